Context: an optimization exercise on an open-source flow, tuned for small area and a short achievable clock period. The choices shown serve that exercise and are no tape-out recipe. Only simulation tests tie the RTL to the original design; equivalence was not proved. The runs stand in the order in which they began. Some may have run side by side, so a run need not build on the results above it, and the first need not be the original design. The series may have gaps, and a smaller design here may also do less where the tests do not look. Power figures rest on the tool's default switching activity, not on a simulated workload.

`flow/run.sh`:
```
#!/bin/bash
# synth_recipe.tcl (not shown) runs the flow's synth.tcl, then flattens the netlist and writes it again
# the make line also repeats each setting of config.mk as NAME=value (left out here)
make -C /OpenROAD-flow-scripts/flow DESIGN_CONFIG=/design/flow/config.mk WORK_HOME=/design/flow/orfs CLKGATE_MAP_FILE= SYNTH_SCRIPT=/design/flow/synth_recipe.tcl finish
```
`flow/config.mk`:
```
export PLATFORM = sky130hd
export DESIGN_NAME = pipeline_top
export DESIGN_NICKNAME = pipeline_top
export VERILOG_FILES = /design/flow/design.v
export SDC_FILE = /design/flow/constraint.sdc
export NUM_CORES = 4
export LEC_CHECK = 0
export CAP_MARGIN = 20
export CORE_MARGIN = 2
export CORE_UTILIZATION = 40
export SLEW_MARGIN = 20
```
`flow/constraint.sdc`:
```
create_clock -name core_clock -period 10.0 [get_ports {clk_i}]
set_input_delay 2.0000 -clock core_clock [delete_from_list [all_inputs] [get_ports {clk_i}]]
set_output_delay 2.0000 -clock core_clock [all_outputs]
set_load 0.01 [all_outputs]
```
`flow/design.v`:
```
module mux_2x1 (
input logic [12:0] a,b,
input logic sel,
output logic [12:0] mux_out
);
always_comb begin
case(sel)
1'b0: mux_out = a;
1'b1: mux_out = b;
endcase
end 
endmodule
module mux_3x1 (
input logic [31:0] A,B,C,
input logic [1:0] sel,
output logic [31:0] mux3		
);
always_comb begin
case(sel)
2'b00 : mux3 = A;
2'b01 : mux3 = B;
2'b10 : mux3 = C;
2'b11 : mux3 = 0;
endcase
end
endmodule
module mux_AB_sel (
input logic [31:0] a,b,
input logic select,
output logic [31:0] result 		
);
always_comb begin
case(select)
1'b0 : result = a;
1'b1 : result = b;
endcase
end
endmodule
module next_PC_calculator (
input logic [12:0] number_a, number_b, 
output logic [12:0] sum
);
assign sum = number_a + number_b;
endmodule
module PC_adder (
input logic [31:0] a,
input logic [31:0] b,
output logic [31:0] c
);
assign c = a + b;
endmodule
module D_flipflop (
input logic [12:0] D, 
input logic clk, rst, en,
output logic [12:0] Q
);
always_ff@ (posedge clk or negedge rst) begin
if (!rst)
begin
Q <= 0;
end
else begin
if (!en)
begin
Q <= D;
end
else if (en)
begin
Q <= Q;
end 
end
end
endmodule
module program_counter (
input logic [12:0] PC_branch,
input logic clk_i,
input logic rst_ni,
input logic selPC,
input logic enable,
output reg [12:0] current_PC,
output reg [12:0] PC_plus_4
);
logic [12:0] mux_output;
logic [12:0] PC_now;
logic [12:0] PC_next;
assign current_PC = PC_now;
assign PC_plus_4 = PC_next;
next_PC_calculator next_PC(.number_a(PC_now),
.number_b(4),
.sum(PC_next)
);
 mux_2x1 PC_select (.a(PC_next), 
.b(PC_branch),
.sel(selPC),
.mux_out(mux_output)
);
D_flipflop reg_1 (.D(mux_output), 
.en(enable),
.clk(clk_i),
.rst(rst_ni),
.Q(PC_now)
);
endmodule
module fetch_cycle (
input logic clk, rst,
input logic flush,
input logic PCSrcE,
input logic StallF,
input logic StallD,
input logic [12:0] PCTargetE,
output logic [12:0] imem_addr_o,
input logic [31:0] imem_rdata_i,
output logic [31:0] InstrD,
output logic [12:0] PCD, PCPlus4D
);
logic [12:0] PCF;
logic [12:0] PCPlus4F;
reg [31:0] InstrF_reg;
reg [12:0] PCF_reg;
reg [12:0] PCPlus4F_reg; 
program_counter PC_module (.clk_i(clk),
.enable(StallF),
.rst_ni(rst),
.selPC(PCSrcE),
.PC_branch(PCTargetE),
.current_PC(PCF),
.PC_plus_4(PCPlus4F)
);
logic [31:0] InstrF;
assign imem_addr_o = PCF;
assign InstrF = imem_rdata_i;
always@ (posedge clk or negedge rst) begin
if (rst == 1'b0)
begin
InstrF_reg <= 32'h00000000;
PCF_reg <= 13'b0;
PCPlus4F_reg <= 13'b0;
end
else begin
if (flush == 1'b1)
begin
InstrF_reg <= 32'h00000000;
PCF_reg <= 13'b0;
PCPlus4F_reg <= 13'b0;
end
else if (StallD == 1'b0)
begin
InstrF_reg <= InstrF;
PCF_reg <= PCF;
PCPlus4F_reg <= PCPlus4F;
end
end
end
assign InstrD = InstrF_reg;
assign PCD = PCF_reg;
assign PCPlus4D = PCPlus4F_reg;
endmodule
module alu_dec(
    input logic [6:0] func7,
    input logic [2:0] func3,
    input logic instr30,
    output logic [3:0] alucontrol
	);
    always_comb begin
	 alucontrol = 4'b0000;
	 if(func7 == 7'b1100011 && func3 == 3'b001)  
	 begin
	 alucontrol = 4'b0001;  
	 end
	 else if(func7 == 7'b1100011 && func3 == 3'b000)  
	 begin
	 alucontrol = 4'b0001;  
	 end
	 else if(func7 == 7'b1100011 && func3 == 3'b100)  
	 begin
	 alucontrol = 4'b0010;  
	 end
	 else if(func7 == 7'b1100011 && func3 == 3'b110)  
	 begin
	 alucontrol = 4'b0011;  
	 end
	 else if (func7 == 7'b1101111 || func7 == 7'b0010111 || func7 == 7'b0100011 || func7 == 7'b0110111 ) 
	 begin
	 alucontrol = 4'b0000;  
	 end
	 else if (func7 == 7'b0010011)
	 begin
	 case(func3)
	 3'b000 : alucontrol = 4'b0000;  
	 3'b010 : alucontrol = 4'b0010;  
	 3'b011 : alucontrol = 4'b0011;  
	 3'b100 : alucontrol = 4'b0100;  
	 3'b110 : alucontrol = 4'b0101;  
	 3'b111 : alucontrol = 4'b0110;  
	 3'b001 : alucontrol = 4'b0111;  
	 3'b101 : case(instr30)
	        1'b0 : alucontrol = 4'b1000;  
			  1'b1 : alucontrol = 4'b1001;  
			  endcase
	 endcase
	 end
	 else if (func7 == 7'b0110011)
	 begin
	 case(func3)
	 3'b000 : case(instr30)
	        1'b0 : alucontrol = 4'b0000;  
			  1'b1 : alucontrol = 4'b0001;  
			  endcase
	 3'b001 : alucontrol = 4'b0111;  
	 3'b010 : alucontrol = 4'b0010;  
	 3'b011 : alucontrol = 4'b0011;  
	 3'b100 : alucontrol = 4'b0100;  
	 3'b101 : case(instr30)
	        1'b0 : alucontrol = 4'b1000;  
			  1'b1 : alucontrol = 4'b1001;  
			  endcase
	 3'b110 : alucontrol = 4'b0101;  
	 3'b111 : alucontrol = 4'b0110;  
	 endcase
	 end
	 else if (func7 == 7'b0000011 || func7 == 7'b1100111)
	 begin
	 alucontrol = 4'b0000;  
	 end
	 end
	 endmodule
module ctrl_unit (
   input logic [6:0] funct7,
   input logic [2:0] funct3,
	input logic inst30,
   output logic jump_sel,
   output logic br_sel,
   output logic rd_wren,
	output logic mem_wren,
	output logic op_b_sel,
	output logic [1:0] op_a_sel,
	output logic [6:0] imm_sel,
	output logic [1:0] wb_sel,
   output logic [3:0] alu_sel
	);
	alu_dec alu_decoder0 (.func7(funct7), .func3(funct3), .instr30(inst30),
	.alucontrol(alu_sel)
	);
	always_comb begin
	wb_sel = 2'b00;
	imm_sel = 7'b0000000;
	br_sel = 0;
	jump_sel = 0;
	op_b_sel = 0;
	op_a_sel = 2'b00;  
	mem_wren = 0;
	rd_wren = 0;
	if (funct7 == 7'b0110011)  
   begin
	wb_sel = 2'b00;
	br_sel = 0;
	jump_sel = 0;
	op_b_sel = 0;
	mem_wren = 0;
	rd_wren = 1;
	end
	else if (funct7 == 7'b0010011)  
	begin
	wb_sel = 2'b00;
	imm_sel = funct7;
	br_sel = 0;
	jump_sel = 0;
	op_b_sel = 1;
	mem_wren = 0;
	rd_wren = 1;
	end
	else if (funct7 == 7'b0000011)
	begin
	wb_sel = 2'b01;
	imm_sel = funct7;
	br_sel = 0;
	jump_sel = 0;
	op_b_sel = 1;
	mem_wren = 0;
	rd_wren = 1;
	end
	else if(funct7 == 7'b0100011)
	begin
	imm_sel = funct7;
	br_sel = 0;
	jump_sel = 0;
	op_b_sel = 1;
	mem_wren = 1;
	rd_wren = 0;
	end
	else if(funct7 == 7'b1100011 && funct3 == 3'b001)  
	begin
	imm_sel = funct7;
	br_sel = 1;
	jump_sel = 0;
	op_b_sel = 0;
	mem_wren = 0;
	rd_wren = 0;
	end
	else if(funct7 == 7'b1100011 && funct3 == 3'b000)  
	begin
	imm_sel = funct7;
	br_sel = 1;
	jump_sel = 0;
	op_b_sel = 0;
	mem_wren = 0;
	rd_wren = 0;
	end
	else if(funct7 == 7'b1100011 && funct3 == 3'b100)  
	begin
	imm_sel = funct7;
	br_sel = 1;
	jump_sel = 0;
	op_b_sel = 0;
	mem_wren = 0;
	rd_wren = 0;
	end
	else if(funct7 == 7'b1100011 && funct3 == 3'b110)  
	begin
	imm_sel = funct7;
	br_sel = 1;
	jump_sel = 0;
	op_b_sel = 0;
	mem_wren = 0;
	rd_wren = 0;
	end
	else if (funct7 == 7'b1101111)  
	begin
	imm_sel = funct7;
	wb_sel = 2'b10;
	br_sel = 1;
	jump_sel = 1;
	op_b_sel = 1;
	mem_wren = 0;
	rd_wren = 1;
	end
	else if (funct7 == 7'b1100111)  
	begin
	imm_sel = 7'b0010011;
	wb_sel = 2'b10;
	br_sel = 1;
	jump_sel = 1;
	op_b_sel = 1;
	mem_wren = 0;
	rd_wren = 1;
	end
	else if (funct7 == 7'b0010111)  
	begin 
	imm_sel = funct7;
	wb_sel = 2'b00;
	br_sel = 0;
	jump_sel = 0;
	op_b_sel = 1;
	op_a_sel = 2'b01;
	mem_wren = 0;
	rd_wren = 1;
	end
	else if (funct7 == 7'b0110111)  
	begin
	imm_sel = 7'b0010111;  
	wb_sel = 2'b00;
	op_a_sel = 2'b10;
	br_sel = 0;
	jump_sel = 0;
	op_b_sel = 1;
	mem_wren = 0;
	rd_wren = 1;
	end
end
	endmodule
module immediate_generator (
   input logic [31:0] instruction,
   output logic [31:0] immOut,
   input logic [6:0] opcode
	);
   always_comb 
   case (opcode)
        7'b0010011: immOut  = { {21{instruction[31]}}, instruction[30:25], instruction[24:21], instruction[20]};    
        7'b0100011: immOut  = { {21{instruction[31]}}, instruction[30:25], instruction[11:8], instruction[7]};      
        7'b0010111: immOut  = { instruction[31], instruction[30:20], instruction[19:12], {12{1'b0}} };              
        7'b0000011: immOut  = { {21{instruction[31]}}, instruction[30:25], instruction[24:21], instruction[20]};    
        7'b1101111: immOut  = { {12{instruction[31]}}, instruction[19:12], instruction[20], instruction[30:25], instruction[24:21], {1{1'b0}}};   
        7'b1100011: immOut  = { {20{instruction[31]}}, instruction[7], instruction[30:25], instruction[11:8], {1{1'b0}}};   
        default: immOut = 32'b0;
		  endcase
		  endmodule 
module regfile (
  input logic clk_i,
  input logic rst_ni,
  input logic [4:0] rs1_addr,
  input logic [4:0] rs2_addr,
  input logic [4:0] rd_addr,
  input logic [31:0] rd_data,
  input logic rd_wren,
  output logic [31:0] rs1_data,
  output logic [31:0] rs2_data
  );
  reg [31:0] register[0:31];
  integer i;
  assign rs1_data = (rs1_addr == 0) ? 0 :
                    (rd_wren && (rd_addr == rs1_addr)) ? rd_data : register[rs1_addr];
  assign rs2_data = (rs2_addr == 0) ? 0 :
                    (rd_wren && (rd_addr == rs2_addr)) ? rd_data : register[rs2_addr];
  always@ (posedge clk_i or negedge rst_ni) begin
    if (!rst_ni) 
	 begin
      for (i=0;i<32;i=i+1) begin
	   register[i] <= 0;
	   end
	 end
    else begin
	 if (rd_wren)
	 begin
	 register[rd_addr] <= rd_data;
	 end
	 end
	 end
	 endmodule
module decode_cycle (
input logic clk, RegWriteW, rst,
input logic flush,
input logic [31:0] InstrD,
input logic [31:0] ResultW,
input logic [12:0] PCD,PCPlus4D,
input logic [4:0] rd_addr_W,
output logic [1:0] op_a_sel_E,
output logic JalrE,
output logic [2:0] funct3_E,
output logic RegWriteE,
output logic MemWriteE,
output logic BrE,
output logic JumpE,
output logic [3:0] ALUControlE,
output logic [1:0] ResultSrcE,
output logic op_b_sel_E,
output logic [31:0] rs1_E,
output logic [31:0] rs2_E,
output logic [31:0] immOut_E,
output logic [4:0] rd_addr_E,
output logic [12:0] PCE,
output logic [12:0] PCPlus4E,
output logic [4:0] rs1_addr_E,
output logic [4:0] rs2_addr_E,
output logic [4:0] rs1_addr_D_out,
output logic [4:0] rs2_addr_D_out
);
logic RegWriteD;
logic MemWriteD;
logic BrD;
logic JumpD;
logic [3:0] ALUControlD;
logic [1:0] ResultSrcD;
logic [6:0] ImmSrcD;
logic op_b_sel_D;
logic [1:0] op_a_sel_D;
logic [31:0] rs1_D;
logic [31:0] rs2_D;
logic [31:0] immOut_D;
logic [4:0] rs1_addr_D;
logic [4:0] rs2_addr_D;
assign rs1_addr_D = InstrD[19:15];
assign rs2_addr_D = InstrD[24:20];
ctrl_unit control (.funct7(InstrD[6:0]),
.funct3(InstrD[14:12]),
.inst30(InstrD[30]),
.br_sel(BrD),
.jump_sel(JumpD),
.rd_wren(RegWriteD),
.mem_wren(MemWriteD),
.op_b_sel(op_b_sel_D),
.op_a_sel(op_a_sel_D),
.imm_sel(ImmSrcD),
.wb_sel(ResultSrcD),
.alu_sel(ALUControlD)
 );
 regfile rf (.clk_i(clk),
.rst_ni(rst),
.rs1_addr(InstrD[19:15]),
.rs2_addr(InstrD[24:20]),
.rd_addr(rd_addr_W),
.rd_data(ResultW),
.rd_wren(RegWriteW),
.rs1_data(rs1_D),
.rs2_data(rs2_D)
 );
 immediate_generator imm_ext(.instruction(InstrD),
.immOut(immOut_D),
.opcode(ImmSrcD)
 );
reg RegWriteD_reg;
reg MemWriteD_reg;
reg BrD_reg;
reg JumpD_reg;
reg [3:0] ALUControlD_reg;
reg [1:0] ResultSrcD_reg;
reg op_b_sel_D_reg;
reg [1:0] op_a_sel_D_reg;
reg JalrD_reg;
reg [2:0] funct3_D_reg;
reg [31:0] rs1_D_reg;
reg [31:0] rs2_D_reg;
reg [31:0] immOut_D_reg;
reg [4:0] rd_addr_D_reg;
reg [12:0] PCD_reg;
reg [12:0] PCPlus4D_reg;
reg [4:0] rs1_addr_D_reg;
reg [4:0] rs2_addr_D_reg;
always@ (posedge clk or negedge rst) begin
if (rst == 1'b0)
begin
RegWriteD_reg <= 1'b0;
MemWriteD_reg <= 1'b0;
BrD_reg <= 1'b0;
JumpD_reg <= 1'b0;
ALUControlD_reg <= 4'b0;
ResultSrcD_reg <= 2'b0;
op_b_sel_D_reg <= 1'b0;
rs1_D_reg <= 32'b0;
rs2_D_reg <= 32'b0;
immOut_D_reg <= 32'b0;
rd_addr_D_reg <= 5'b0;
PCD_reg <= 13'b0;
PCPlus4D_reg <= 13'b0;
rs1_addr_D_reg <= 5'b0;
rs2_addr_D_reg <= 5'b0;
op_a_sel_D_reg <= 2'b0;
JalrD_reg <= 1'b0;
funct3_D_reg <= 3'b0;
end
else if (flush == 1'b1) begin
RegWriteD_reg <= 1'b0;
MemWriteD_reg <= 1'b0;
BrD_reg <= 1'b0;
JumpD_reg <= 1'b0;
ALUControlD_reg <= 4'b0;
ResultSrcD_reg <= 2'b0;
op_b_sel_D_reg <= 1'b0;
rs1_D_reg <= 32'b0;
rs2_D_reg <= 32'b0;
immOut_D_reg <= 32'b0;
rd_addr_D_reg <= 5'b0;
PCD_reg <= 13'b0;
PCPlus4D_reg <= 13'b0;
rs1_addr_D_reg <= 5'b0;
rs2_addr_D_reg <= 5'b0;
op_a_sel_D_reg <= 2'b0;
JalrD_reg <= 1'b0;
funct3_D_reg <= 3'b0;
end
else begin
op_a_sel_D_reg <= op_a_sel_D;
JalrD_reg <= (InstrD[6:0] == 7'b1100111);
funct3_D_reg <= InstrD[14:12];
RegWriteD_reg <= RegWriteD;
MemWriteD_reg <= MemWriteD;
BrD_reg <= BrD;
JumpD_reg <= JumpD;
ALUControlD_reg <= ALUControlD;
ResultSrcD_reg <= ResultSrcD;
op_b_sel_D_reg <= op_b_sel_D;
rs1_D_reg <= rs1_D;
rs2_D_reg <= rs2_D;
immOut_D_reg <= immOut_D;
rd_addr_D_reg <= InstrD[11:7];
PCD_reg <= PCD;
PCPlus4D_reg <= PCPlus4D;
rs1_addr_D_reg <= rs1_addr_D;
rs2_addr_D_reg <= rs2_addr_D;
end
end
assign op_a_sel_E = op_a_sel_D_reg;
assign JalrE = JalrD_reg;
assign funct3_E = funct3_D_reg;
assign RegWriteE = RegWriteD_reg;
assign MemWriteE = MemWriteD_reg;
assign BrE = BrD_reg;
assign JumpE = JumpD_reg;
assign ALUControlE = ALUControlD_reg;
assign ResultSrcE = ResultSrcD_reg;
assign op_b_sel_E = op_b_sel_D_reg;
assign rs1_E =  rs1_D_reg;
assign rs2_E =  rs2_D_reg;
assign immOut_E = immOut_D_reg;
assign rd_addr_E =  rd_addr_D_reg;
assign PCE = PCD_reg;
assign PCPlus4E = PCPlus4D_reg;
assign rs1_addr_E = rs1_addr_D_reg;
assign rs2_addr_E = rs2_addr_D_reg;
assign rs1_addr_D_out = rs1_addr_D;
assign rs2_addr_D_out = rs2_addr_D;
endmodule
  module alu (
  input logic [31:0] operand_a,
  input logic [31:0] operand_b,
  input logic [3:0] alu_op,
  output logic [31:0] alu_data,
  output logic br_less,
  output logic br_less_u,
  output logic br_equal
  );
  logic [31:0] a_xor_b;
  logic [31:0] a_or_b;
  logic [31:0] a_and_b;
  logic [31:0] sll;
  logic [31:0] srl;
  logic [31:0] sra;
  logic [31:0] not_b;
  logic [31:0] sum_or_sub;
  logic [31:0] mux_2x1;
  logic [32:0] compare_unsigned;
  logic slt;
  logic sltu;
  assign a_xor_b = operand_a ^ operand_b;
  assign a_or_b = operand_a | operand_b;
  assign a_and_b = operand_a & operand_b;
  assign sll = operand_a << operand_b[4:0];
  assign srl = operand_a >> operand_b[4:0];
  assign sra = $signed(operand_a) >>> operand_b[4:0];
  assign not_b = ~operand_b;
  assign mux_2x1 = (alu_op[0] == 1'b0) ? operand_b:not_b;
  assign sum_or_sub = operand_a + mux_2x1 + {31'b0,alu_op[0]};
  assign compare_unsigned = {1'b0,operand_a} + {1'b0,not_b} + 33'd1;
  assign sltu = ~compare_unsigned[32];
  assign slt = (operand_a[31] ^ operand_b[31]) ? operand_a[31] : compare_unsigned[31];
  assign br_less = slt;
  assign br_less_u = sltu;
  assign br_equal = (operand_a == operand_b) ? 1 : 0;
  always_comb begin 
  case (alu_op)
  4'b0000 : alu_data = sum_or_sub;  
  4'b0001 : alu_data = sum_or_sub;  
  4'b0010 : alu_data = {31'b0,slt};
  4'b0011 : alu_data = {31'b0,sltu};
  4'b0100 : alu_data = a_xor_b;
  4'b0101 : alu_data = a_or_b;
  4'b0110 : alu_data = a_and_b;
  4'b0111 : alu_data = sll;
  4'b1000 : alu_data = srl;
  4'b1001 : alu_data = sra;
  default : alu_data = 32'b0;
  endcase
  end
  endmodule
module execute_cycle (
input logic clk, rst,
input logic [1:0] op_a_sel_E,
input logic JalrE,
input logic [2:0] funct3_E,
input logic RegWriteE,
input logic MemWriteE,
input logic BrE,
input logic JumpE,
input logic [3:0] ALUControlE,
input logic [1:0] ResultSrcE,
input logic op_b_sel_E,
input logic [31:0] rs1_E,
input logic [31:0] rs2_E,
input logic [31:0] immOut_E,
input logic [4:0] rd_addr_E,
input logic [12:0] PCE,
input logic [12:0] PCPlus4E,
input logic [1:0] ForwardAE,
input logic [1:0] ForwardBE,
input logic [31:0] ResultW,
output logic [12:0] PCTargetE,
output logic PCSrcE,
output logic RegWriteM,
output logic MemWriteM,
output logic [1:0] ResultSrcM,
output logic [31:0] ALUResultM,
output logic [31:0] WriteDataM,
output logic [4:0] rd_addr_M,
output logic [12:0] PCPlus4M
);
logic [31:0] SrcA;
logic [31:0] SrcB;
logic [31:0] srcA_forward;
logic [31:0] srcB_forward;
logic [31:0] ResultE;
logic br_less_E;
logic br_less_u_E;
logic br_equal_E;
logic br_taken_E;
logic [31:0] PC_result;
reg RegWriteE_reg;
reg [1:0] ResultSrcE_reg;
reg MemWriteE_reg;
reg [31:0] ResultE_reg;
reg [31:0] rs2_E_reg;  
reg [4:0] rd_addr_E_reg;
reg [12:0] PCPlus4E_reg;
mux_3x1 op_A_forward (.A(rs1_E),
.B(ResultW),
.C(ALUResultM),
.sel(ForwardAE),
.mux3(srcA_forward)
);
mux_3x1 op_B_forward (.A(rs2_E),
.B(ResultW),
.C(ALUResultM),
.sel(ForwardBE),
.mux3(srcB_forward)
);
mux_3x1 alu_src_A (.A(srcA_forward),
.B({19'b0,PCE}),
.C(32'b0),
.sel(op_a_sel_E),
.mux3(SrcA)
);
mux_AB_sel alu_src_B (.a(srcB_forward),
.b(immOut_E),
.select(op_b_sel_E),
.result(SrcB)
);
alu alu_unit (.operand_a(SrcA),
.operand_b(SrcB),
.alu_op(ALUControlE),
.alu_data(ResultE),
.br_less(br_less_E),
.br_less_u(br_less_u_E),
.br_equal(br_equal_E)
);
PC_adder PC_branch_compute (.a(JalrE ? srcA_forward : {19'b0,PCE}),
.b(immOut_E),
.c(PC_result)
);
always_comb begin
case (funct3_E)
3'b000 : br_taken_E = br_equal_E;
3'b001 : br_taken_E = ~br_equal_E;
3'b100 : br_taken_E = br_less_E;
3'b110 : br_taken_E = br_less_u_E;
default : br_taken_E = 1'b0;
endcase
end
always@ (posedge clk or negedge rst) begin
if (rst == 1'b0)
begin
RegWriteE_reg <= 1'b0;
MemWriteE_reg <= 1'b0;
ResultE_reg <= 32'b0;
ResultSrcE_reg <= 2'b0;
rs2_E_reg <= 32'b0;
rd_addr_E_reg <= 5'b0;
PCPlus4E_reg <= 13'b0;
end
else begin
RegWriteE_reg <= RegWriteE;
MemWriteE_reg <= MemWriteE;
ResultE_reg <= ResultE;
ResultSrcE_reg <= ResultSrcE;
rs2_E_reg <= srcB_forward;
rd_addr_E_reg <= rd_addr_E;
PCPlus4E_reg <= PCPlus4E;
end
end
assign PCSrcE = (BrE & br_taken_E) | (JumpE); 
assign PCTargetE = {PC_result[12:1], PC_result[0] & ~JalrE};
assign RegWriteM = RegWriteE_reg;
assign MemWriteM = MemWriteE_reg;
assign ALUResultM = ResultE_reg;
assign ResultSrcM = ResultSrcE_reg;
assign WriteDataM = rs2_E_reg;
assign rd_addr_M = rd_addr_E_reg;
assign PCPlus4M = PCPlus4E_reg;
endmodule
module reg32 (
 input logic clk_reg,
 input logic rstn_reg,
 input logic reg_we,
 input logic [9:0] operand_a, operand_b,
 input logic [31:0] reg_in,
 output logic [31:0] reg_out
 );
 always_ff@(posedge clk_reg,negedge rstn_reg)
 begin
 if (!rstn_reg) 
 begin
 reg_out <= 0;
 end
 else begin
 if ((reg_we) && (operand_a >= operand_b) && ((operand_a) <= (operand_b + 9))) 
 begin
 reg_out <= reg_in;
 end
 end
 end
 endmodule
 module data_region (
 input logic clk_d,
 input logic [5:0] d_addr,
 input logic wren,
 input logic [31:0] data_in,
 output logic [31:0] data_out
 );
 reg[31:0] data_mem[0:63];
 assign data_out = (wren == 0) ? data_mem[d_addr] : 0;
 always@(posedge clk_d) begin
 if(wren)
 begin
 data_mem[d_addr] <= data_in;
 end
 end
 endmodule
 module final_mux (
 input [9:0] main_addr,
 input [31:0] a, c,
 output [31:0] mux_out
 );
 assign mux_out = (main_addr < 512) ? a :
 (main_addr > 575 && main_addr < 640) ? c : 0;
 endmodule
 module lsu (
 input logic clk_i, 
 input logic [9:0] addr,
 input logic [31:0] st_data,
 input logic st_en,
 input logic rst_ni,
 input logic [31:0] io_sw,
 output logic [31:0] ld_data,
 output logic [31:0] io_hex0,
 output logic [31:0] io_hex1,
 /*verilator lint_off unused*/
 output logic [31:0] io_hex2,
 output logic [31:0] io_hex3,
 output logic [31:0] io_hex4,
 output logic [31:0] io_hex5,
 output logic [31:0] io_hex6,
 output logic [31:0] io_hex7,
 output logic [31:0] io_ledr,
 output logic [31:0] io_ledg,
 output logic [31:0] io_lcd
 /*verilator lint_on unused*/
 );
 logic [31:0] data_region_out;
 logic data_we;
 logic [5:0] daddr;
 assign data_we = (addr < 512 && st_en) ? 1 : 0;
 assign daddr = addr[5:0];
 reg32 hex0 (.clk_reg(clk_i),
 .reg_we(st_en),
 .rstn_reg(rst_ni),
 .operand_a(addr),
 .operand_b(10'h200),
 .reg_in(st_data),
 .reg_out(io_hex0)
 );
 reg32 hex1 (.clk_reg(clk_i),
 .reg_we(st_en),
 .rstn_reg(rst_ni),
 .operand_a(addr),
 .operand_b(10'h210),
 .reg_in(st_data),
 .reg_out(io_hex1)
 );
 reg32 hex2 (.clk_reg(clk_i),
 .reg_we(st_en),
 .rstn_reg(rst_ni),
 .operand_a(addr),
 .operand_b(10'h220),
 .reg_in(st_data),
 .reg_out(io_hex2)
 );
 reg32 hex3 (.clk_reg(clk_i),
 .reg_we(st_en),
 .rstn_reg(rst_ni),
 .operand_a(addr),
 .operand_b(10'h230),
 .reg_in(st_data),
 .reg_out(io_hex3)
 );
 reg32 hex4 (.clk_reg(clk_i),
 .reg_we(st_en),
 .rstn_reg(rst_ni),
 .operand_a(addr),
 .operand_b(10'h240),
 .reg_in(st_data),
 .reg_out(io_hex4)
 );
 reg32 hex5 (.clk_reg(clk_i),
 .reg_we(st_en),
 .rstn_reg(rst_ni),
 .operand_a(addr),
 .operand_b(10'h250),
 .reg_in(st_data),
 .reg_out(io_hex5)
 );
 reg32 hex6 (.clk_reg(clk_i),
 .reg_we(st_en),
 .rstn_reg(rst_ni),
 .operand_a(addr),
 .operand_b(10'h260),
 .reg_in(st_data),
 .reg_out(io_hex6)
 );
 reg32 hex7 (.clk_reg(clk_i),
 .reg_we(st_en),
 .rstn_reg(rst_ni),
 .operand_a(addr),
 .operand_b(10'h270),
 .reg_in(st_data),
 .reg_out(io_hex7)
 );
 reg32 ledr (.clk_reg(clk_i),
 .reg_we(st_en),
 .rstn_reg(rst_ni),
 .operand_a(addr),
 .operand_b(10'h280),
 .reg_in(st_data),
 .reg_out(io_ledr)
 );
 reg32 ledg (.clk_reg(clk_i),
 .reg_we(st_en),
 .rstn_reg(rst_ni),
 .operand_a(addr),
 .operand_b(10'h290),
 .reg_in(st_data),
 .reg_out(io_ledg)
 );
 reg32 lcd (.clk_reg(clk_i),
 .reg_we(st_en),
 .rstn_reg(rst_ni),
 .operand_a(addr),
 .operand_b(10'h2A0),
 .reg_in(st_data),
 .reg_out(io_lcd)
 );
 data_region region_0 (.clk_d(clk_i),
 .d_addr(daddr),
 .wren(data_we),
 .data_in(st_data),
 .data_out(data_region_out)
 );
 final_mux output_select (.main_addr(addr),
 .a(data_region_out),
 .c(io_sw),
 .mux_out(ld_data)
 );
 endmodule
module decoder_7seg (
input logic [3:0] data,
output logic [6:0] hexcode
); 
always_comb begin
case(data)
4'b0000 : hexcode = 7'b0000001;  
4'b0001 : hexcode = 7'b1001111;  
4'b0010 : hexcode = 7'b0010010;  
4'b0011 : hexcode = 7'b0000110;  
4'b0100 : hexcode = 7'b1001100;  
4'b0101 : hexcode = 7'b0100100;  
4'b0110 : hexcode = 7'b0100000;  
4'b0111 : hexcode = 7'b0001111;  
4'b1000 : hexcode = 7'b0000000;  
4'b1001 : hexcode = 7'b0000100;  
4'b1010 : hexcode = 7'b0001000;  
4'b1011 : hexcode = 7'b1100000;  
4'b1100 : hexcode = 7'b0110001;  
4'b1101 : hexcode = 7'b1000010;  
4'b1110 : hexcode = 7'b0110000;  
4'b1111 : hexcode = 7'b0111000;  
default : hexcode = 7'b1111111;
endcase
end 
endmodule		  
module memory_cycle (
input logic clk, rst,
input logic [31:0] io_sw_M,
input logic RegWriteM,
input logic MemWriteM,
input logic [1:0] ResultSrcM,
input logic [31:0] ALUResultM,
input logic [31:0] WriteDataM,
input logic [4:0] rd_addr_M,
input logic [12:0] PCPlus4M,
output logic RegWriteW,
output logic [1:0] ResultSrcW,
output logic [31:0] ALUResultW,
output logic [31:0] ReadData_W,
output logic [4:0] rd_addr_W,
output logic [12:0] PCPlus4W,
output logic [6:0] io_hex0_M,
output logic [6:0] io_hex1_M,
output logic [31:0] io_hex2_M,
output logic [31:0] io_hex3_M,
output logic [31:0] io_hex4_M,
output logic [31:0] io_hex5_M,
output logic [31:0] io_hex6_M,
output logic [31:0] io_hex7_M, 
output logic [31:0] io_ledr_M,
output logic [31:0] io_ledg_M,
output logic [31:0] io_lcd_M
);
logic [31:0] ReadData_M;
logic [31:0] hex0_o_M;
logic [31:0] hex1_o_M;
reg RegWriteM_reg;
reg [1:0] ResultSrcM_reg;
reg [31:0] ALUResultM_reg;
reg [31:0] ReadDataM_reg;
reg [4:0] rd_addr_M_reg;
reg [12:0] PCPlus4M_reg;
lsu DMEM(.clk_i(clk), 
.addr(ALUResultM[9:0]),
.io_sw(io_sw_M),
.st_data(WriteDataM),
.st_en(MemWriteM),
.rst_ni(rst),
.ld_data(ReadData_M),
.io_hex0(hex0_o_M),
.io_hex1(hex1_o_M),
.io_hex2(io_hex2_M),
.io_hex3(io_hex3_M),
.io_hex4(io_hex4_M),
.io_hex5(io_hex5_M),
.io_hex6(io_hex6_M),
.io_hex7(io_hex7_M),
.io_ledr(io_ledr_M),
.io_ledg(io_ledg_M),
.io_lcd(io_lcd_M)
);
decoder_7seg hex0 (.data(hex0_o_M[3:0]),
.hexcode(io_hex0_M)
);
decoder_7seg hex1 (.data(hex1_o_M[3:0]),
.hexcode(io_hex1_M)
);
always @(posedge clk or negedge rst) begin
if (rst == 1'b0) 
begin
RegWriteM_reg <= 1'b0;
ResultSrcM_reg <= 2'b0;
ALUResultM_reg <= 32'b0;
ReadDataM_reg <= 32'b0;
rd_addr_M_reg <= 5'b0;
PCPlus4M_reg <= 13'b0;
end
else begin
RegWriteM_reg <= RegWriteM;
ResultSrcM_reg <= ResultSrcM;
ALUResultM_reg <= ALUResultM;
ReadDataM_reg <= ReadData_M;
rd_addr_M_reg <= rd_addr_M;
PCPlus4M_reg <= PCPlus4M;
end
end
assign RegWriteW = RegWriteM_reg;
assign ResultSrcW = ResultSrcM_reg;
assign ALUResultW = ALUResultM_reg;
assign ReadData_W = ReadDataM_reg;
assign rd_addr_W = rd_addr_M_reg;
assign PCPlus4W = PCPlus4M_reg;
endmodule
module WB_cycle (
input logic [1:0] ResultSrcW,
input logic [31:0] ALUResultW,
input logic [31:0] ReadDataW,
input logic [12:0] PCPlus4W,
output logic [31:0] ResultW
);
mux_3x1 WBselect (
.A(ALUResultW),
.B(ReadDataW),
.C({19'b0,PCPlus4W}),
.sel(ResultSrcW),
.mux3(ResultW)
);
endmodule
module hazard_unit (
input logic rst, RegWriteM, RegWriteW,
input logic PCSrcE, ResultSrcEb0,
input logic [4:0] rd_addr_M, rd_addr_W, rd_addr_E, rs1_addr_E, rs2_addr_E, rs1_addr_D, rs2_addr_D, 
output logic [1:0] ForwardAE, ForwardBE,
output logic StallF, StallD, FlushD, FlushE
);
assign ForwardAE = (rst == 1'b0) ? 2'b00 : 
((RegWriteM == 1'b1) && (rs1_addr_E != 5'b0) && (rd_addr_M == rs1_addr_E)) ? 2'b10 :
((RegWriteW == 1'b1) && (rs1_addr_E != 5'b0) && (rd_addr_W == rs1_addr_E)) ? 2'b01 : 2'b00;
assign ForwardBE = (rst == 1'b0) ? 2'b00 : 
((RegWriteM == 1'b1) && (rs2_addr_E != 5'b0) && (rd_addr_M == rs2_addr_E)) ? 2'b10 :
((RegWriteW == 1'b1) && (rs2_addr_E != 5'b0) && (rd_addr_W == rs2_addr_E)) ? 2'b01 : 2'b00;
logic lwStallD;
assign lwStallD = ResultSrcEb0 & ((rs1_addr_D == rd_addr_E) | (rs2_addr_D == rd_addr_E));
assign StallD = lwStallD;
assign StallF = lwStallD;
assign FlushD = PCSrcE;
assign FlushE = lwStallD | PCSrcE;
endmodule
module pipelined (
input logic clk_i,
input logic rst_ni,
input logic [31:0] io_sw_i,
output logic [12:0] imem_addr_o,
input logic [31:0] imem_rdata_i,
output logic [12:0] pc_debug_o,
output logic [31:0] io_lcd_o,
output logic [31:0] io_ledr_o,
output logic [31:0] io_ledg_o,
output logic [6:0] io_hex0_o,
output logic [6:0] io_hex1_o,
  /*verilator lint_off UNUSED*/
output logic [31:0] io_hex2_o,
output logic [31:0] io_hex3_o,
output logic [31:0] io_hex4_o,
output logic [31:0] io_hex5_o,
output logic [31:0] io_hex6_o,
output logic [31:0] io_hex7_o
  /*verilator lint_on UNUSED*/
);
logic PCSrcE;
logic [12:0] PCTargetE;
logic [31:0] InstrD;
logic [12:0] PCD;
logic [12:0] PCE;
logic [12:0] PCPlus4D;
logic [12:0] PCPlus4E;
logic [12:0] PCPlus4M;
logic [12:0] PCPlus4W;
logic RegWriteW;
logic [4:0] rd_addr_W;
logic [31:0] ResultW;
logic RegWriteE;
logic MemWriteE;
logic BrE;
logic JumpE;
logic [3:0] ALUControlE;
logic [1:0] op_a_sel_E;
logic JalrE;
logic [2:0] funct3_E;
logic [1:0] ResultSrcE;
logic op_b_sel_E;
logic [31:0] rs1_E;
logic [31:0] rs2_E;
logic [31:0] immOut_E;
logic [4:0] rd_addr_E;
logic RegWriteM;
logic MemWriteM;
logic [1:0] ResultSrcM;
logic [31:0] ALUResultM;
logic [31:0] WriteDataM;
logic [4:0] rd_addr_M;
logic [1:0] ResultSrcW;
logic [31:0] ALUResultW;
logic [31:0] ReadData_W;
logic [4:0] rs1_addr_E;
logic [4:0] rs2_addr_E;
logic [4:0] rs1_addr_D;
logic [4:0] rs2_addr_D;
logic [1:0] ForwardAE;
logic [1:0] ForwardBE;
logic StallF;
logic StallD;
logic FlushD;
logic FlushE;
fetch_cycle fetch (.clk(clk_i),
.rst(rst_ni),
.flush(FlushD),
.imem_addr_o(imem_addr_o),
.imem_rdata_i(imem_rdata_i),
.PCSrcE(PCSrcE),
.StallF(StallF),
.StallD(StallD),
.PCTargetE(PCTargetE),
.InstrD(InstrD),
.PCD(PCD), 
.PCPlus4D(PCPlus4D)
);
decode_cycle decode (.clk(clk_i), 
.rst(rst_ni),
.flush(FlushE),
.op_a_sel_E(op_a_sel_E),
.JalrE(JalrE),
.funct3_E(funct3_E),
.RegWriteW(RegWriteW),
.InstrD(InstrD),
.ResultW(ResultW),
.PCD(PCD),
.PCPlus4D(PCPlus4D),
.rd_addr_W(rd_addr_W),
.RegWriteE(RegWriteE),
.MemWriteE(MemWriteE),
.BrE(BrE),
.JumpE(JumpE),
.ALUControlE(ALUControlE),
.ResultSrcE(ResultSrcE),
.op_b_sel_E(op_b_sel_E),
.rs1_E(rs1_E),
.rs2_E(rs2_E),
.immOut_E(immOut_E),
.rd_addr_E(rd_addr_E),
.PCE(PCE),
.PCPlus4E(PCPlus4E),
.rs1_addr_E(rs1_addr_E),
.rs2_addr_E(rs2_addr_E),
.rs1_addr_D_out(rs1_addr_D),
.rs2_addr_D_out(rs2_addr_D)
);
execute_cycle execute (.clk(clk_i), 
.rst(rst_ni),
.op_a_sel_E(op_a_sel_E),
.JalrE(JalrE),
.funct3_E(funct3_E),
.RegWriteE(RegWriteE),
.MemWriteE(MemWriteE),
.BrE(BrE),
.JumpE(JumpE),
.ALUControlE(ALUControlE),
.ResultSrcE(ResultSrcE),
.op_b_sel_E(op_b_sel_E),
.rs1_E(rs1_E),
.rs2_E(rs2_E),
.immOut_E(immOut_E),
.rd_addr_E(rd_addr_E),
.PCE(PCE),
.PCPlus4E(PCPlus4E),
.ForwardAE(ForwardAE),
.ForwardBE(ForwardBE),
.ResultW(ResultW),
.PCTargetE(PCTargetE),
.PCSrcE(PCSrcE),
.RegWriteM(RegWriteM),
.MemWriteM(MemWriteM),
.ResultSrcM(ResultSrcM),
.ALUResultM(ALUResultM),
.WriteDataM(WriteDataM),
.rd_addr_M(rd_addr_M),
.PCPlus4M(PCPlus4M)
);
memory_cycle memory (.clk(clk_i), 
.rst(rst_ni),
.io_sw_M(io_sw_i),
.RegWriteM(RegWriteM),
.MemWriteM(MemWriteM),
.ResultSrcM(ResultSrcM),
.ALUResultM(ALUResultM),
.WriteDataM(WriteDataM),
.rd_addr_M(rd_addr_M),
.PCPlus4M(PCPlus4M),
.RegWriteW(RegWriteW),
.ResultSrcW(ResultSrcW),
.ALUResultW(ALUResultW),
.ReadData_W(ReadData_W),
.rd_addr_W(rd_addr_W),
.PCPlus4W(PCPlus4W),
.io_hex0_M(io_hex0_o),
.io_hex1_M(io_hex1_o),
.io_hex2_M(io_hex2_o),
.io_hex3_M(io_hex3_o),
.io_hex4_M(io_hex4_o),
.io_hex5_M(io_hex5_o),
.io_hex6_M(io_hex6_o),
.io_hex7_M(io_hex7_o), 
.io_ledr_M(io_ledr_o),
.io_ledg_M(io_ledg_o),
.io_lcd_M(io_lcd_o)
);
WB_cycle writeback (.ResultSrcW(ResultSrcW),
.ALUResultW(ALUResultW),
.ReadDataW(ReadData_W),
.PCPlus4W(PCPlus4W),
.ResultW(ResultW)
);
hazard_unit hazard_handler (.rst(rst_ni), 
.RegWriteM(RegWriteM), 
.RegWriteW(RegWriteW),
.ResultSrcEb0(ResultSrcE[0]),
.PCSrcE(PCSrcE),
.rd_addr_M(rd_addr_M), 
.rd_addr_W(rd_addr_W), 
.rd_addr_E(rd_addr_E),
.rs1_addr_E(rs1_addr_E), 
.rs2_addr_E(rs2_addr_E),
.rs1_addr_D(rs1_addr_D),
.rs2_addr_D(rs2_addr_D),
.ForwardAE(ForwardAE), 
.ForwardBE(ForwardBE),
.StallF(StallF),
.StallD(StallD),
.FlushD(FlushD),
.FlushE(FlushE)
);
assign pc_debug_o = PCD;
endmodule
module pipeline_top (
	input logic clk_i,
	input logic rst_ni, 
	input logic [31:0] io_sw_i,
	output logic [12:0] imem_addr_o,
	input logic [31:0] imem_rdata_i,
	output logic [12:0] pc_debug_o, 
	output logic [31:0] io_lcd_o,
	output logic [31:0] io_ledr_o,
	output logic [31:0] io_ledg_o,
	output logic [6:0] io_hex0_o,
	output logic [6:0] io_hex1_o,
	output logic [31:0] io_hex2_o,
	output logic [31:0] io_hex3_o,
	output logic [31:0] io_hex4_o,
	output logic [31:0] io_hex5_o,
	output logic [31:0] io_hex6_o,
	output logic [31:0] io_hex7_o
	);
	pipelined dut (
	.clk_i(clk_i),
	.rst_ni(rst_ni), 
	.io_sw_i(io_sw_i),
	.imem_addr_o(imem_addr_o),
	.imem_rdata_i(imem_rdata_i),
	.pc_debug_o(pc_debug_o),
	.io_lcd_o(io_lcd_o),
	.io_ledr_o(io_ledr_o),
	.io_ledg_o(io_ledg_o),
	.io_hex0_o(io_hex0_o),
	.io_hex1_o(io_hex1_o),
	.io_hex2_o(io_hex2_o),
	.io_hex3_o(io_hex3_o),
	.io_hex4_o(io_hex4_o),
	.io_hex5_o(io_hex5_o),
	.io_hex6_o(io_hex6_o),
	.io_hex7_o(io_hex7_o)
	);
endmodule
```
==> results.json, run 1 <==
{
  "outcome": "no timing/DRC/antenna violations",
  "wirelength_mm": 630,
  "fin_nets": 12000,
  "avgRoutedWirePerCell_um": 36.1,
  "avgSynthCellArea_um2": 13.9,
  "firstDrtPassIters": 10,
  "synthMuxAreaShare": 0.127,
  "place_inst": 16700,
  "tightestPinTransition_ps": 1300,
  "power_density_nw_per_um2": 190,
  "synth_compound_area_frac": 0.116,
  "drc": 0,
  "yosys.area.top_type": "edfxtp_1",
  "crit_chain": "buf_16 > nand2_1 > or4_4 > or3_1 > o32ai_2 > o31ai_2 > ha_1 > o21a_1 > o21ai_0 > nand2b_1 > a21oi_1 > o21a_1 > o21ai_0 > a21o_1 > a21o_1 > a21oi_1 > o21ai_0 > fa_1 > nand2_1 > nor3_1 > a211oi_4 > or3_1 > a21oi_1",
  "ant_nets": 0,
  "hp-class": "reg -> reg",
  "utilization": 0.463,
  "grt_use_total": 0.303,
  "fin_ws_ps": 2260,
  "core_um2": 400000,
  "numPortBuffers": 393,
  "place_area_um2": 172000,
  "critPathKind": "in -> reg",
  "antenna_found_initial": 45,
  "drive_above_1_share": 0.189,
  "finalCritPeriodShare": 0.774,
  "dpl.hpwl_mm": 373,
  "die_h_um": 638,
  "fp-row-count": 232,
  "grt_pass1_vias": 110000,
  "power_leakage_nw": 69.0,
  "clk-insertion-delay-late_ps": 990,
  "cts_sinks": 3727,
  "cts_buffers": 374,
  "syn_inst": 11600,
  "drtIter0Drc": 18000,
  "synth_edf_count": 2048,
  "synth_top_area_frac": 0.382,
  "rsz0062_at_grt": "false",
  "ys.flop_type": "edfxtp_1",
  "synthTopCellsByArea": "edfxtp_1 38%, dfrtp_1 26%, mux4_2 9.4%, o21ai_0 3.4%, nand2_1 3.1%",
  "synthSimpleGateAreaFrac": 0.0698,
  "cp-start-kind": "primary input",
  "yosys.area_share.adder": 0.0122,
  "pin_count": 394,
  "ys_seq_elements": 3727,
  "cts_tree": "yes",
  "drv_cap": 0,
  "crit_required_ps": 10790,
  "min_period_ps": 7740,
  "cts_setup_buffers": 0,
  "setup_viol": 0,
  "cts_hold_buf": 0,
  "grt-ovfl-total": 0,
  "cts-resized-gates": 0,
  "synth_cell_type_count": 111,
  "maxSlewViolCount": 0,
  "dieWidth_um": 638,
  "clk_pin_slew_ps": 70,
  "via_count": 113000,
  "synthArstFlopShare": 0.450,
  "gp_congestion": 1.01,
  "layout.cells.non_filler": 17500,
  "die_area_um2": 407000,
  "endpoint_kind": "flop",
  "start_util": 0.402,
  "area_growth_pct": 15.2,
  "yosys_warnings": 20,
  "tns_ps": 0,
  "crit_slowest_cell": "or3_1",
  "crit_fanout": 43,
  "total_power_mw": 35.2,
  "largest_register_ffs": 2048,
  "synth_top_family_by_area": "multiplexers",
  "finalHoldWorstSlack_ps": 346,
  "clock_path_buffers": 4,
  "dpl_worst_slack_ps": 1470,
  "grt_max_degree": 171,
  "final_area_um2": 185000,
  "clock.fmax_mhz": 129,
  "hold_viol": 0,
  "netlist_area_um2": 161000,
  "cts-htree-levels": 5,
  "viasPerCell": 6.49,
  "cts_root_buffer": "clkbuf_16",
  "ys_seq_area_frac": 0.643,
  "max_stage_delay_ps": 880,
  "skew_ps": 61.6,
  "synth_nets": 11800,
  "crit_arrival_ps": 8530,
  "synth_xor_area_frac": 0.00648,
  "grt_pass1_wl_mm": 875,
  "slew_headroom": 0.131,
  "peakVddDrop_mv": 0.156
}
[synth_stat cells, types with 33 or more instances]
master    number
a22oi_1      593
a22o_1       174
a211oi_1      33
a21oi_1      350
buf_1        115
mux4_2       670
and2_1        57
ha_1         152
mux2_2       318
a21o_1        54
mux2i_1      173
or2_2         34
clkbuf_1     727
o22ai_1       54
inv_1         97
nand3_1      159
o211ai_1      37
edfxtp_1    2048
nor4_1        57
o21ai_0     1102
nor3_1       133
xor2_1        38
xnor2_1       81
a221oi_1     140
dfrtp_1     1679
a222oi_1      69
nand4_1      157
nor2_1       507
nand2_1     1311
buf_2         45
[layer usage]
layer	track usage	vias to the layer above	wire length, um
li1	-	45000	-
met1	0.393	57900	233000
met4	0.173	16	43900
met2	0.453	8032	278000
met5	0.000945	-	138
met3	0.0926	2269	74800
[logic make-up (layout without fill, tap and decap cells)]
family | Yosys count | after routing
adder cells (fa/ha/maj) | 155 | 155
AND/OR/NAND/NOR | 2561 | 2561
multiplexers | 1166 | 1166
other | 0 | 43
AO/OA/AOI/OAI | 2846 | 2846
flip-flops | 3727 | 3727
XOR/XNOR | 119 | 119
buffers and inverters | 1013 | 1569
[power by group]
group	internal, mW	leakage (nW)	switching, mW	total, mW
logic	1.21	20.9	2.35	3.56
registers	16.6	41.8	0.477	17.0
clock network	8.37	6.22	6.25	14.6
total	26.1	69.0	9.08	35.2
[path summary, 6_finish.rpt]
check | from | end | slack, ps | cells past startpoint
setup reg to reg | dut.decode.rs1_addr_D_reg[2]$_DFF_PN0_ | dut.decode.immOut_D_reg[29]$_DFF_PN0_ | 2700 | 22
hold reg to reg | dut.decode.PCPlus4D_reg[10]$_DFF_PN0_ | dut.execute.PCPlus4E_reg[10]$_DFF_PN0_ | 350 | 0
max in group asynchronous | rst_ni | dut.memory.DMEM.hex7.reg_out[4]$_DFFE_PN0P_ | 3410 | 8
min in group asynchronous | rst_ni | dut.decode.rf.register[31][17]$_DFFE_PN0P_ | 890 | 1
setup / recovery | rst_ni | dut.decode.immOut_D_reg[29]$_DFF_PN0_ | 2260 | 23
hold / removal | dut.decode.PCPlus4D_reg[10]$_DFF_PN0_ | dut.execute.PCPlus4E_reg[10]$_DFF_PN0_ | 350 | 0
[cell type report]
cell class / count / area (um^2)
diodes: 43 / 108
clock buffers: 504 / 10400
clock inverters: 191 / 2260
fillers: 34800 / 215000
inverters: 103 / 390
multi-input cells: 6847 / 54800
flip-flops and latches: 3727 / 104000
well taps: 5265 / 6590
repair buffers: 771 / 7110
[cell usage in the layout (no fill, tap or decap), types with 43 or more instances in the layout]
cell | netlist | final
inv_1 | 97 | 95
a221oi_1 | 140 | 140
a21oi_1 | 350 | 337
nand3_1 | 159 | 149
edfxtp_1 | 2048 | 2048
a22o_1 | 174 | 174
xnor2_1 | 81 | 81
a21o_1 | 54 | 54
mux4_2 | 670 | 670
nor2_1 | 507 | 386
o21ai_0 | 1102 | 1101
dfrtp_1 | 1679 | 1637
clkdlybuf4s50_1 | 0 | 392
o22ai_1 | 54 | 54
clkbuf_1 | 727 | 73
nand2_1 | 1311 | 1285
a222oi_1 | 69 | 69
ha_1 | 152 | 152
and2_1 | 57 | 56
mux2_2 | 318 | 318
nor2_4 | 2 | 120
mux2i_1 | 173 | 173
diode_2 | 0 | 43
a22oi_1 | 593 | 593
buf_4 | 9 | 355
clkbuf_16 | 0 | 380
nor3_1 | 133 | 123
nand4_1 | 157 | 157
clkbuf_8 | 0 | 45
clkinv_2 | 1 | 66
[worst max-delay path: cells and delay by family]
kind	cells	cell delay [ps]
AOI/OAI and AO/OA	13	2660
adders and majority gates	2	940
buffers and inverters	1	260
and+or+nand+nor	7	2590
==> run 2, diff against run 1 <==
==> flow/design.v (replaced) <==
module pipeline_top (
	input  logic        clk_i,
	input  logic        rst_ni,
	input  logic [31:0] io_sw_i,
	output logic [12:0] imem_addr_o,
	input  logic [31:0] imem_rdata_i,
	output logic [12:0] pc_debug_o,
	output logic [31:0] io_lcd_o,
	output logic [31:0] io_ledr_o,
	output logic [31:0] io_ledg_o,
	output logic [6:0]  io_hex0_o,
	output logic [6:0]  io_hex1_o,
	output logic [31:0] io_hex2_o,
	output logic [31:0] io_hex3_o,
	output logic [31:0] io_hex4_o,
	output logic [31:0] io_hex5_o,
	output logic [31:0] io_hex6_o,
	output logic [31:0] io_hex7_o
);
  logic [12:0] pc_q;
  logic [31:0] id_instr;
  logic [12:0] id_pc;
  logic        id_valid;
  logic        ex_regw, ex_memw, ex_load, ex_beq, ex_bne, ex_blt, ex_jump;
  logic        ex_jalr, ex_sgn, ex_sub, ex_shl, ex_sra;
  logic [31:0] ex_rs1, ex_rs2, ex_imm;
  logic [12:0] ex_pc;
  logic [4:0]  ex_rd;
  logic [3:0]  ex_asel;    
  logic [3:0]  ex_bsel;    
  logic [2:0]  ex_dsel;    
  logic [6:0]  ex_rsel;    
  logic        m_regw, m_memw;
  logic        m_load;
  logic [31:0] m_alu, m_wd;
  logic [4:0]  m_rd;
  logic        w_regw;
  logic [31:0] w_res;
  logic [4:0]  w_rd;
  logic [31:1]      rf_v;
  logic [31*32-1:0] rf_c1, rf_c2;    
  logic [31:0] dmem [0:63];
  logic [3:0]  hex0_q, hex1_q;
  logic [31:0] hex2_q, hex3_q, hex4_q, hex5_q, hex6_q, hex7_q, ledr_q, ledg_q, lcd_q;
  logic [6:0] opc;
  logic [2:0] f3;
  logic       b30;
  logic [4:0] rs1a, rs2a, rda;
  assign opc  = id_instr[6:0];
  assign f3   = id_instr[14:12];
  assign b30  = id_instr[30];
  assign rs1a = id_instr[19:15];
  assign rs2a = id_instr[24:20];
  assign rda  = id_instr[11:7];
  logic op_r, op_i, op_l, op_s, op_b, op_jal, op_jalr, op_auipc, op_lui;
  assign op_r     = (opc == 7'b0110011);
  assign op_i     = (opc == 7'b0010011);
  assign op_l     = (opc == 7'b0000011);
  assign op_s     = (opc == 7'b0100011);
  assign op_b     = (opc == 7'b1100011);
  assign op_jal   = (opc == 7'b1101111);
  assign op_jalr  = (opc == 7'b1100111);
  assign op_auipc = (opc == 7'b0010111);
  assign op_lui   = (opc == 7'b0110111);
  logic d_regw, d_memw, d_load, d_beq, d_bne, d_blt, d_jump;
  assign d_regw = id_valid & (op_r | op_i | op_l | op_jal | op_jalr | op_auipc | op_lui);
  assign d_memw = id_valid & op_s;
  assign d_load = id_valid & op_l;
  assign d_beq  = id_valid & op_b & (f3 == 3'b000);
  assign d_bne  = id_valid & op_b & (f3 == 3'b001);
  assign d_blt  = id_valid & op_b & (f3 == 3'b100 || f3 == 3'b110);
  assign d_jump = id_valid & (op_jal | op_jalr);
  logic [31:0] d_imm;
  always_comb begin
    if (op_s)
      d_imm = {{21{id_instr[31]}}, id_instr[30:25], id_instr[11:7]};
    else if (op_b)
      d_imm = {{20{id_instr[31]}}, id_instr[7], id_instr[30:25], id_instr[11:8], 1'b0};
    else if (op_jal)
      d_imm = {{12{id_instr[31]}}, id_instr[19:12], id_instr[20], id_instr[30:21], 1'b0};
    else if (op_auipc | op_lui)
      d_imm = {id_instr[31:12], 12'b0};
    else
      d_imm = {{21{id_instr[31]}}, id_instr[30:20]};
  end
  logic arith;
  assign arith = op_r | op_i;
  logic [6:0] d_rsel;
  assign d_rsel[0] = ~arith ? ~(op_jal | op_jalr) : (f3 == 3'b000);  
  assign d_rsel[1] = arith & (f3[2:1] == 2'b01);        
  assign d_rsel[2] = arith & (f3 == 3'b100);            
  assign d_rsel[3] = arith & (f3 == 3'b110);            
  assign d_rsel[4] = arith & (f3 == 3'b111);            
  assign d_rsel[5] = arith & (f3[1:0] == 2'b01);        
  assign d_rsel[6] = op_jal | op_jalr;                   
  logic d_sub, d_sgn, d_shl, d_sra;
  assign d_sub = op_r & b30;
  assign d_sgn = op_b ? ~f3[1] : ~f3[0];
  assign d_shl = ~f3[2];
  assign d_sra = b30 & f3[2];
  logic fa_m, fa_w, fb_m, fb_w;
  assign fa_m = ex_regw & (rs1a != 5'd0) & (ex_rd == rs1a);
  assign fa_w = m_regw  & (rs1a != 5'd0) & (m_rd  == rs1a);
  assign fb_m = ex_regw & (rs2a != 5'd0) & (ex_rd == rs2a);
  assign fb_w = m_regw  & (rs2a != 5'd0) & (m_rd  == rs2a);
  logic a_reg, b_imm;
  assign a_reg = ~(op_auipc | op_lui);
  assign b_imm = op_i | op_l | op_s | op_auipc | op_lui;
  logic [3:0] d_asel, d_bsel;
  logic [2:0] d_dsel;
  assign d_asel = {op_auipc, a_reg & ~fa_m & fa_w, a_reg & fa_m, a_reg & ~fa_m & ~fa_w};
  assign d_bsel = {b_imm, ~b_imm & ~fb_m & fb_w, ~b_imm & fb_m, ~b_imm & ~fb_m & ~fb_w};
  assign d_dsel = {~fb_m & fb_w, fb_m, ~fb_m & ~fb_w};
  logic [31:0] rd1, rd2;
  always_comb begin
    rd1 = 32'b0;
    rd2 = 32'b0;
    for (int i = 0; i < 31; i++) begin
      rd1 = rd1 | rf_c1[i*32 +: 32];
      rd2 = rd2 | rf_c2[i*32 +: 32];
    end
  end
  logic byp1, byp2;
  assign byp1 = w_regw & (rs1a != 5'd0) & (w_rd == rs1a);
  assign byp2 = w_regw & (rs2a != 5'd0) & (w_rd == rs2a);
  logic [31:0] d_rs1, d_rs2;
  logic [12:0] id_pc4;
  assign id_pc4 = id_pc + 13'd4;
  assign d_rs1 = byp1 ? w_res : rd1;
  assign d_rs2 = (op_jal | op_jalr) ? {19'b0, id_pc4} : byp2 ? w_res : rd2;
  logic [31:0] srca, srcb, sdata;
  assign srca = ({32{ex_asel[0]}} & ex_rs1) | ({32{ex_asel[1]}} & m_alu) |
                ({32{ex_asel[2]}} & w_res)  | ({32{ex_asel[3]}} & {19'b0, ex_pc});
  assign srcb = ({32{ex_bsel[0]}} & ex_rs2) | ({32{ex_bsel[1]}} & m_alu) |
                ({32{ex_bsel[2]}} & w_res)  | ({32{ex_bsel[3]}} & ex_imm);
  assign sdata = ({32{ex_dsel[0]}} & ex_rs2) | ({32{ex_dsel[1]}} & m_alu) |
                 ({32{ex_dsel[2]}} & w_res);
  logic [31:0] sum;
  assign sum = srca + (srcb ^ {32{ex_sub}}) + {31'b0, ex_sub};
  logic cmp, eq;
  assign cmp = {srca[31] ^ ex_sgn, srca[30:0]} < {srcb[31] ^ ex_sgn, srcb[30:0]};
  assign eq  = (srca == srcb);
  logic [31:0] sh_in, sh_rev, sh_r, sh_out;
  always_comb begin
    for (int i = 0; i < 32; i++) sh_rev[i] = srca[31-i];
  end
  assign sh_in = ex_shl ? sh_rev : srca;
  logic [32:0] sh_r33;
  assign sh_r33 = $signed({ex_sra & srca[31], sh_in}) >>> srcb[4:0];
  assign sh_r   = sh_r33[31:0];
  always_comb begin
    for (int i = 0; i < 32; i++) sh_out[i] = ex_shl ? sh_r[31-i] : sh_r[i];
  end
  logic [31:0] ex_res;
  assign ex_res = ({32{ex_rsel[0]}} & sum) |
                  ({32{ex_rsel[1]}} & {31'b0, cmp}) |
                  ({32{ex_rsel[2]}} & (srca ^ srcb)) |
                  ({32{ex_rsel[3]}} & (srca | srcb)) |
                  ({32{ex_rsel[4]}} & (srca & srcb)) |
                  ({32{ex_rsel[5]}} & sh_out) |
                  ({32{ex_rsel[6]}} & ex_rs2);
  logic pcsrc;
  assign pcsrc = ex_jump | (ex_beq & eq) | (ex_bne & ~eq) | (ex_blt & cmp);
  logic [12:0] tgt_sum, tgt;
  assign tgt_sum = (ex_jalr ? srca[12:0] : ex_pc) + ex_imm[12:0];
  assign tgt = {tgt_sum[12:1], tgt_sum[0] & ~ex_jalr};
  logic lw_stall;
  assign lw_stall = ex_load & ((ex_rd == rs1a) | (ex_rd == rs2a));
  logic [9:0] addr;
  assign addr = m_alu[9:0];
  logic [31:0] dm_rd, ld_data, m_res;
  assign dm_rd = dmem[addr[5:0]];
  assign ld_data = ~addr[9] ? dm_rd : (addr[9:6] == 4'b1001) ? io_sw_i : 32'b0;
  assign m_res = m_load ? ld_data : m_alu;
  logic io_lo;
  assign io_lo = m_memw & (addr[3:0] <= 4'd9);
  always_ff @(posedge clk_i or negedge rst_ni) begin
    if (!rst_ni) begin
      pc_q     <= 13'b0;
      id_pc    <= 13'b0;
      id_valid <= 1'b0;
    end else begin
      if (pcsrc) pc_q <= tgt;
      else if (!lw_stall) pc_q <= pc_q + 13'd4;
      if (pcsrc) begin
        id_pc    <= 13'b0;
        id_valid <= 1'b0;
      end else if (!lw_stall) begin
        id_pc    <= pc_q;
        id_valid <= 1'b1;
      end
    end
  end
  always_ff @(posedge clk_i) begin
    if (!lw_stall) id_instr <= imem_rdata_i;
  end
  always_ff @(posedge clk_i or negedge rst_ni) begin
    if (!rst_ni) begin
      ex_regw <= 1'b0; ex_memw <= 1'b0; ex_load <= 1'b0;
      ex_beq  <= 1'b0; ex_bne  <= 1'b0; ex_blt  <= 1'b0; ex_jump <= 1'b0;
    end else if (lw_stall | pcsrc) begin
      ex_regw <= 1'b0; ex_memw <= 1'b0; ex_load <= 1'b0;
      ex_beq  <= 1'b0; ex_bne  <= 1'b0; ex_blt  <= 1'b0; ex_jump <= 1'b0;
    end else begin
      ex_regw <= d_regw; ex_memw <= d_memw; ex_load <= d_load;
      ex_beq  <= d_beq;  ex_bne  <= d_bne;  ex_blt  <= d_blt; ex_jump <= d_jump;
    end
  end
  always_ff @(posedge clk_i) begin
    ex_jalr <= op_jalr;
    ex_sgn  <= d_sgn;
    ex_sub  <= d_sub;
    ex_shl  <= d_shl;
    ex_sra  <= d_sra;
    ex_rs1  <= d_rs1;
    ex_rs2  <= d_rs2;
    ex_imm  <= d_imm;
    ex_pc   <= id_pc;
    ex_rd   <= rda;
    ex_asel <= d_asel;
    ex_bsel <= d_bsel;
    ex_dsel <= d_dsel;
    ex_rsel <= d_rsel;
  end
  always_ff @(posedge clk_i or negedge rst_ni) begin
    if (!rst_ni) begin
      m_regw <= 1'b0;
      m_memw <= 1'b0;
      w_regw <= 1'b0;
    end else begin
      m_regw <= ex_regw;
      m_memw <= ex_memw;
      w_regw <= m_regw;
    end
  end
  always_ff @(posedge clk_i) begin
    m_load <= ex_load;
    m_alu  <= ex_res;
    m_wd   <= sdata;
    m_rd   <= ex_rd;
    w_res  <= m_res;
    w_rd   <= m_rd;
  end
  genvar gi;
  generate
    for (gi = 1; gi < 32; gi++) begin : g_rf
      logic we;
      logic [31:0] r;
      assign we = w_regw & (w_rd == gi);
      always_ff @(posedge clk_i) begin
        if (we) r <= w_res;
      end
      assign rf_c1[(gi-1)*32 +: 32] = {32{rf_v[gi] && rs1a == gi}} & r;
      assign rf_c2[(gi-1)*32 +: 32] = {32{rf_v[gi] && rs2a == gi}} & r;
      always_ff @(posedge clk_i or negedge rst_ni) begin
        if (!rst_ni) rf_v[gi] <= 1'b0;
        else if (we) rf_v[gi] <= 1'b1;
      end
    end
  endgenerate
  always_ff @(posedge clk_i) begin
    if (m_memw & ~addr[9]) dmem[addr[5:0]] <= m_wd;
  end
  always_ff @(posedge clk_i or negedge rst_ni) begin
    if (!rst_ni) begin
      hex0_q <= 4'b0; hex1_q <= 4'b0;
      hex2_q <= 32'b0; hex3_q <= 32'b0; hex4_q <= 32'b0; hex5_q <= 32'b0;
      hex6_q <= 32'b0; hex7_q <= 32'b0; ledr_q <= 32'b0; ledg_q <= 32'b0;
      lcd_q  <= 32'b0;
    end else if (io_lo && addr[9:7] == 3'b100) begin
      case (addr[6:4])
        3'd0: hex0_q <= m_wd[3:0];
        3'd1: hex1_q <= m_wd[3:0];
        3'd2: hex2_q <= m_wd;
        3'd3: hex3_q <= m_wd;
        3'd4: hex4_q <= m_wd;
        3'd5: hex5_q <= m_wd;
        3'd6: hex6_q <= m_wd;
        default: hex7_q <= m_wd;
      endcase
    end else if (io_lo && addr[9:6] == 4'b1010) begin
      case (addr[5:4])
        2'd0: ledr_q <= m_wd;
        2'd1: ledg_q <= m_wd;
        2'd2: lcd_q  <= m_wd;
        default: ;
      endcase
    end
  end
  function automatic logic [6:0] seg7(input logic [3:0] d);
    case (d)
      4'h0: seg7 = 7'b0000001;
      4'h1: seg7 = 7'b1001111;
      4'h2: seg7 = 7'b0010010;
      4'h3: seg7 = 7'b0000110;
      4'h4: seg7 = 7'b1001100;
      4'h5: seg7 = 7'b0100100;
      4'h6: seg7 = 7'b0100000;
      4'h7: seg7 = 7'b0001111;
      4'h8: seg7 = 7'b0000000;
      4'h9: seg7 = 7'b0000100;
      4'hA: seg7 = 7'b0001000;
      4'hB: seg7 = 7'b1100000;
      4'hC: seg7 = 7'b0110001;
      4'hD: seg7 = 7'b1000010;
      4'hE: seg7 = 7'b0110000;
      default: seg7 = 7'b0111000;
    endcase
  endfunction
  assign imem_addr_o = pc_q;
  assign pc_debug_o  = id_pc;
  assign io_hex0_o   = seg7(hex0_q);
  assign io_hex1_o   = seg7(hex1_q);
  assign io_hex2_o   = hex2_q;
  assign io_hex3_o   = hex3_q;
  assign io_hex4_o   = hex4_q;
  assign io_hex5_o   = hex5_q;
  assign io_hex6_o   = hex6_q;
  assign io_hex7_o   = hex7_q;
  assign io_ledr_o   = ledr_q;
  assign io_ledg_o   = ledg_q;
  assign io_lcd_o    = lcd_q;
endmodule
==> run 2 against run 1 <==
Worst hold slack improved by 53 ps. Highest routed layer unchanged. Flip-flop and latch count fell by 47. Still clean. Core utilization rose by 0.41 points. Synthesized area fell by 6.2%. Largest power group unchanged. Fmax rose by 20%. Count of clock-buffer cells in the layout fell by 19.
==> results.json, run 2 <==
{
  "synth_most_common_cell": "edfxtp_1",
  "power_leakage_nw": 60.3,
  "syn_inst": 8987,
  "crit_required_ps": 10830,
  "ys.flop_type": "edfxtp_1",
  "dpl_worst_slack_ps": 3430,
  "avgRoutedWirePerCell_um": 41.6,
  "peakVddDrop_mv": 0.154,
  "drive_above_1_share": 0.209,
  "hold_viol": 0,
  "numPortBuffers": 393,
  "cts_buffers": 384,
  "n_fill_cell": 31800,
  "ys_seq_area_frac": 0.704,
  "place_area_um2": 163000,
  "path_common_cell": "buf_4",
  "cts_tree": "yes",
  "grt-ovfl-total": 0,
  "clock_path_buffers": 4,
  "critPathKind": "reg -> reg",
  "via_count": 100000,
  "tns_ps": 0,
  "crit_chain": "buf_12 > buf_4 > buf_4 > buf_4 > mux4_2 > mux2i_1 > o22ai_1 > nor4_1 > nor2_1 > a21oi_1 > a21oi_1",
  "synth_edf_count": 3072,
  "outcome": "no timing/DRC/antenna violations",
  "ant_nets": 0,
  "firstDrtPassIters": 10,
  "clk-insertion-delay-late_ps": 990,
  "final_area_um2": 176000,
  "endpoint_kind": "flop",
  "core_um2": 376000,
  "yosys_warnings": 1,
  "seq_area_um2": 106000,
  "gp_congestion": 0.987,
  "cts_setup_buffers": 0,
  "synth_nets": 9207,
  "synth_top_family_by_area": "multiplexers",
  "avgSynthCellArea_um2": 16.8,
  "fin_ws_ps": 3570,
  "area_growth_pct": 16.3,
  "start_util": 0.402,
  "crit_fanout": 57,
  "grt_pass1_vias": 95700,
  "power_density_nw_per_um2": 206,
  "fin_nets": 9679,
  "finalCritPeriodShare": 0.643,
  "cts-resized-gates": 0,
  "synthTopCellsByArea": "edfxtp_1 61%, mux4_2 8.2%, dfrtp_1 6.0%, dfxtp_1 3.2%, a22oi_1 2.9%",
  "maxSlewViolCount": 0,
  "synth_cell_type_count": 75,
  "synthMuxAreaShare": 0.127,
  "grt_pass1_wl_mm": 829,
  "grt_use_total": 0.315,
  "drtIter0Drc": 18700,
  "yosys.area_share.adder": 0.0129,
  "cts_sinks": 3680,
  "finalHoldWorstSlack_ps": 399,
  "cp-start-kind": "flop",
  "fp-row-count": 225,
  "crit_arrival_ps": 7260,
  "antenna_found_initial": 60,
  "most-common-layout-cells": "3072 x edfxtp_1, 579 x a22oi_1, 548 x mux4_2",
  "largest_register_ffs": 2048,
  "clk_pin_slew_ps": 60,
  "drc": 0,
  "synthTopCellsByCount": "3072 x edfxtp_1, 579 x a22oi_1, 548 x mux4_2",
  "die_area_um2": 382000,
  "crit_slowest_cell": "mux2i_1",
  "synth_top_area_frac": 0.611,
  "dpl.hpwl_mm": 366,
  "synthSimpleGateAreaFrac": 0.0391,
  "clock.fmax_mhz": 156,
  "wirelength_mm": 617,
  "drv_cap": 0,
  "pin_count": 394,
  "final_common_cell": "edfxtp_1",
  "netlist_area_um2": 151000,
  "ys_seq_elements": 3680,
  "total_power_mw": 36.2,
  "viasPerCell": 6.76,
  "setup_viol": 0,
  "cts_root_buffer": "clkbuf_16",
  "skew_ps": 49.9,
  "synthArstFlopShare": 0.0989,
  "multi_input_area_um2": 43000,
  "max_stage_delay_ps": 810,
  "grt_max_degree": 150,
  "slew_headroom": 0.0783,
  "cts_hold_buf": 0,
  "cts-htree-levels": 5,
  "synth_compound_area_frac": 0.0909,
  "die_h_um": 618,
  "yosys.area.top_type": "edfxtp_1",
  "synth_xor_area_frac": 0.00690,
  "min_period_ps": 6430,
  "rsz0062_at_grt": "false",
  "hp-class": "reg -> reg",
  "tightestPinTransition_ps": 1380,
  "dieWidth_um": 618
}
[run 2: changes by cell type after synthesis, sizes merged, moves of 71 or more]
cell,before,now
o21ai,1111,159
dfrtp,1679,364
a221oi,144,237
nand2,1311,254
o22ai,54,134
clkbuf,728,441
mux2i,176,343
a22o,174,245
a21oi,350,233
edfxtp,2048,3072
dfxtp,0,244
mux4,670,548
nor2,510,326
[run 2: area by class of cell]
cell class	instances	area share
tap	4994	0.0356
timing repair buffer	718	0.0372
clock buffer	485	0.0595
clock inverter	226	0.0134
multi-input combinational	4544	0.245
antenna	62	0.000884
sequential	3680	0.606
inverter	131	0.00280
[run 2: final timing paths]
path	from	end	slack (ps)	cells after the start
worst max-delay path	m_alu[0]$_DFF_P_	w_res[5]$_DFF_P_	3570	11
worst min-delay path	m_rd[2]$_DFF_P_	w_rd[2]$_DFF_P_	400	0
worst max register to register	m_alu[0]$_DFF_P_	w_res[5]$_DFF_P_	3570	11
worst min register to register	m_rd[2]$_DFF_P_	w_rd[2]$_DFF_P_	400	0
max in group asynchronous	rst_ni	lcd_q[6]$_DFFE_PN0P_	7360	2
min in group asynchronous	rst_ni	hex5_q[13]$_DFFE_PN0P_	1160	1
[run 2: cell families after synthesis]
kind of cell,count (synthesis)
multiplexers,1197
flip-flops,3680
AND/OR/NAND/NOR,1214
adder cells (fa/ha/maj),154
buffers and inverters,763
XOR/XNOR,119
AO/OA/AOI/OAI,1860
[run 2: through the flow]
step,std cells,utilization
after floorplan,8987,-
after global placement,14100,0.433
after detailed placement,14100,0.433
after CTS,14800,0.467
after global routing,14800,0.467
final,14800,0.467
[run 2: metal layers]
| layer | GRT usage | up-vias | share of wire |
|---|---|---|---|
| li1 | - | 37800 | - |
| met2 | 0.471 | 8670 | 0.43 |
| met3 | 0.0926 | 2339 | 0.13 |
| met5 | 0 | - | 0.00022 |
| met4 | 0.202 | 20 | 0.082 |
| met1 | 0.401 | 51500 | 0.35 |
[run 2: critical path: cells and delay by family (launching register included)]
kind            cells  cell delay [ps]
buf+inv             4             2590
compound gates      3              720
simple gates        2              670
flops               1              670
mux                 2             1400
[run 2: where the power goes]
group	leakage, nW	switching [mW]	total (mW)	internal (mW)
Combinational	17.9	2.56	3.93	1.38
Sequential	36.1	0.568	17.5	17.0
Clock	6.25	6.18	14.7	8.51
==> run 3, diff against run 2 <==
--- a/flow/design.v
+++ b/flow/design.v
@@ -40,8 +40,28 @@
   logic [31:1]      rf_v;
   logic [31*32-1:0] rf_c1, rf_c2;    
   logic [31:0] dmem [0:63];
-  logic [3:0]  hex0_q, hex1_q;
+  logic [6:0]  hex0_q, hex1_q;    
   logic [31:0] hex2_q, hex3_q, hex4_q, hex5_q, hex6_q, hex7_q, ledr_q, ledg_q, lcd_q;
+  function automatic logic [6:0] seg7(input logic [3:0] d);
+    case (d)
+      4'h0: seg7 = 7'b0000001;
+      4'h1: seg7 = 7'b1001111;
+      4'h2: seg7 = 7'b0010010;
+      4'h3: seg7 = 7'b0000110;
+      4'h4: seg7 = 7'b1001100;
+      4'h5: seg7 = 7'b0100100;
+      4'h6: seg7 = 7'b0100000;
+      4'h7: seg7 = 7'b0001111;
+      4'h8: seg7 = 7'b0000000;
+      4'h9: seg7 = 7'b0000100;
+      4'hA: seg7 = 7'b0001000;
+      4'hB: seg7 = 7'b1100000;
+      4'hC: seg7 = 7'b0110001;
+      4'hD: seg7 = 7'b1000010;
+      4'hE: seg7 = 7'b0110000;
+      default: seg7 = 7'b0111000;
+    endcase
+  endfunction
   logic [6:0] opc;
   logic [2:0] f3;
   logic       b30;
@@ -169,7 +189,10 @@
   logic [9:0] addr;
   assign addr = m_alu[9:0];
   logic [31:0] dm_rd, ld_data, m_res;
-  assign dm_rd = dmem[addr[5:0]];
+  always_comb begin
+    dm_rd = 32'b0;
+    for (int i = 0; i < 64; i++) dm_rd = dm_rd | ({32{addr[5:0] == i}} & dmem[i]);
+  end
   assign ld_data = ~addr[9] ? dm_rd : (addr[9:6] == 4'b1001) ? io_sw_i : 32'b0;
   assign m_res = m_load ? ld_data : m_alu;
   logic io_lo;
@@ -263,14 +286,14 @@
   end
   always_ff @(posedge clk_i or negedge rst_ni) begin
     if (!rst_ni) begin
-      hex0_q <= 4'b0; hex1_q <= 4'b0;
+      hex0_q <= 7'b0000001; hex1_q <= 7'b0000001;
       hex2_q <= 32'b0; hex3_q <= 32'b0; hex4_q <= 32'b0; hex5_q <= 32'b0;
       hex6_q <= 32'b0; hex7_q <= 32'b0; ledr_q <= 32'b0; ledg_q <= 32'b0;
       lcd_q  <= 32'b0;
     end else if (io_lo && addr[9:7] == 3'b100) begin
       case (addr[6:4])
-        3'd0: hex0_q <= m_wd[3:0];
-        3'd1: hex1_q <= m_wd[3:0];
+        3'd0: hex0_q <= seg7(m_wd[3:0]);
+        3'd1: hex1_q <= seg7(m_wd[3:0]);
         3'd2: hex2_q <= m_wd;
         3'd3: hex3_q <= m_wd;
         3'd4: hex4_q <= m_wd;
@@ -287,30 +310,10 @@
       endcase
     end
   end
-  function automatic logic [6:0] seg7(input logic [3:0] d);
-    case (d)
-      4'h0: seg7 = 7'b0000001;
-      4'h1: seg7 = 7'b1001111;
-      4'h2: seg7 = 7'b0010010;
-      4'h3: seg7 = 7'b0000110;
-      4'h4: seg7 = 7'b1001100;
-      4'h5: seg7 = 7'b0100100;
-      4'h6: seg7 = 7'b0100000;
-      4'h7: seg7 = 7'b0001111;
-      4'h8: seg7 = 7'b0000000;
-      4'h9: seg7 = 7'b0000100;
-      4'hA: seg7 = 7'b0001000;
-      4'hB: seg7 = 7'b1100000;
-      4'hC: seg7 = 7'b0110001;
-      4'hD: seg7 = 7'b1000010;
-      4'hE: seg7 = 7'b0110000;
-      default: seg7 = 7'b0111000;
-    endcase
-  endfunction
   assign imem_addr_o = pc_q;
   assign pc_debug_o  = id_pc;
-  assign io_hex0_o   = seg7(hex0_q);
-  assign io_hex1_o   = seg7(hex1_q);
+  assign io_hex0_o   = hex0_q;
+  assign io_hex1_o   = hex1_q;
   assign io_hex2_o   = hex2_q;
   assign io_hex3_o   = hex3_q;
   assign io_hex4_o   = hex4_q;
==> flow/flow/run.sh (new file) <==
#!/bin/bash
set -euo pipefail
bash standard.sh SETUP_SLACK_MARGIN=${MARGIN:-6.2} finish > standard.log 2>&1
==> flow/standard.sh (new file) <==
#!/bin/bash
# synth_recipe.tcl (not shown) runs the flow's synth.tcl, then flattens the netlist and writes it again
# the make line also repeats each setting of config.mk as NAME=value (left out here)
make -C /OpenROAD-flow-scripts/flow DESIGN_CONFIG=/design/flow/config.mk WORK_HOME=/design/flow/orfs CLKGATE_MAP_FILE= SYNTH_SCRIPT=/design/flow/synth_recipe.tcl "${@:-finish}"
removed: flow/run.sh
==> run 3 against run 2 <==
Global-route usage rose by 5.6 points. Final cell count up 2.8%. Wire length grew 16%.
==> results.json, run 3 <==
{
  "outcome": "no timing/DRC/antenna violations",
  "synth_most_common_cell": "edfxtp_1",
  "syn_inst": 9373,
  "drive_above_1_share": 0.202,
  "cts_buffers": 367,
  "core_um2": 365000,
  "antenna_found_initial": 61,
  "cts_root_buffer": "clkbuf_16",
  "ys.flop_type": "edfxtp_1",
  "clk-insertion-delay-late_ps": 1050,
  "via_count": 111000,
  "drc": 0,
  "yosys_warnings": 1,
  "cts-htree-levels": 5,
  "die_h_um": 609,
  "crit_slowest_cell": "a21oi_1",
  "cp-start-kind": "flop",
  "clock.fmax_mhz": 252,
  "peakVddDrop_mv": 0.162,
  "area_growth_pct": 18.8,
  "dr_wl_met2_mm": 299,
  "ant_nets": 0,
  "met3_length_mm": 113,
  "finalHoldWorstSlack_ps": 391,
  "synthTopCellsByArea": "edfxtp_1 63%, dfrtp_1 6.3%, a22oi_1 4.7%, a221oi_1 3.4%, a22o_1 3.4%",
  "grt_max_degree": 134,
  "most-common-layout-cells": "3072 x edfxtp_1, 899 x a22oi_1, 571 x a22o_1",
  "wl_met1_mm": 235,
  "synth_cell_type_count": 89,
  "slew_headroom": 0.0811,
  "synth_nets": 9587,
  "cts_hold_buf": 0,
  "grt_pass1_wl_mm": 933,
  "setup_viol": 0,
  "tns_ps": 0,
  "total_power_mw": 34.7,
  "min_period_ps": 3980,
  "cts_tree": "yes",
  "cts_sinks": 3686,
  "avgSynthCellArea_um2": 15.6,
  "fp-row-count": 222,
  "largest_register_ffs": 2048,
  "path_buf_inv": 3,
  "hold_viol": 0,
  "ys_seq_elements": 3686,
  "synthTopCellsByCount": "3072 x edfxtp_1, 913 x a22oi_1, 573 x a221oi_1",
  "path_common_cell": "buf_4",
  "hp-class": "reg -> reg",
  "maxSlewViolCount": 0,
  "gp_congestion": 0.985,
  "crit_fanout": 18,
  "crit_arrival_ps": 4790,
  "synth_edf_count": 3072,
  "start_util": 0.401,
  "die_area_um2": 371000,
  "wirelength_mm": 714,
  "clk_pin_slew_ps": 70,
  "rsz0062_at_grt": "true",
  "endpoint_kind": "flop",
  "highest_layer": "met5",
  "crit_required_ps": 10810,
  "numPortBuffers": 393,
  "firstDrtPassIters": 9,
  "max_stage_delay_ps": 560,
  "grt_pass1_vias": 102000,
  "power_leakage_nw": 62.4,
  "synthArstFlopShare": 0.100,
  "ys_seq_area_frac": 0.726,
  "finalCritPeriodShare": 0.398,
  "dieWidth_um": 609,
  "drv_cap": 0,
  "tightestPinTransition_ps": 1370,
  "yosys.area.top_type": "edfxtp_1",
  "viasPerCell": 7.26,
  "path_delay_family": "buffers and inverters",
  "synth_top_area_frac": 0.630,
  "skew_ps": 88.2,
  "clock_path_buffers": 4,
  "avgRoutedWirePerCell_um": 46.8,
  "netlist_area_um2": 146000,
  "grt_use_total": 0.371,
  "fin_nets": 10300,
  "final_common_cell": "edfxtp_1",
  "grt-ovfl-total": 0,
  "pin_count": 394,
  "drtIter0Drc": 24800,
  "crit_chain": "or3b_2 > buf_8 > nor2_4 > buf_4 > buf_4 > a22o_1 > a221oi_1 > nand3_1 > nor4_4 > a2bb2oi_1 > a21oi_1",
  "critPathKind": "reg -> reg",
  "dpl.hpwl_mm": 407,
  "power_density_nw_per_um2": 200
}
-- run 3: changes by cell type after synthesis, sizes merged, moves of 37 or more --
cell,delta
mux4,-510
a221oi,+341
a22oi,+335
a22o,+327
mux2i,-261
nand4,+136
o22ai,-122
clkbuf,+96
buf,-57
nor3,+37
-- run 3: kinds of logic after synthesis --
group,share of synthesized area
adder cells (fa/ha/maj),0.0127
flip-flops,0.726
multiplexers,0.0344
AO/OA/AOI/OAI,0.148
XOR/XNOR,0.00688
AND/OR/NAND/NOR,0.0504
buffers and inverters,0.0214
-- run 3: worst paths after layout --
| path | slack [ps] | from | cells after the start | end |
|---|---|---|---|---|
| hold reg to reg | 390 | m_rd[3]$_DFF_P_ | 0 | w_rd[3]$_DFF_P_ |
| setup / recovery | 6020 | m_alu[5]$_DFF_P_ | 11 | w_res[2]$_DFF_P_ |
| hold / removal | 390 | m_rd[3]$_DFF_P_ | 0 | w_rd[3]$_DFF_P_ |
| min in group asynchronous | 1090 | rst_ni | 1 | ledg_q[6]$_DFFE_PN0P_ |
| max in group asynchronous | 7290 | rst_ni | 2 | id_pc[8]$_DFFE_PN0P_ |
| setup reg to reg | 6020 | m_alu[5]$_DFF_P_ | 11 | w_res[2]$_DFF_P_ |
-- run 3: where the power goes --
| group | switching, mW | internal (mW) | leakage [nW] |
|---|---|---|---|
| clock | 6.16 | 7.90 | 5.90 |
| sequential | 0.333 | 17.0 | 36.0 |
| combinational | 2.34 | 1.01 | 20.5 |
| total | 8.84 | 25.9 | 62.4 |
-- run 3: layer usage --
| layer | GRT usage | up-vias |
|---|---|---|
| met3 | 0.136 | 3449 |
| met2 | 0.542 | 12100 |
| met1 | 0.454 | 54900 |
| met5 | 0 | - |
| met4 | 0.261 | 39 |
| li1 | - | 40200 |
-- run 3: through the flow --
step	util	instances	setup WS (ps)	cell area [um^2]
global placement	0.435	14300	4370	159000
finish	0.477	15300	6020	174000
global route	0.477	15200	6060	174000
floorplan	-	9373	5970	147000
detailed placement	0.435	14300	4440	159000
CTS	0.473	15100	6130	173000
-- run 3: worst register-to-register path, cell delays in order, from the launching register on --
cell	delay, ps
dfxtp_4	530
or3b_2	510
buf_8	220
nor2_4	140
buf_4	450
buf_4	550
a22o_1	290
a221oi_1	50
nand3_1	190
nor4_4	110
a2bb2oi_1	160
a21oi_1	560
-- run 3: what timing repair did --
item	4_1_cts	5_1_grt
gates cloned	11	5
resized for setup	636	153
hold endpoints to repair	0	0
pin swaps	51	60
setup endpoints to repair	655	100
buffers inserted	104	79
-- run 3: final cells by class --
class / count / area, um^2
sequential: 3686 / 107000
timing repair inverter: 2 / 13.8
fill: 31000 / 191000
inverter: 128 / 567
timing repair buffer: 1017 / 9010
clock buffer: 489 / 10100
antenna: 40 / 100
tap: 4816 / 6030
clock inverter: 190 / 1850
multi-input combinational: 4892 / 39800
==> run 4, diff against run 3 <==
==> flow/flow/run.sh (replaced) <==
#!/bin/bash
set -euo pipefail
bash standard.sh SETUP_SLACK_MARGIN=${MARGIN:-6.4} \
  "BUFFER_PORTS_ARGS=-buffer_cell sky130_fd_sc_hd__buf_2" finish > standard.log 2>&1
--- a/flow/config.mk
+++ b/flow/config.mk
@@ -8,4 +8,7 @@
 export CAP_MARGIN = 20
 export CORE_MARGIN = 2
 export CORE_UTILIZATION = 40
+export CTS_CLUSTER_DIAMETER = 70
+export CTS_CLUSTER_SIZE = 25
 export SLEW_MARGIN = 20
+export TNS_END_PERCENT = 5
==> run 4 against run 3 <==
Worst hold slack improved by 7.7 ps. Cell area down 3.9%. Non-clock buffer count grew 37. Via count decreased by 0.64%. Wire length shrank 1.0%. Critical path depth increased by 2. Critical endpoint is now w_res[16]$_DFF_P_.
==> results.json, run 4 <==
{
  "skew_ps": 84.4,
  "critical_path.startpoint": "m_alu[5]$_DFF_P_",
  "dpl_worst_slack_ps": 4500,
  "synthArstFlopShare": 0.100,
  "outcome": "no timing/DRC/antenna violations",
  "grt_max_degree": 116,
  "power_density_nw_per_um2": 179,
  "crit_arrival_ps": 4860,
  "most-common-layout-cells": "3072 x edfxtp_1, 887 x a22oi_1, 571 x a22o_1",
  "numPortBuffers": 393,
  "cts_tree": "yes",
  "reg2reg_depth": 13,
  "synthTopCellsByArea": "edfxtp_1 63%, dfrtp_1 6.3%, a22oi_1 4.7%, a221oi_1 3.4%, a22o_1 3.4%",
  "yosys.area.top_type": "edfxtp_1",
  "fp-row-count": 222,
  "gp_congestion": 0.972,
  "core_um2": 365000,
  "die_h_um": 609,
  "grt_use_total": 0.366,
  "yosys_warnings": 1,
  "synth_cell_type_count": 89,
  "grt_pass1_wl_mm": 922,
  "synth_top_area_frac": 0.630,
  "finalHoldWorstSlack_ps": 398,
  "dpl.hpwl_mm": 394,
  "crit_slowest_cell": "nor2_4",
  "cts-htree-levels": 4,
  "die_area_um2": 371000,
  "cts_root_buffer": "clkbuf_16",
  "synth_edf_count": 3072,
  "r2r_setup_slack_ps": 5950,
  "layout.cells.non_filler": 14900,
  "clk-insertion-delay-late_ps": 960,
  "firstDrtPassIters": 10,
  "fin_ws_ps": 5950,
  "min_period_ps": 4050,
  "synth_nets": 9587,
  "grt_util_met1": 0.462,
  "maxSlewViolCount": 0,
  "tightestPinTransition_ps": 1370,
  "p_comb_frac": 0.113,
  "pin_count": 394,
  "place_area_um2": 157000,
  "syn_inst": 9373,
  "drtIter0Drc": 26000,
  "endpoint_kind": "flop",
  "min_to": "ex_rd[4]$_DFF_P_",
  "rsz0062_at_grt": "true",
  "critPathKind": "reg -> reg",
  "tns_ps": 0,
  "hold_viol": 0,
  "clock.fmax_mhz": 247,
  "grt_pass1_vias": 101000,
  "drc": 0,
  "hp-class": "reg -> reg",
  "max_stage_delay_ps": 820,
  "power_leakage_nw": 58.9,
  "avgRoutedWirePerCell_um": 47.3,
  "ant_nets": 0,
  "min_from": "id_instr[11]$_DFFE_PN_",
  "grt-ovfl-total": 0,
  "cp-start-kind": "flop",
  "seq_power_share": 0.578,
  "antenna_found_initial": 62,
  "wirelength_mm": 707,
  "viasPerCell": 7.37,
  "top_usage_layer": "met2",
  "netlist_area_um2": 146000,
  "dieWidth_um": 609,
  "drv_cap": 0,
  "final_common_cell": "edfxtp_1",
  "crit_required_ps": 10810,
  "area_growth_pct": 14.2,
  "synth_most_common_cell": "edfxtp_1",
  "largest_register_ffs": 2048,
  "finalCritPeriodShare": 0.405,
  "n_fill_cell": 31600,
  "start_util": 0.401,
  "ys.flop_type": "edfxtp_1",
  "path_common_cell": "a21oi_1",
  "avgSynthCellArea_um2": 15.6,
  "crit_chain": "buf_12 > or3_4 > buf_12 > nor2_4 > buf_4 > a22o_1 > a221oi_1 > nand3_1 > nor4_1 > a21oi_1 > buf_4 > a21oi_1 > a21oi_1",
  "total_power_mw": 29.9,
  "cts_buffers": 193,
  "crit_fanout": 17,
  "ys_seq_area_frac": 0.726,
  "drive_above_1_share": 0.220,
  "via_count": 110000,
  "r2r-start": "m_alu[5]$_DFF_P_",
  "peakVddDrop_mv": 0.138,
  "p_int_mw": 22.0,
  "p_sw_mw": 7.95,
  "ys_seq_elements": 3686,
  "hold_path_depth": 0,
  "fin_nets": 10200,
  "setup_viol": 0,
  "rr_endpoint": "w_res[16]$_DFF_P_",
  "synthTopCellsByCount": "3072 x edfxtp_1, 913 x a22oi_1, 573 x a221oi_1",
  "clock_power_share": 0.309,
  "groute.layer.met3.usage": 0.145,
  "clock_path_buffers": 4,
  "cts_sinks": 3686,
  "place_inst": 14300,
  "swShare": 0.266,
  "utilization": 0.458,
  "grtUsageMet2": 0.526,
  "final_area_um2": 167000,
  "slew_headroom": 0.0854,
  "clk_pin_slew_ps": 100
}
[run 4: worst max-delay path by stage]
stage	to	slack, ps
6_report	w_res[16]$_DFF_P_	5950
5_1_grt	pc_q[12]$_DFFE_PN0P_	6040
4_1_cts	w_res[15]$_DFF_P_	6120
3_5_place_dp	m_alu[27]$_DFF_P_	4500
3_3_place_gp	m_alu[27]$_DFF_P_	4530
2_1_floorplan	dmem[16][0]$_DFFE_PP_	5260
[run 4: routing by layer]
| metal | share of wire | wire length [um] |
|---|---|---|
| met1 | 0.33 | 235000 |
| met2 | 0.41 | 291000 |
| met3 | 0.17 | 120000 |
| met4 | 0.085 | 60000 |
| met5 | 0.00083 | 584 |
[run 4: cell type report]
type / count / area [um^2] / share of cell area
multi-input combinational: 4894 / 39800 / 0.238
sequential: 3686 / 107000 / 0.637
tap: 4816 / 6030 / 0.0360
clock inverter: 64 / 862 / 0.00515
antenna: 37 / 92.6 / 0.000553
timing repair inverter: 1 / 16.3 / 0.0000972
inverter: 128 / 526 / 0.00314
timing repair buffer: 1054 / 8310 / 0.0497
clock buffer: 257 / 5180 / 0.0310
[run 4: kinds of logic after synthesis]
family / Yosys count / synth area share
buf+inv: 799 / 0.0214
mux: 418 / 0.0344
compound gates: 2744 / 0.148
xor+xnor: 115 / 0.00688
fa+ha+maj: 148 / 0.0127
flops: 3686 / 0.726
simple gates: 1463 / 0.0504
[run 4: critical path: cells and delay by family, from the launching register on]
family                 cells  cell delay [ps]
AND/OR/NAND/NOR            4             1460
flip-flops                 1              340
AO/OA/AOI/OAI              5              880
buffers and inverters      4             1170
[run 4: what timing repair did]
action | in CTS | in global routing
resized for setup | 293 | 194
setup endpoints to repair | 409 | 210
buffers inserted | 91 | 113
pin swaps | 57 | 65
hold endpoints to repair | 0 | 0
cloned | 18 | 8
hold buffers | 0 | 0
[run 4: power by group through the flow]
stage | Sequential (mW) | Clock (mW) | Combinational, mW
2_1_floorplan | 17.6 | 0 | 1.11
4_1_cts | 17.3 | 9.15 | 3.05
6_report | 17.3 | 9.24 | 3.39
5_1_grt | 17.3 | 9.64 | 3.40
3_3_place_gp | 17.6 | 0 | 2.76
3_5_place_dp | 17.6 | 0 | 2.78
==> run 5, diff against run 4 <==
--- a/flow/design.v
+++ b/flow/design.v
@@ -23,10 +23,11 @@
   logic        id_valid;
   logic        ex_regw, ex_memw, ex_load, ex_beq, ex_bne, ex_blt, ex_jump;
   logic        ex_jalr, ex_sgn, ex_sub, ex_shl, ex_sra;
-  logic [31:0] ex_rs1, ex_rs2, ex_imm;
+  logic [31:0] ex_rs1, ex_rs2;
+  logic [12:0] ex_imm;      
   logic [12:0] ex_pc;
   logic [4:0]  ex_rd;
-  logic [3:0]  ex_asel;    
+  logic [2:0]  ex_asel;    
   logic [3:0]  ex_bsel;    
   logic [2:0]  ex_dsel;    
   logic [6:0]  ex_rsel;    
@@ -39,7 +40,10 @@
   logic [4:0]  w_rd;
   logic [31:1]      rf_v;
   logic [31*32-1:0] rf_c1, rf_c2;    
-  logic [31:0] dmem [0:63];
+  logic [64*32-1:0] dm_c;             
+  logic [3:0]  id_r1hi, id_r2hi;      
+  logic [7:0]  id_r1lo, id_r2lo;      
+  logic [7:0]  m_dhi, m_dlo;          
   logic [6:0]  hex0_q, hex1_q;    
   logic [31:0] hex2_q, hex3_q, hex4_q, hex5_q, hex6_q, hex7_q, ledr_q, ledg_q, lcd_q;
   function automatic logic [6:0] seg7(input logic [3:0] d);
@@ -90,29 +94,32 @@
   assign d_bne  = id_valid & op_b & (f3 == 3'b001);
   assign d_blt  = id_valid & op_b & (f3 == 3'b100 || f3 == 3'b110);
   assign d_jump = id_valid & (op_jal | op_jalr);
-  logic [31:0] d_imm;
+  logic [12:0] d_imm;
   always_comb begin
     if (op_s)
-      d_imm = {{21{id_instr[31]}}, id_instr[30:25], id_instr[11:7]};
+      d_imm = {{2{id_instr[31]}}, id_instr[30:25], id_instr[11:7]};
     else if (op_b)
-      d_imm = {{20{id_instr[31]}}, id_instr[7], id_instr[30:25], id_instr[11:8], 1'b0};
+      d_imm = {id_instr[31], id_instr[7], id_instr[30:25], id_instr[11:8], 1'b0};
     else if (op_jal)
-      d_imm = {{12{id_instr[31]}}, id_instr[19:12], id_instr[20], id_instr[30:21], 1'b0};
-    else if (op_auipc | op_lui)
-      d_imm = {id_instr[31:12], 12'b0};
+      d_imm = {id_instr[12], id_instr[20], id_instr[30:21], 1'b0};
     else
-      d_imm = {{21{id_instr[31]}}, id_instr[30:20]};
+      d_imm = {{2{id_instr[31]}}, id_instr[30:20]};
   end
+  logic [31:0] d_ures;
+  assign d_ures = {id_instr[31:12] + {19'b0, op_auipc & id_pc[12]},
+                   op_auipc ? id_pc[11:0] : 12'b0};
   logic arith;
   assign arith = op_r | op_i;
   logic [6:0] d_rsel;
-  assign d_rsel[0] = ~arith ? ~(op_jal | op_jalr) : (f3 == 3'b000);  
+  logic pass;
+  assign pass = op_jal | op_jalr | op_lui | op_auipc;
+  assign d_rsel[0] = ~arith ? ~pass : (f3 == 3'b000);  
   assign d_rsel[1] = arith & (f3[2:1] == 2'b01);        
   assign d_rsel[2] = arith & (f3 == 3'b100);            
   assign d_rsel[3] = arith & (f3 == 3'b110);            
   assign d_rsel[4] = arith & (f3 == 3'b111);            
   assign d_rsel[5] = arith & (f3[1:0] == 2'b01);        
-  assign d_rsel[6] = op_jal | op_jalr;                   
+  assign d_rsel[6] = pass;                               
   logic d_sub, d_sgn, d_shl, d_sra;
   assign d_sub = op_r & b30;
   assign d_sgn = op_b ? ~f3[1] : ~f3[0];
@@ -123,12 +130,11 @@
   assign fa_w = m_regw  & (rs1a != 5'd0) & (m_rd  == rs1a);
   assign fb_m = ex_regw & (rs2a != 5'd0) & (ex_rd == rs2a);
   assign fb_w = m_regw  & (rs2a != 5'd0) & (m_rd  == rs2a);
-  logic a_reg, b_imm;
-  assign a_reg = ~(op_auipc | op_lui);
-  assign b_imm = op_i | op_l | op_s | op_auipc | op_lui;
-  logic [3:0] d_asel, d_bsel;
-  logic [2:0] d_dsel;
-  assign d_asel = {op_auipc, a_reg & ~fa_m & fa_w, a_reg & fa_m, a_reg & ~fa_m & ~fa_w};
+  logic b_imm;
+  assign b_imm = op_i | op_l | op_s;
+  logic [2:0] d_asel, d_dsel;
+  logic [3:0] d_bsel;
+  assign d_asel = {~fa_m & fa_w, fa_m, ~fa_m & ~fa_w};
   assign d_bsel = {b_imm, ~b_imm & ~fb_m & fb_w, ~b_imm & fb_m, ~b_imm & ~fb_m & ~fb_w};
   assign d_dsel = {~fb_m & fb_w, fb_m, ~fb_m & ~fb_w};
   logic [31:0] rd1, rd2;
@@ -147,12 +153,13 @@
   logic [12:0] id_pc4;
   assign id_pc4 = id_pc + 13'd4;
   assign d_rs1 = byp1 ? w_res : rd1;
-  assign d_rs2 = (op_jal | op_jalr) ? {19'b0, id_pc4} : byp2 ? w_res : rd2;
+  assign d_rs2 = (op_jal | op_jalr) ? {19'b0, id_pc4} : (op_lui | op_auipc) ? d_ures :
+                 byp2 ? w_res : rd2;
   logic [31:0] srca, srcb, sdata;
   assign srca = ({32{ex_asel[0]}} & ex_rs1) | ({32{ex_asel[1]}} & m_alu) |
-                ({32{ex_asel[2]}} & w_res)  | ({32{ex_asel[3]}} & {19'b0, ex_pc});
+                ({32{ex_asel[2]}} & w_res);
   assign srcb = ({32{ex_bsel[0]}} & ex_rs2) | ({32{ex_bsel[1]}} & m_alu) |
-                ({32{ex_bsel[2]}} & w_res)  | ({32{ex_bsel[3]}} & ex_imm);
+                ({32{ex_bsel[2]}} & w_res)  | ({32{ex_bsel[3]}} & {{19{ex_imm[12]}}, ex_imm});
   assign sdata = ({32{ex_dsel[0]}} & ex_rs2) | ({32{ex_dsel[1]}} & m_alu) |
                  ({32{ex_dsel[2]}} & w_res);
   logic [31:0] sum;
@@ -182,7 +189,7 @@
   logic pcsrc;
   assign pcsrc = ex_jump | (ex_beq & eq) | (ex_bne & ~eq) | (ex_blt & cmp);
   logic [12:0] tgt_sum, tgt;
-  assign tgt_sum = (ex_jalr ? srca[12:0] : ex_pc) + ex_imm[12:0];
+  assign tgt_sum = (ex_jalr ? srca[12:0] : ex_pc) + ex_imm;
   assign tgt = {tgt_sum[12:1], tgt_sum[0] & ~ex_jalr};
   logic lw_stall;
   assign lw_stall = ex_load & ((ex_rd == rs1a) | (ex_rd == rs2a));
@@ -191,7 +198,7 @@
   logic [31:0] dm_rd, ld_data, m_res;
   always_comb begin
     dm_rd = 32'b0;
-    for (int i = 0; i < 64; i++) dm_rd = dm_rd | ({32{addr[5:0] == i}} & dmem[i]);
+    for (int i = 0; i < 64; i++) dm_rd = dm_rd | dm_c[i*32 +: 32];
   end
   assign ld_data = ~addr[9] ? dm_rd : (addr[9:6] == 4'b1001) ? io_sw_i : 32'b0;
   assign m_res = m_load ? ld_data : m_alu;
@@ -200,22 +207,23 @@
   always_ff @(posedge clk_i or negedge rst_ni) begin
     if (!rst_ni) begin
       pc_q     <= 13'b0;
-      id_pc    <= 13'b0;
       id_valid <= 1'b0;
     end else begin
       if (pcsrc) pc_q <= tgt;
       else if (!lw_stall) pc_q <= pc_q + 13'd4;
-      if (pcsrc) begin
-        id_pc    <= 13'b0;
-        id_valid <= 1'b0;
-      end else if (!lw_stall) begin
-        id_pc    <= pc_q;
-        id_valid <= 1'b1;
-      end
+      if (pcsrc) id_valid <= 1'b0;
+      else if (!lw_stall) id_valid <= 1'b1;
     end
   end
   always_ff @(posedge clk_i) begin
-    if (!lw_stall) id_instr <= imem_rdata_i;
+    if (!lw_stall) begin
+      id_instr <= imem_rdata_i;
+      id_r1hi  <= 4'b1 << imem_rdata_i[19:18];
+      id_r1lo  <= 8'b1 << imem_rdata_i[17:15];
+      id_r2hi  <= 4'b1 << imem_rdata_i[24:23];
+      id_r2lo  <= 8'b1 << imem_rdata_i[22:20];
+      id_pc    <= pc_q;
+    end
   end
   always_ff @(posedge clk_i or negedge rst_ni) begin
     if (!rst_ni) begin
@@ -258,6 +266,8 @@
   end
   always_ff @(posedge clk_i) begin
     m_load <= ex_load;
+    m_dhi  <= 8'b1 << sum[5:3];
+    m_dlo  <= 8'b1 << sum[2:0];
     m_alu  <= ex_res;
     m_wd   <= sdata;
     m_rd   <= ex_rd;
@@ -273,17 +283,27 @@
       always_ff @(posedge clk_i) begin
         if (we) r <= w_res;
       end
-      assign rf_c1[(gi-1)*32 +: 32] = {32{rf_v[gi] && rs1a == gi}} & r;
-      assign rf_c2[(gi-1)*32 +: 32] = {32{rf_v[gi] && rs2a == gi}} & r;
+      assign rf_c1[(gi-1)*32 +: 32] = {32{rf_v[gi] & id_r1hi[gi/8] & id_r1lo[gi%8]}} & r;
+      assign rf_c2[(gi-1)*32 +: 32] = {32{rf_v[gi] & id_r2hi[gi/8] & id_r2lo[gi%8]}} & r;
       always_ff @(posedge clk_i or negedge rst_ni) begin
         if (!rst_ni) rf_v[gi] <= 1'b0;
         else if (we) rf_v[gi] <= 1'b1;
       end
     end
   endgenerate
-  always_ff @(posedge clk_i) begin
-    if (m_memw & ~addr[9]) dmem[addr[5:0]] <= m_wd;
-  end
+  logic dm_we;
+  assign dm_we = m_memw & ~addr[9];
+  generate
+    for (gi = 0; gi < 64; gi++) begin : g_dm
+      logic sel;
+      logic [31:0] w;
+      assign sel = m_dhi[gi/8] & m_dlo[gi%8];
+      always_ff @(posedge clk_i) begin
+        if (dm_we & sel) w <= m_wd;
+      end
+      assign dm_c[gi*32 +: 32] = {32{sel}} & w;
+    end
+  endgenerate
   always_ff @(posedge clk_i or negedge rst_ni) begin
     if (!rst_ni) begin
       hex0_q <= 7'b0000001; hex1_q <= 7'b0000001;
@@ -311,7 +331,7 @@
     end
   end
   assign imem_addr_o = pc_q;
-  assign pc_debug_o  = id_pc;
+  assign pc_debug_o  = id_pc & {13{id_valid}};
   assign io_hex0_o   = hex0_q;
   assign io_hex1_o   = hex1_q;
   assign io_hex2_o   = hex2_q;
--- a/flow/config.mk
+++ b/flow/config.mk
@@ -10,5 +10,5 @@
 export CORE_UTILIZATION = 40
 export CTS_CLUSTER_DIAMETER = 70
 export CTS_CLUSTER_SIZE = 25
-export SLEW_MARGIN = 20
+export SLEW_MARGIN = 25
 export TNS_END_PERCENT = 5
==> run 5 against run 4 <==
Synthesized area up 0.54%. Worst setup slack worse by 27 ps. First-iteration DRC count down 7.2%. Flip-flop and latch count up 20. Die area up 0.53%. Power up 4.7%. Register-to-register slack worse by 30 ps. Highest routed layer unchanged. Global-route usage down 0.93 points. Synthesized cell count up 1.2%. Via count down 0.98%. Still clean. Critical path depth down 5. Clock skew up 38 ps.
==> results.json, run 5 <==
{
  "outcome": "no timing/DRC/antenna violations",
  "cts_root_buffer": "clkbuf_16",
  "largest_register_ffs": 2048,
  "ant_nets": 0,
  "avgSynthCellArea_um2": 15.5,
  "via_count": 109000,
  "maxSlewViolCount": 0,
  "rsz0062_at_grt": "true",
  "hp-class": "reg -> reg",
  "skew_ps": 123,
  "grt_pass1_vias": 100000,
  "firstDrtPassIters": 13,
  "path_delay_family": "simple AND/OR/NAND/NOR gates",
  "synthTopCellsByArea": "edfxtp_1 63%, dfrtp_1 6.0%, a22oi_1 4.8%, dfxtp_1 3.3%, a221oi_1 3.1%",
  "final_common_cell": "edfxtp_1",
  "viasPerCell": 7.33,
  "ys_seq_elements": 3706,
  "critPathKind": "reg -> reg",
  "pin_count": 394,
  "synth_top_area_frac": 0.634,
  "crit_arrival_ps": 4900,
  "clock_path_buffers": 4,
  "ys_seq_area_frac": 0.727,
  "ys.flop_type": "edfxtp_1",
  "cts_buffers": 201,
  "synth_edf_count": 3109,
  "path_buf_inv": 2,
  "crit_required_ps": 10830,
  "crit_fanout": 64,
  "synth_nets": 9702,
  "utilization": 0.453,
  "cts_tree": "yes",
  "power_density_nw_per_um2": 189,
  "crit_chain": "buf_4 > or4_1 > nor2_1 > or4_2 > buf_4 > nor3b_1 > nor3_1 > a221o_1",
  "area_growth_pct": 12.6,
  "cts_hold_buf": 0,
  "crit_slowest_cell": "nor3b_1",
  "path_common_cell": "buf_4",
  "min_period_ps": 4080,
  "drc": 0,
  "numPortBuffers": 393,
  "synthTopCellsByCount": "3109 x edfxtp_1, 943 x a22oi_1, 617 x clkbuf_1",
  "dpl.hpwl_mm": 376,
  "max_stage_delay_ps": 1010,
  "synth_cell_type_count": 81,
  "place_inst": 14400,
  "die_h_um": 611,
  "clock.fmax_mhz": 245,
  "finalHoldWorstSlack_ps": 392,
  "yosys.area.top_type": "edfxtp_1",
  "peakVddDrop_mv": 0.162,
  "grt-ovfl-total": 0,
  "clk_pin_slew_ps": 100,
  "grt_max_degree": 83,
  "cts_sinks": 3706,
  "yosys_warnings": 1,
  "finalCritPeriodShare": 0.408,
  "core_um2": 366000,
  "synthArstFlopShare": 0.0963,
  "setup_viol": 0,
  "tightestPinTransition_ps": 1360,
  "gp_congestion": 0.964,
  "tns_ps": 0,
  "antenna_found_initial": 56,
  "hold_viol": 0,
  "slew_headroom": 0.0851,
  "fin_nets": 10100,
  "netlist_area_um2": 147000,
  "most-common-layout-cells": "3109 x edfxtp_1, 938 x a22oi_1, 524 x a22o_1",
  "dieWidth_um": 611,
  "drtIter0Drc": 24100,
  "grt_use_total": 0.357,
  "wirelength_mm": 689,
  "cp-start-kind": "flop",
  "drive_above_1_share": 0.203,
  "synth_most_common_cell": "edfxtp_1",
  "grt_pass1_wl_mm": 904,
  "fp-row-count": 222,
  "endpoint_kind": "flop",
  "syn_inst": 9486,
  "die_area_um2": 373000,
  "power_leakage_nw": 57.6,
  "cts-htree-levels": 4,
  "layout.cells.non_filler": 14900,
  "start_util": 0.402,
  "avgRoutedWirePerCell_um": 46.4,
  "total_power_mw": 31.3,
  "clk-insertion-delay-late_ps": 1030,
  "drv_cap": 0
}
run 5: metal layers:
| layer | routed length, um | GRT usage | vias up |
|---|---|---|---|
| li1 | - | - | 39400 |
| met1 | 230000 | 0.452 | 54500 |
| met2 | 282000 | 0.508 | 12000 |
| met3 | 120000 | 0.145 | 2947 |
| met4 | 56300 | 0.223 | 30 |
| met5 | 657 | 0.00620 | - |
run 5: through the flow:
| step | area, um^2 | worst slack (ps) |
|---|---|---|
| finish | 166000 | 5920 |
| global route | 166000 | 5990 |
| CTS | 165000 | 6100 |
| detailed placement | 157000 | 4990 |
| global placement | 157000 | 4780 |
| floorplan | 147000 | 6090 |
run 5: final cells by class:
type,count,area (um^2)
repair inverters,1,8.76
fillers,31700,200000
well taps,4816,6030
flip-flops and latches,3706,107000
multi-input cells,4931,38900
repair buffers,890,6460
clock inverters,95,1240
diodes,40,100
clock buffers,250,5330
inverters,128,537
run 5: repair_timing:
action / CTS / global route
buffers inserted: 82 / 11
resized for setup: 164 / 92
pin swaps: 40 / 18
setup endpoints to repair: 698 / 487
cloned: 13 / 0
hold endpoints to repair: 0 / 0
run 5: power by group:
part	leakage [nW]	total, mW	internal, mW	switching [mW]
logic	18.6	3.96	1.03	2.92
clock network	3.13	9.66	4.15	5.51
registers	35.9	17.7	17.2	0.456
run 5: path summary, 6_finish.rpt:
path,from,end,slack [ps],cells past startpoint
max in group asynchronous,rst_ni,hex4_q[2]$_DFFE_PN0P_,7510,2
worst min register to register,ex_rd[4]$_DFF_P_,m_rd[4]$_DFF_P_,390,0
worst min-delay path,ex_rd[4]$_DFF_P_,m_rd[4]$_DFF_P_,390,0
worst max register to register,id_instr[24]$_DFFE_PN_,ex_rs2[9]$_DFF_P_,5920,8
worst max-delay path,id_instr[24]$_DFFE_PN_,ex_rs2[9]$_DFF_P_,5920,8
min in group asynchronous,rst_ni,m_memw$_DFF_PN0_,940,1
run 5: cells by family after synthesis:
logic type      after synthesis  synth area share
buf+inv                     850            0.0219
mux                         421            0.0343
flops                      3706             0.727
fa+ha+maj                   150            0.0128
compound gates             2676             0.143
simple gates               1552            0.0531
xor+xnor                    131           0.00779
==> run 6, diff against run 5 <==
--- a/flow/design.v
+++ b/flow/design.v
@@ -207,12 +207,18 @@
   always_ff @(posedge clk_i or negedge rst_ni) begin
     if (!rst_ni) begin
       pc_q     <= 13'b0;
+      id_pc    <= 13'b0;
       id_valid <= 1'b0;
     end else begin
       if (pcsrc) pc_q <= tgt;
       else if (!lw_stall) pc_q <= pc_q + 13'd4;
-      if (pcsrc) id_valid <= 1'b0;
-      else if (!lw_stall) id_valid <= 1'b1;
+      if (pcsrc) begin
+        id_pc    <= 13'b0;
+        id_valid <= 1'b0;
+      end else if (!lw_stall) begin
+        id_pc    <= pc_q;
+        id_valid <= 1'b1;
+      end
     end
   end
   always_ff @(posedge clk_i) begin
@@ -222,7 +228,6 @@
       id_r1lo  <= 8'b1 << imem_rdata_i[17:15];
       id_r2hi  <= 4'b1 << imem_rdata_i[24:23];
       id_r2lo  <= 8'b1 << imem_rdata_i[22:20];
-      id_pc    <= pc_q;
     end
   end
   always_ff @(posedge clk_i or negedge rst_ni) begin
@@ -331,7 +336,7 @@
     end
   end
   assign imem_addr_o = pc_q;
-  assign pc_debug_o  = id_pc & {13{id_valid}};
+  assign pc_debug_o  = id_pc;
   assign io_hex0_o   = hex0_q;
   assign io_hex1_o   = hex1_q;
   assign io_hex2_o   = hex2_q;
==> flow/flow/run.sh (replaced) <==
#!/bin/bash
set -euo pipefail
bash standard.sh SETUP_SLACK_MARGIN=${MARGIN:-6.6} \
  "BUFFER_PORTS_ARGS=-buffer_cell sky130_fd_sc_hd__buf_2" finish > standard.log 2>&1
==> run 6 against run 5 <==
Synthesized cell count about the same. Sequential power about the same. Wire length up 0.39%. Worst hold slack lost 27 ps. Cell area rose by 0.69%. Core utilization rose by 0.35 points. Still clean.
==> results.json, run 6 <==
{
  "pin_count": 394,
  "finalCritPeriodShare": 0.401,
  "core_um2": 366000,
  "cts_buffers": 204,
  "die_h_um": 610,
  "power_density_nw_per_um2": 189,
  "tightestPinTransition_ps": 1310,
  "start_util": 0.402,
  "crit_arrival_ps": 4790,
  "grt_pass1_vias": 100000,
  "ys.flop_type": "edfxtp_1",
  "top_usage_layer": "met2",
  "grtUsageMet2": 0.515,
  "synth_most_common_cell": "edfxtp_1",
  "clk-insertion-delay-late_ps": 1030,
  "avgRoutedWirePerCell_um": 46.4,
  "grt_max_degree": 149,
  "gp_congestion": 0.973,
  "clock_path_buffers": 4,
  "hold_path_depth": 0,
  "final_common_cell": "edfxtp_1",
  "drtIter0Drc": 25100,
  "dpl.hpwl_mm": 378,
  "via_count": 109000,
  "fp-row-count": 222,
  "drc": 0,
  "wirelength_mm": 691,
  "firstDrtPassIters": 11,
  "maxSlewViolCount": 0,
  "ant_nets": 0,
  "yosys_warnings": 1,
  "area_growth_pct": 13.6,
  "crit_fanout": 16,
  "clock.fmax_mhz": 249,
  "tns_ps": 0,
  "drive_above_1_share": 0.215,
  "cts_root_buffer": "clkbuf_16",
  "dieWidth_um": 610,
  "avgSynthCellArea_um2": 15.5,
  "cts_sinks": 3706,
  "clk_pin_slew_ps": 100,
  "reg2reg_depth": 13,
  "setup_viol": 0,
  "netlist_area_um2": 147000,
  "synth_nets": 9701,
  "total_power_mw": 31.5,
  "groute.layer.met3.usage": 0.136,
  "n_fill_cell": 31400,
  "outcome": "no timing/DRC/antenna violations",
  "numPortBuffers": 393,
  "antenna_found_initial": 40,
  "synthArstFlopShare": 0.0998,
  "crit_required_ps": 10780,
  "peakVddDrop_mv": 0.167,
  "synthTopCellsByCount": "3096 x edfxtp_1, 924 x a22oi_1, 623 x clkbuf_1",
  "viasPerCell": 7.32,
  "most-common-layout-cells": "3096 x edfxtp_1, 908 x a22oi_1, 537 x a22o_1",
  "synthTopCellsByArea": "edfxtp_1 63%, dfrtp_1 6.3%, a22oi_1 4.7%, dfxtp_1 3.3%, a221oi_1 3.2%",
  "syn_inst": 9485,
  "slew_headroom": 0.123,
  "hp-class": "reg -> reg",
  "skew_ps": 147,
  "yosys.area.top_type": "edfxtp_1",
  "hold_viol": 0,
  "synth_top_area_frac": 0.632,
  "rsz0062_at_grt": "true",
  "ys_seq_elements": 3706,
  "fin_nets": 10100,
  "largest_register_ffs": 2048,
  "min_period_ps": 4010,
  "synth_cell_type_count": 85,
  "endpoint_kind": "flop",
  "die_area_um2": 372000,
  "power_leakage_nw": 58.2,
  "synth_edf_count": 3096,
  "grt_use_total": 0.359,
  "cp-start-kind": "flop",
  "cts_tree": "yes",
  "cts_hold_buf": 0,
  "cts-htree-levels": 4,
  "grt_util_met1": 0.453,
  "drv_cap": 0,
  "grt_pass1_wl_mm": 908,
  "grt-ovfl-total": 0,
  "ys_seq_area_frac": 0.728,
  "critPathKind": "reg -> reg"
}
run 6: changes by cell type after synthesis, sizes merged, moves of 14 or more:
cell	delta
a21oi	-18
nor3	+14
a221oi	+19
mux2	-25
mux2i	+18
nand3	+16
a22oi	-19
o21ai	+26
and2	-20
run 6: final timing paths:
kind / from / slack [ps] / endpoint
max in group asynchronous: rst_ni / 7300 / pc_q[0]$_DFFE_PN0P_
hold reg to reg: ex_memw$_DFF_PN0_ / 360 / m_memw$_DFF_PN0_
min in group asynchronous: rst_ni / 1020 / ledr_q[17]$_DFFE_PN0P_
setup / recovery: ex_asel[1]$_DFF_P_ / 5990 / pc_q[0]$_DFFE_PN0P_
setup reg to reg: ex_asel[1]$_DFF_P_ / 5990 / pc_q[0]$_DFFE_PN0P_
hold / removal: ex_memw$_DFF_PN0_ / 360 / m_memw$_DFF_PN0_
run 6: stage by stage:
step | cells | setup slack, ps | utilization | cell area, um^2 | hold slack, ps
floorplan | 9485 | 6280 | - | 147000 | 331
CTS | 14800 | 6140 | 0.454 | 166000 | 362
global route | 14900 | 6020 | 0.456 | 167000 | 388
detailed placement | 14300 | 4690 | 0.428 | 156000 | 340
global placement | 14300 | 4660 | 0.427 | 156000 | 347
finish | 14900 | 5990 | 0.457 | 167000 | 365
run 6: power by group:
group          switching, mW  internal (mW)
clock                   5.53           4.33
combinational           2.87           1.08
sequential             0.472           17.2
run 6: area by class of cell:
cell class	count	area (um^2)	area share
clock buffers	251	5460	0.0327
diodes	28	70.1	0.000420
multi-input cells	4938	39600	0.237
repair inverters	2	13.8	0.0000824
clock inverters	105	1320	0.00787
repair buffers	926	6830	0.0409
well taps	4816	6030	0.0361
inverters	131	531	0.00318
flip-flops and latches	3706	107000	0.642
run 6: kinds of logic after synthesis:
logic type,Yosys count,synth area share
AND/OR/NAND/NOR,1558,0.0529
flip-flops,3706,0.728
adder cells (fa/ha/maj),150,0.0129
AO/OA/AOI/OAI,2683,0.143
multiplexers,407,0.0327
buffers and inverters,846,0.0219
XOR/XNOR,135,0.00804
run 6: layer usage:
layer,up-vias,share of wire
li1,39500,-
met1,54900,0.33
met2,11700,0.41
met3,2945,0.17
met4,22,0.088
met5,-,0.00051
run 6: worst max-delay path: stages (launching register included):
cell	delay, ps
dfxtp_4	410
bufbuf_16	320
a222oi_1	350
buf_4	180
inv_1	90
ha_1	350
nand2b_1	120
a21oi_1	70
o21bai_1	130
a21oi_1	80
o21ai_1	470
and3_1	560
a31o_4	350
mux2_2	360
run 6: timing repair:
| action | CTS | global route |
|---|---|---|
| gates resized for setup | 278 | 153 |
| endpoints found under the setup margin | 1113 | 1148 |
| pin swaps | 94 | 33 |
| buffers inserted | 125 | 23 |
| cloned | 17 | 3 |
==> run 7, diff against run 6 <==
--- a/flow/config.mk
+++ b/flow/config.mk
@@ -7,8 +7,9 @@
 export LEC_CHECK = 0
 export CAP_MARGIN = 20
 export CORE_MARGIN = 2
-export CORE_UTILIZATION = 40
+export CORE_UTILIZATION = 50
 export CTS_CLUSTER_DIAMETER = 70
 export CTS_CLUSTER_SIZE = 25
+export PLACE_DENSITY = 0.7
 export SLEW_MARGIN = 25
 export TNS_END_PERCENT = 5
==> run 7 against run 6 <==
Still clean on timing, DRC and antenna. Synthesized cell count unchanged. Non-clock buffer count decreased by 37. Worst setup slack improved by 63 ps. Combinational power decreased by 4%. Sequential power about the same. Critical path depth increased by 1. Synthesized area unchanged. Sequential share of layout area increased by 0.94 points. Cell area decreased by 1.4%. Core utilization increased by 10 points. Clock power decreased by 5.7%. Critical endpoint is now m_alu[0]$_DFF_P_.
==> results.json, run 7 <==
{
  "fin_nets": 10100,
  "gp_congestion": 0.972,
  "r2r_setup_slack_ps": 6050,
  "yosys.area_share.adder": 0.0129,
  "power_leakage_nw": 57.6,
  "finalCritPeriodShare": 0.395,
  "synth_xor_area_frac": 0.00804,
  "crit_fanout": 8,
  "most-common-layout-cells": "3096 x edfxtp_1, 915 x a22oi_1, 537 x a22o_1",
  "synth_cell_type_count": 85,
  "min_from": "ex_memw$_DFF_PN0_",
  "yosys.area.top_type": "edfxtp_1",
  "p_comb_frac": 0.124,
  "rr_endpoint": "m_alu[0]$_DFF_P_",
  "grt_pass1_wl_mm": 859,
  "power_density_nw_per_um2": 187,
  "grt-ovfl-total": 0,
  "slew_headroom": 0.100,
  "endpoint_kind": "flop",
  "drive_above_1_share": 0.204,
  "cts_tree": "yes",
  "ys.flop_type": "edfxtp_1",
  "path_delay_family": "compound AO/OA/AOI/OAI gates",
  "synth_top_family_by_area": "compound AO/OA/AOI/OAI gates",
  "avgSynthCellArea_um2": 15.5,
  "drtIter0Drc": 25600,
  "synth_compound_area_frac": 0.143,
  "numPortBuffers": 393,
  "crit_required_ps": 10770,
  "synth_nets": 9701,
  "cts_sinks": 3706,
  "ys_seq_elements": 3706,
  "grt_use_total": 0.420,
  "grt_pass1_vias": 101000,
  "critPathKind": "reg -> reg",
  "tns_ps": 0,
  "reg2reg_depth": 14,
  "synth_top_area_frac": 0.632,
  "path_buf_inv": 6,
  "cts_root_buffer": "clkbuf_16",
  "finalHoldWorstSlack_ps": 356,
  "ant_nets": 0,
  "largest_register_ffs": 2048,
  "clock_path_buffers": 4,
  "peakVddDrop_mv": 0.174,
  "dpl_worst_slack_ps": 4720,
  "netlist_area_um2": 147000,
  "clock.fmax_mhz": 253,
  "synth_edf_count": 3096,
  "synthMuxAreaShare": 0.0327,
  "clk_pin_slew_ps": 110,
  "wirelength_mm": 647,
  "via_count": 109000,
  "synthTopCellsByArea": "edfxtp_1 63%, dfrtp_1 6.3%, a22oi_1 4.7%, dfxtp_1 3.3%, a221oi_1 3.2%",
  "rsz0062_at_grt": "true",
  "antenna_found_initial": 43,
  "start_util": 0.501,
  "min_period_ps": 3950,
  "grt_max_degree": 152,
  "avgRoutedWirePerCell_um": 46.4,
  "ys_seq_area_frac": 0.728,
  "crit_arrival_ps": 4710,
  "fin_ws_ps": 6050,
  "path_common_cell": "buf_4",
  "drc": 0,
  "hp-class": "reg -> reg",
  "hold_path_depth": 0,
  "outcome": "no timing/DRC/antenna violations",
  "synthArstFlopShare": 0.0998,
  "max_stage_delay_ps": 580,
  "r2r-start": "ex_asel[1]$_DFF_P_",
  "synthTopCellsByCount": "3096 x edfxtp_1, 924 x a22oi_1, 623 x clkbuf_1",
  "swShare": 0.275,
  "dieWidth_um": 546,
  "firstDrtPassIters": 12,
  "synth_most_common_cell": "edfxtp_1",
  "dpl.hpwl_mm": 352,
  "synthSimpleGateAreaFrac": 0.0529,
  "syn_inst": 9485,
  "fp-row-count": 199,
  "crit_slowest_cell": "mux4_2",
  "utilization": 0.561,
  "cts-htree-levels": 4,
  "clock_power_share": 0.302,
  "hold_viol": 0,
  "cp-start-kind": "flop",
  "die_h_um": 546,
  "area_growth_pct": 12.0,
  "setup_viol": 0,
  "core_um2": 293000,
  "crit_chain": "buf_4 > buf_16 > a222oi_1 > buf_4 > buf_4 > buf_4 > buf_4 > mux2i_1 > mux4_2 > a22o_1 > a21oi_1 > mux2i_1 > a211oi_1 > o221ai_1",
  "die_area_um2": 298000,
  "min_to": "m_memw$_DFF_PN0_",
  "p_int_mw": 22.3,
  "p_sw_mw": 8.48,
  "tightestPinTransition_ps": 1350,
  "critical_path.startpoint": "ex_asel[1]$_DFF_P_",
  "viasPerCell": 7.81,
  "maxSlewViolCount": 0,
  "seq_power_share": 0.574,
  "pin_count": 394,
  "drv_cap": 0,
  "skew_ps": 110,
  "cts_buffers": 192,
  "clk-insertion-delay-late_ps": 1010,
  "final_common_cell": "edfxtp_1",
  "yosys_warnings": 1
}
## run 7: cell counts after synthesis
Identical to the previous run, type by type.
## run 7: area by class of cell
cell class | count | area (um^2)
Tap cell | 3919 | 4900
Timing Repair Buffer | 889 | 6420
Clock buffer | 269 | 5340
Antenna cell | 36 | 90.1
Multi-Input combinational cell | 4939 | 39300
Sequential cell | 3706 | 107000
Clock inverter | 63 | 877
Fill cell | 22700 | 129000
Inverter | 131 | 531
## run 7: repair_timing
item | in CTS | in global routing
cloned | 12 | 2
endpoints found under the setup margin | 1337 | 1472
gates resized for setup | 240 | 144
hold buffers | 0 | 0
pin swaps | 86 | 18
setup buffers | 112 | 20
## run 7: kinds of logic (layout without fill, tap and decap cells)
| kind of cell | count (synthesis) | after routing |
|---|---|---|
| flops | 3706 | 3706 |
| compound gates | 2683 | 2687 |
| simple gates | 1558 | 1560 |
| buf+inv | 846 | 1352 |
| mux | 407 | 407 |
| fa+ha+maj | 150 | 150 |
| xor+xnor | 135 | 135 |
| other cells | 0 | 36 |
## run 7: worst max path at each step
stage	end	slack, ps	cells past startpoint
2_1_floorplan	m_alu[30]$_DFF_P_	6280	16
3_3_place_gp	m_alu[30]$_DFF_P_	4730	14
3_5_place_dp	m_alu[30]$_DFF_P_	4720	14
4_1_cts	w_res[11]$_DFF_P_	6050	9
5_1_grt	m_alu[4]$_DFF_P_	6070	14
6_report	m_alu[0]$_DFF_P_	6050	14
## run 7: routing by layer
metal  global-route usage  share of wire
met5              0.00962         0.0014
met1                0.526           0.31
met4                0.285          0.092
met2                0.576           0.40
met3                0.197           0.20
## run 7: worst reg2reg max path, cell delays in order (launching register included)
cell and delay, ps:
dfxtp_4 400, buf_4 160, buf_16 150, a222oi_1 440, buf_4 190, buf_4 100
buf_4 100, buf_4 130, mux2i_1 170, mux4_2 580, a22o_1 250, a21oi_1 240
mux2i_1 140, a211oi_1 520, o221ai_1 220
## run 7: stage by stage
step,std cells,cell area [um^2],power (mW)
3_3_place_gp,13400,155000,21.2
5_1_grt,13900,165000,31.2
3_5_place_dp,13400,155000,21.2
6_report,14000,165000,30.8
2_1_floorplan,9485,147000,19.3
4_1_cts,13900,164000,30.3
## run 7: power by group through the flow
stage	registers (mW)	clock network (mW)	logic (mW)
final	17.7	9.31	3.81
after global routing	17.7	9.72	3.81
after CTS	17.6	9.19	3.46
after detailed placement	18.0	0	3.24
after global placement	18.0	0	3.20
after floorplan	18.0	0	1.38

==> what the ideal ports hide <==
The results above use ideal ports. As a check the final layouts listed here were re-extracted and re-timed, cells and wires unchanged. Step 1, drivers: a clkbuf_16 drives clk_i and a buf_2 each remaining input, both assumed. Step 2 times the ports against the registers' clock, not the clock port: input delays grow and output delays shrink by t, the midpoint of the rising clock arrivals with the driver on. a / b / c = ideal / step 1 / step 2; a / b = the first two.
run	t (ns)	setup slack, ns	worst setup path at the end
run 1	1.052	2.257 / 2.256 / 1.203	input to register
run 2	1.078	3.571 / 3.571 / 3.571	register to register
run 3	1.106	6.024 / 6.024 / 6.024	register to register
run 4	1.019	5.950 / 5.950 / 5.950	register to register
run 5	1.093	5.923 / 5.923 / 5.923	register to register
run 6	1.058	5.989 / 5.989 / 5.989	register to register
run 7	1.055	6.053 / 6.053 / 5.891	input, reset recovery
After both steps setup and hold are still met in every run listed. The setup slack of run 1, which loses most, moves by -0.001 ns with the drivers and by -1.054 ns with both steps. Setup slack includes reset recovery checks.
